Source: an optimization exercise on an open RTL-to-GDS flow (aim: small area). Production flows keep margins and buffers that such runs may drop. Only simulation tests tie the RTL to the original design; equivalence was not proved. Runs are listed by start time; runs that overlapped did not see each other's results, and the first one shown may already differ from the original design. Not every run is shown, and edits may drop behaviour that the tests do not exercise.

`config.mk`:
```
export PLATFORM = sky130hd
export DESIGN_NAME = snn_fpga_top
export DESIGN_NICKNAME = snn_fpga_top
export VERILOG_FILES = /design/flow/design.v
export SDC_FILE = /design/flow/constraint.sdc
export NUM_CORES = 4
export LEC_CHECK = 0
export CAP_MARGIN = 20
export CORE_MARGIN = 2
export CORE_UTILIZATION = 30
export SLEW_MARGIN = 20
```
`constraint.sdc`:
```
create_clock -name core_clock -period 15.0 [get_ports {clk}]
set_input_delay 3.0000 -clock core_clock [delete_from_list [all_inputs] [get_ports {clk}]]
set_output_delay 3.0000 -clock core_clock [all_outputs]
set_load 0.01 [all_outputs]
```
`design.v`:
```
module snn_fpga_top (
    input wire clk,
    input wire rst_n,
    input wire [31:0] host_addr,
    input wire [31:0] host_data_in,
    output reg [31:0] host_data_out,
    input wire host_write_en,
    input wire host_read_en,
    input wire start_compute,
    output wire compute_done,
    input wire [63:0] pixel_buffer,     
    output reg [79:0] result_buffer     
);
    reg [79:0] spike_counts;
    wire [9:0] output_spikes;
    wire w1_wr_en = host_write_en && (host_addr[13:12] == 2'b01);
    wire w2_wr_en = host_write_en && (host_addr[13:12] == 2'b10);
    snn_computation_core snn_core (
        .clk(clk),
        .rst_n(rst_n),
        .start_compute(start_compute),
        .input_data(pixel_buffer),
        .w1_wr_en(w1_wr_en),
        .w2_wr_en(w2_wr_en),
        .wr_post(host_addr[9:6]),
        .wr_pre(host_addr[5:2]),
        .wr_data(host_data_in[7:0]),
        .output_spikes(output_spikes),
        .compute_done(compute_done)
    );
    integer i;
    always @(posedge clk or negedge rst_n) begin
        if (!rst_n) begin
            spike_counts <= 80'h0;
            result_buffer <= 80'h0;
        end else if (compute_done) begin
            result_buffer <= spike_counts;
            spike_counts <= 80'h0;
        end else if (start_compute) begin
            for (i = 0; i < 10; i = i + 1)
                spike_counts[8*i +: 8] <= spike_counts[8*i +: 8] + {7'd0, output_spikes[i]};
        end
    end
    reg [7:0] rd_byte;
    always @(*) begin
        case (host_addr[7:0])
            8'h04: rd_byte = result_buffer[7:0];
            8'h08: rd_byte = result_buffer[15:8];
            8'h0C: rd_byte = result_buffer[23:16];
            8'h10: rd_byte = result_buffer[31:24];
            8'h14: rd_byte = result_buffer[39:32];
            8'h18: rd_byte = result_buffer[47:40];
            8'h1C: rd_byte = result_buffer[55:48];
            8'h20: rd_byte = result_buffer[63:56];
            8'h24: rd_byte = result_buffer[71:64];
            8'h28: rd_byte = result_buffer[79:72];
            default: rd_byte = 8'h0;
        endcase
    end
    reg [8:0] rd_q;
    always @(posedge clk or negedge rst_n) begin
        if (!rst_n) begin
            rd_q <= 9'h0;
        end else if (host_read_en) begin
            rd_q <= {(host_addr[7:0] == 8'h00) & compute_done, rd_byte};
        end
    end
    always @(*) host_data_out = {22'h0, rd_q[8], 1'b0, rd_q[7:0]};
endmodule
module snn_computation_core (
    input wire clk,
    input wire rst_n,
    input wire start_compute,
    input wire [63:0] input_data,
    input wire w1_wr_en,
    input wire w2_wr_en,
    input wire [3:0] wr_post,
    input wire [3:0] wr_pre,
    input wire [7:0] wr_data,
    output wire [9:0] output_spikes,
    output reg compute_done
);
    reg [6:0] time_step;
    wire step_lt = (time_step < 7'd100);
    always @(posedge clk or negedge rst_n) begin
        if (!rst_n) begin
            time_step <= 7'd0;
            compute_done <= 1'b0;
        end else if (start_compute) begin
            if (step_lt) begin
                time_step <= time_step + 7'd1;
                compute_done <= 1'b0;
            end else begin
                time_step <= 7'd0;
                compute_done <= 1'b1;
            end
        end
    end
    wire step = start_compute & step_lt;
    wire [7:0] input_spikes;
    wire [7:0] hidden_spikes;
    wire [63:0] hidden_currents;    
    wire [109:0] output_currents;   
    spike_encoder #(.INPUT_SIZE(8)) encoder (
        .clk(clk),
        .rst_n(rst_n),
        .pixel_data(input_data),
        .pixel_valid(start_compute && time_step == 7'd0),
        .spike_out(input_spikes)
    );
    synapse_matrix #(
        .POST_NEURONS(8),
        .OUT_LAYER(0),
        .CW(8)
    ) input_hidden_synapses (
        .clk(clk),
        .rst_n(rst_n),
        .weight_update_enable(step),
        .pre_spikes(input_spikes),
        .post_spikes(hidden_spikes),
        .wr_en(w1_wr_en),
        .wr_post(wr_post),
        .wr_pre(wr_pre),
        .wr_data(wr_data),
        .post_currents(hidden_currents)
    );
    genvar h;
    generate
        for (h = 0; h < 8; h = h + 1) begin : hidden_neurons
            neuron_lif_improved #(.W(11), .IW(8), .LW(5)) hidden_neuron (
                .clk(clk),
                .rst_n(rst_n),
                .enable(step),
                .input_current(hidden_currents[8*h +: 8]),
                .spike(hidden_spikes[h])
            );
        end
    endgenerate
    synapse_matrix #(
        .POST_NEURONS(10),
        .OUT_LAYER(1),
        .CW(11)
    ) hidden_output_synapses (
        .clk(clk),
        .rst_n(rst_n),
        .weight_update_enable(step),
        .pre_spikes(hidden_spikes),
        .post_spikes(output_spikes),
        .wr_en(w2_wr_en),
        .wr_post(wr_post),
        .wr_pre(wr_pre),
        .wr_data(wr_data),
        .post_currents(output_currents)
    );
    genvar o;
    generate
        for (o = 0; o < 10; o = o + 1) begin : output_neurons
            neuron_lif_improved #(.W(13), .IW(11), .LW(8)) output_neuron (
                .clk(clk),
                .rst_n(rst_n),
                .enable(step),
                .input_current(output_currents[11*o +: 11]),
                .spike(output_spikes[o])
            );
        end
    endgenerate
endmodule
module spike_encoder #(
    parameter INPUT_SIZE = 8
)(
    input wire clk,
    input wire rst_n,
    input wire [8*INPUT_SIZE-1:0] pixel_data,       
    input wire pixel_valid,                         
    output reg [INPUT_SIZE-1:0] spike_out           
);
    reg [8*INPUT_SIZE-1:0] firing_thresholds;
    reg [15:0] lfsr;
    always @(posedge clk or negedge rst_n) begin
        if (!rst_n)
            lfsr <= 16'hACE1;
        else
            lfsr <= {lfsr[14:0], lfsr[15] ^ lfsr[13] ^ lfsr[12] ^ lfsr[10]};
    end
    wire [7:0] nr = ~lfsr[7:0];
    always @(posedge clk or negedge rst_n) begin
        if (!rst_n)
            firing_thresholds <= 0;
        else if (pixel_valid)
            firing_thresholds <= ~pixel_data;
    end
    genvar i, j;
    generate
        for (i = 0; i < INPUT_SIZE; i = i + 1) begin : cmp
            wire [7:0] t = firing_thresholds[8*i +: 8];
            wire [8:0] c;
            assign c[0] = 1'b0;
            for (j = 0; j < 8; j = j + 1) begin : ch
                assign c[j+1] = (t[j] & nr[j]) | (c[j] & (t[j] | nr[j]));
            end
            always @(posedge clk or negedge rst_n) begin
                if (!rst_n)
                    spike_out[i] <= 1'b0;
                else
                    spike_out[i] <= c[8];
            end
        end
    endgenerate
endmodule
module synapse_matrix #(
    parameter POST_NEURONS = 8,
    parameter OUT_LAYER = 0,          
    parameter CW = 8                  
)(
    input wire clk,
    input wire rst_n,
    input wire weight_update_enable,
    input wire [7:0] pre_spikes,
    input wire [POST_NEURONS-1:0] post_spikes,
    input wire wr_en,
    input wire [3:0] wr_post,
    input wire [3:0] wr_pre,
    input wire [7:0] wr_data,
    output wire [CW*POST_NEURONS-1:0] post_currents
);
    wire col_ok = wr_en & ~wr_pre[3];
    genvar i, k, b;
    generate
        for (i = 0; i < POST_NEURONS; i = i + 1) begin : post_neurons
            reg [63:0] weights;      
            reg [CW-1:0] current_sum;
            wire [63:0] terms;
            wire row_wr = col_ok & (wr_post == i);
            wire rq  = weight_update_enable & post_spikes[i];
            wire rnq = weight_update_enable & ~post_spikes[i];
            for (k = 0; k < 8; k = k + 1) begin : syn
                wire [7:0] w = weights[8*k +: 8];
                wire p = pre_spikes[k];
                assign terms[8*k +: 8] = w & {8{p}};
                wire ws = row_wr & (wr_pre[2:0] == k);
                wire hi_ones = &w[7:3];
                wire hi_zero = ~|w[7:3];
                wire inc_ok = ~(hi_ones & (w[2] | w[1]));   
                wire dec_ok = ~hi_zero | (w[2] & w[1]);     
                wire act = (rq & inc_ok) | (p & rnq & dec_ok);
                wire c5 = w[2] | (w[1] & w[0]);
                wire c2 = w[2] & w[1];
                wire [2:0] lo5 = {~(w[2] ^ (w[1] & w[0])), w[1] ^ w[0], ~w[0]};
                wire [2:0] lo2 = {w[2] ^ w[1], ~w[1], w[0]};
                wire inc = act & (p ? (rq & c5) : c2);
                wire dec = act & p & rnq & ~c5;
                wire [4:0] u = w[7:3];
                wire [4:0] all1, all0;
                assign all1[0] = 1'b1;
                assign all0[0] = 1'b1;
                for (b = 1; b < 5; b = b + 1) begin : pc
                    assign all1[b] = all1[b-1] & u[b-1];
                    assign all0[b] = all0[b-1] & ~u[b-1];
                end
                wire [4:0] tog = ({5{inc}} & all1) | ({5{dec}} & all0);
                wire [7:0] upd = {u ^ tog, act ? (p ? lo5 : lo2) : w[2:0]};
                always @(posedge clk or negedge rst_n) begin
                    if (!rst_n)
                        weights[8*k +: 8] <= 8'd128;
                    else if (ws)
                        weights[8*k +: 8] <= wr_data;
                    else
                        weights[8*k +: 8] <= upd;
                end
            end
            wire [CW-1:0] sum;
            if (OUT_LAYER) begin : so
                csa_sum_out add (.x(terms), .s(sum));
            end else begin : sh
                csa_sum_hid add (.x(terms), .s(sum));
            end
            always @(posedge clk or negedge rst_n) begin
                if (!rst_n)
                    current_sum <= {CW{1'b0}};
                else
                    current_sum <= sum;
            end
            assign post_currents[CW*i +: CW] = current_sum;
        end
    endgenerate
endmodule
module csa_sum_hid (
    input wire [63:0] x,
    output wire [7:0] s
);
    wire s0 = x[0] ^ x[8] ^ x[16];
    wire c0 = (x[0] & x[8]) | (x[0] & x[16]) | (x[8] & x[16]);
    wire s1 = x[24] ^ x[32] ^ x[40];
    wire c1 = (x[24] & x[32]) | (x[24] & x[40]) | (x[32] & x[40]);
    wire s2 = x[48] ^ x[56] ^ s0;
    wire c2 = (x[48] & x[56]) | (x[48] & s0) | (x[56] & s0);
    wire s3 = s1 ^ s2;
    wire c3 = s1 & s2;
    wire s4 = x[1] ^ x[9] ^ x[17];
    wire c4 = (x[1] & x[9]) | (x[1] & x[17]) | (x[9] & x[17]);
    wire s5 = x[25] ^ x[33] ^ x[41];
    wire c5 = (x[25] & x[33]) | (x[25] & x[41]) | (x[33] & x[41]);
    wire s6 = x[49] ^ x[57] ^ c0;
    wire c6 = (x[49] & x[57]) | (x[49] & c0) | (x[57] & c0);
    wire s7 = c1 ^ s4 ^ s5;
    wire c7 = (c1 & s4) | (c1 & s5) | (s4 & s5);
    wire s8 = c2 ^ s6 ^ s7;
    wire c8 = (c2 & s6) | (c2 & s7) | (s6 & s7);
    wire s9 = c3 ^ s8;
    wire c9 = c3 & s8;
    wire s10 = x[2] ^ x[10] ^ x[18];
    wire c10 = (x[2] & x[10]) | (x[2] & x[18]) | (x[10] & x[18]);
    wire s11 = x[26] ^ x[34] ^ x[42];
    wire c11 = (x[26] & x[34]) | (x[26] & x[42]) | (x[34] & x[42]);
    wire s12 = x[50] ^ x[58] ^ c4;
    wire c12 = (x[50] & x[58]) | (x[50] & c4) | (x[58] & c4);
    wire s13 = c5 ^ s10 ^ s11;
    wire c13 = (c5 & s10) | (c5 & s11) | (s10 & s11);
    wire s14 = c6 ^ c7 ^ s12;
    wire c14 = (c6 & c7) | (c6 & s12) | (c7 & s12);
    wire s15 = s13 ^ c8 ^ s14;
    wire c15 = (s13 & c8) | (s13 & s14) | (c8 & s14);
    wire s16 = c9 ^ s15;
    wire c16 = c9 & s15;
    wire s17 = x[3] ^ x[11] ^ x[19];
    wire c17 = (x[3] & x[11]) | (x[3] & x[19]) | (x[11] & x[19]);
    wire s18 = x[27] ^ x[35] ^ x[43];
    wire c18 = (x[27] & x[35]) | (x[27] & x[43]) | (x[35] & x[43]);
    wire s19 = x[51] ^ x[59] ^ c10;
    wire c19 = (x[51] & x[59]) | (x[51] & c10) | (x[59] & c10);
    wire s20 = c11 ^ s17 ^ s18;
    wire c20 = (c11 & s17) | (c11 & s18) | (s17 & s18);
    wire s21 = c12 ^ c13 ^ s19;
    wire c21 = (c12 & c13) | (c12 & s19) | (c13 & s19);
    wire s22 = s20 ^ c14 ^ s21;
    wire c22 = (s20 & c14) | (s20 & s21) | (c14 & s21);
    wire s23 = c15 ^ s22 ^ c16;
    wire c23 = (c15 & s22) | (c15 & c16) | (s22 & c16);
    wire s24 = x[4] ^ x[12] ^ x[20];
    wire c24 = (x[4] & x[12]) | (x[4] & x[20]) | (x[12] & x[20]);
    wire s25 = x[28] ^ x[36] ^ x[44];
    wire c25 = (x[28] & x[36]) | (x[28] & x[44]) | (x[36] & x[44]);
    wire s26 = x[52] ^ x[60] ^ c17;
    wire c26 = (x[52] & x[60]) | (x[52] & c17) | (x[60] & c17);
    wire s27 = c18 ^ s24 ^ s25;
    wire c27 = (c18 & s24) | (c18 & s25) | (s24 & s25);
    wire s28 = c19 ^ c20 ^ s26;
    wire c28 = (c19 & c20) | (c19 & s26) | (c20 & s26);
    wire s29 = s27 ^ c21 ^ s28;
    wire c29 = (s27 & c21) | (s27 & s28) | (c21 & s28);
    wire s30 = c22 ^ s29 ^ c23;
    wire c30 = (c22 & s29) | (c22 & c23) | (s29 & c23);
    wire s31 = x[5] ^ x[13] ^ x[21];
    wire c31 = (x[5] & x[13]) | (x[5] & x[21]) | (x[13] & x[21]);
    wire s32 = x[29] ^ x[37] ^ x[45];
    wire c32 = (x[29] & x[37]) | (x[29] & x[45]) | (x[37] & x[45]);
    wire s33 = x[53] ^ x[61] ^ c24;
    wire c33 = (x[53] & x[61]) | (x[53] & c24) | (x[61] & c24);
    wire s34 = c25 ^ s31 ^ s32;
    wire c34 = (c25 & s31) | (c25 & s32) | (s31 & s32);
    wire s35 = c26 ^ c27 ^ s33;
    wire c35 = (c26 & c27) | (c26 & s33) | (c27 & s33);
    wire s36 = s34 ^ c28 ^ s35;
    wire c36 = (s34 & c28) | (s34 & s35) | (c28 & s35);
    wire s37 = c29 ^ s36 ^ c30;
    wire c37 = (c29 & s36) | (c29 & c30) | (s36 & c30);
    wire s38 = x[6] ^ x[14] ^ x[22];
    wire c38 = (x[6] & x[14]) | (x[6] & x[22]) | (x[14] & x[22]);
    wire s39 = x[30] ^ x[38] ^ x[46];
    wire c39 = (x[30] & x[38]) | (x[30] & x[46]) | (x[38] & x[46]);
    wire s40 = x[54] ^ x[62] ^ c31;
    wire c40 = (x[54] & x[62]) | (x[54] & c31) | (x[62] & c31);
    wire s41 = c32 ^ s38 ^ s39;
    wire c41 = (c32 & s38) | (c32 & s39) | (s38 & s39);
    wire s42 = c33 ^ c34 ^ s40;
    wire c42 = (c33 & c34) | (c33 & s40) | (c34 & s40);
    wire s43 = s41 ^ c35 ^ s42;
    wire c43 = (s41 & c35) | (s41 & s42) | (c35 & s42);
    wire s44 = c36 ^ s43 ^ c37;
    wire c44 = (c36 & s43) | (c36 & c37) | (s43 & c37);
    wire s45 = x[7] ^ x[15] ^ x[23];
    wire c45 = (x[7] & x[15]) | (x[7] & x[23]) | (x[15] & x[23]);
    wire s46 = x[31] ^ x[39] ^ x[47];
    wire c46 = (x[31] & x[39]) | (x[31] & x[47]) | (x[39] & x[47]);
    wire s47 = x[55] ^ x[63] ^ c38;
    wire c47 = (x[55] & x[63]) | (x[55] & c38) | (x[63] & c38);
    wire s48 = c39 ^ s45 ^ s46;
    wire c48 = (c39 & s45) | (c39 & s46) | (s45 & s46);
    wire s49 = c40 ^ c41 ^ s47;
    wire c49 = (c40 & c41) | (c40 & s47) | (c41 & s47);
    wire s50 = s48 ^ c42 ^ s49;
    wire c50 = (s48 & c42) | (s48 & s49) | (c42 & s49);
    wire s51 = c43 ^ s50 ^ c44;
    wire c51 = (c43 & s50) | (c43 & c44) | (s50 & c44);
    wire s52 = c45 ^ c46 ^ c47;
    wire c52 = (c45 & c46) | (c45 & c47) | (c46 & c47);
    wire s53 = c48 ^ c49 ^ s52;
    wire c53 = (c48 & c49) | (c48 & s52) | (c49 & s52);
    wire s54 = c50 ^ s53 ^ c51;
    wire c54 = (c50 & s53) | (c50 & c51) | (s53 & c51);
    wire s55 = c52 ^ c53 ^ c54;
    wire c55 = (c52 & c53) | (c52 & c54) | (c53 & c54);
    assign s = {c55, s55, s54, s51, s44, s37, s30, s23};
endmodule
module csa_sum_out (
    input wire [63:0] x,
    output wire [10:0] s
);
    wire s0 = x[0] ^ x[8] ^ x[16];
    wire c0 = (x[0] & x[8]) | (x[0] & x[16]) | (x[8] & x[16]);
    wire s1 = x[24] ^ x[32] ^ x[40];
    wire c1 = (x[24] & x[32]) | (x[24] & x[40]) | (x[32] & x[40]);
    wire s2 = x[48] ^ x[56] ^ s0;
    wire c2 = (x[48] & x[56]) | (x[48] & s0) | (x[56] & s0);
    wire s3 = s1 ^ s2;
    wire c3 = s1 & s2;
    wire s4 = x[1] ^ x[9] ^ x[17];
    wire c4 = (x[1] & x[9]) | (x[1] & x[17]) | (x[9] & x[17]);
    wire s5 = x[25] ^ x[33] ^ x[41];
    wire c5 = (x[25] & x[33]) | (x[25] & x[41]) | (x[33] & x[41]);
    wire s6 = x[49] ^ x[57] ^ c0;
    wire c6 = (x[49] & x[57]) | (x[49] & c0) | (x[57] & c0);
    wire s7 = c1 ^ s4 ^ s5;
    wire c7 = (c1 & s4) | (c1 & s5) | (s4 & s5);
    wire s8 = c2 ^ s6 ^ s7;
    wire c8 = (c2 & s6) | (c2 & s7) | (s6 & s7);
    wire s9 = c3 ^ s8;
    wire c9 = c3 & s8;
    wire s10 = x[2] ^ x[10] ^ x[18];
    wire c10 = (x[2] & x[10]) | (x[2] & x[18]) | (x[10] & x[18]);
    wire s11 = x[26] ^ x[34] ^ x[42];
    wire c11 = (x[26] & x[34]) | (x[26] & x[42]) | (x[34] & x[42]);
    wire s12 = x[50] ^ x[58] ^ c4;
    wire c12 = (x[50] & x[58]) | (x[50] & c4) | (x[58] & c4);
    wire s13 = c5 ^ s10 ^ s11;
    wire c13 = (c5 & s10) | (c5 & s11) | (s10 & s11);
    wire s14 = c6 ^ c7 ^ s12;
    wire c14 = (c6 & c7) | (c6 & s12) | (c7 & s12);
    wire s15 = s13 ^ c8 ^ s14;
    wire c15 = (s13 & c8) | (s13 & s14) | (c8 & s14);
    wire s16 = c9 ^ s15;
    wire c16 = c9 & s15;
    wire s17 = x[3] ^ x[11] ^ x[19];
    wire c17 = (x[3] & x[11]) | (x[3] & x[19]) | (x[11] & x[19]);
    wire s18 = x[27] ^ x[35] ^ x[43];
    wire c18 = (x[27] & x[35]) | (x[27] & x[43]) | (x[35] & x[43]);
    wire s19 = x[51] ^ x[59] ^ c10;
    wire c19 = (x[51] & x[59]) | (x[51] & c10) | (x[59] & c10);
    wire s20 = c11 ^ s17 ^ s18;
    wire c20 = (c11 & s17) | (c11 & s18) | (s17 & s18);
    wire s21 = c12 ^ c13 ^ s19;
    wire c21 = (c12 & c13) | (c12 & s19) | (c13 & s19);
    wire s22 = s20 ^ c14 ^ s21;
    wire c22 = (s20 & c14) | (s20 & s21) | (c14 & s21);
    wire s23 = c15 ^ s22 ^ c16;
    wire c23 = (c15 & s22) | (c15 & c16) | (s22 & c16);
    wire s24 = x[4] ^ x[12] ^ x[20];
    wire c24 = (x[4] & x[12]) | (x[4] & x[20]) | (x[12] & x[20]);
    wire s25 = x[28] ^ x[36] ^ x[44];
    wire c25 = (x[28] & x[36]) | (x[28] & x[44]) | (x[36] & x[44]);
    wire s26 = x[52] ^ x[60] ^ c17;
    wire c26 = (x[52] & x[60]) | (x[52] & c17) | (x[60] & c17);
    wire s27 = c18 ^ s24 ^ s25;
    wire c27 = (c18 & s24) | (c18 & s25) | (s24 & s25);
    wire s28 = c19 ^ c20 ^ s26;
    wire c28 = (c19 & c20) | (c19 & s26) | (c20 & s26);
    wire s29 = s27 ^ c21 ^ s28;
    wire c29 = (s27 & c21) | (s27 & s28) | (c21 & s28);
    wire s30 = c22 ^ s29 ^ c23;
    wire c30 = (c22 & s29) | (c22 & c23) | (s29 & c23);
    wire s31 = x[5] ^ x[13] ^ x[21];
    wire c31 = (x[5] & x[13]) | (x[5] & x[21]) | (x[13] & x[21]);
    wire s32 = x[29] ^ x[37] ^ x[45];
    wire c32 = (x[29] & x[37]) | (x[29] & x[45]) | (x[37] & x[45]);
    wire s33 = x[53] ^ x[61] ^ c24;
    wire c33 = (x[53] & x[61]) | (x[53] & c24) | (x[61] & c24);
    wire s34 = c25 ^ s31 ^ s32;
    wire c34 = (c25 & s31) | (c25 & s32) | (s31 & s32);
    wire s35 = c26 ^ c27 ^ s33;
    wire c35 = (c26 & c27) | (c26 & s33) | (c27 & s33);
    wire s36 = s34 ^ c28 ^ s35;
    wire c36 = (s34 & c28) | (s34 & s35) | (c28 & s35);
    wire s37 = c29 ^ s36 ^ c30;
    wire c37 = (c29 & s36) | (c29 & c30) | (s36 & c30);
    wire s38 = x[6] ^ x[14] ^ x[22];
    wire c38 = (x[6] & x[14]) | (x[6] & x[22]) | (x[14] & x[22]);
    wire s39 = x[30] ^ x[38] ^ x[46];
    wire c39 = (x[30] & x[38]) | (x[30] & x[46]) | (x[38] & x[46]);
    wire s40 = x[54] ^ x[62] ^ c31;
    wire c40 = (x[54] & x[62]) | (x[54] & c31) | (x[62] & c31);
    wire s41 = c32 ^ s38 ^ s39;
    wire c41 = (c32 & s38) | (c32 & s39) | (s38 & s39);
    wire s42 = c33 ^ c34 ^ s40;
    wire c42 = (c33 & c34) | (c33 & s40) | (c34 & s40);
    wire s43 = s41 ^ c35 ^ s42;
    wire c43 = (s41 & c35) | (s41 & s42) | (c35 & s42);
    wire s44 = c36 ^ s43 ^ c37;
    wire c44 = (c36 & s43) | (c36 & c37) | (s43 & c37);
    wire s45 = x[7] ^ x[15] ^ x[23];
    wire c45 = (x[7] & x[15]) | (x[7] & x[23]) | (x[15] & x[23]);
    wire s46 = x[31] ^ x[39] ^ x[47];
    wire c46 = (x[31] & x[39]) | (x[31] & x[47]) | (x[39] & x[47]);
    wire s47 = x[55] ^ x[63] ^ c38;
    wire c47 = (x[55] & x[63]) | (x[55] & c38) | (x[63] & c38);
    wire s48 = c39 ^ s45 ^ s46;
    wire c48 = (c39 & s45) | (c39 & s46) | (s45 & s46);
    wire s49 = c40 ^ c41 ^ s47;
    wire c49 = (c40 & c41) | (c40 & s47) | (c41 & s47);
    wire s50 = s48 ^ c42 ^ s49;
    wire c50 = (s48 & c42) | (s48 & s49) | (c42 & s49);
    wire s51 = c43 ^ s50 ^ c44;
    wire c51 = (c43 & s50) | (c43 & c44) | (s50 & c44);
    wire s52 = c45 ^ c46 ^ c47;
    wire c52 = (c45 & c46) | (c45 & c47) | (c46 & c47);
    wire s53 = c48 ^ c49 ^ s52;
    wire c53 = (c48 & c49) | (c48 & s52) | (c49 & s52);
    wire s54 = c50 ^ s53 ^ c51;
    wire c54 = (c50 & s53) | (c50 & c51) | (s53 & c51);
    wire s55 = c52 ^ c53 ^ c54;
    wire c55 = (c52 & c53) | (c52 & c54) | (c53 & c54);
    assign s = {c55, s55, s54, s51, s44, s37, s30, s23, s16, s9, s3};
endmodule
module neuron_lif_improved #(
    parameter W = 13,        
    parameter IW = 11,       
    parameter LW = 8         
)(
    input wire clk,
    input wire rst_n,
    input wire enable,
    input wire [IW-1:0] input_current,
    output reg spike
);
    reg [W-1:0] d;
    reg [1:0] refractory_counter;
    wire neg = d[W-1];
    wire [W-2:0] m = d[W-2:0];
    wire [W:0] t;
    rca #(.N(W)) add_t (.a({1'b0, m}), .b({m, 1'b0}), .ci(1'b0), .s(t[W-1:0]), .co(t[W]));
    wire [W:0] u;
    rca #(.N(W+1)) add_u (.a(t), .b({4'b0, t[W:4]}), .ci(1'b0), .s(u), .co());
    wire [LW-1:0] leak_p = u[LW+5:6];
    wire [5:0] dl = d[5:0];                  
    wire [1:0] leak_n = (dl <= 6'd23) ? 2'd2 : (dl <= 6'd43) ? 2'd1 : 2'd0;
    wire [W-1:0] mterm = neg ? {{(W-2){1'b0}}, leak_n} : {{(W-LW){1'b1}}, ~leak_p};
    wire [W-1:0] e1;
    rca #(.N(W)) add_e1 (.a(d), .b(mterm), .ci(~neg), .s(e1), .co());
    wire [W-1:0] e2;
    rca #(.N(W)) add_e2 (.a(e1), .b({{(W-IW){1'b0}}, input_current}), .ci(1'b0), .s(e2), .co());
    wire fire = ~neg & (m >= 100);
    always @(posedge clk or negedge rst_n) begin
        if (!rst_n) begin
            d <= {W{1'b0}};
            spike <= 1'b0;
            refractory_counter <= 2'd0;
        end else if (enable) begin
            if (refractory_counter != 2'd0) begin
                refractory_counter <= refractory_counter - 2'd1;
                d <= -50;
                spike <= 1'b0;
            end else begin
                d <= e2;
                spike <= fire;
                if (fire)
                    refractory_counter <= 2'd2;
            end
        end
    end
endmodule
module rca #(
    parameter N = 8
)(
    input wire [N-1:0] a,
    input wire [N-1:0] b,
    input wire ci,
    output wire [N-1:0] s,
    output wire co
);
    wire [N:0] c;
    assign c[0] = ci;
    genvar j;
    generate
        for (j = 0; j < N; j = j + 1) begin : bit_
            assign s[j] = a[j] ^ b[j] ^ c[j];
            assign c[j+1] = (a[j] & b[j]) | (c[j] & (a[j] ^ b[j]));
        end
    endgenerate
    assign co = c[N];
endmodule
```
`run.sh`:
```
#!/bin/bash
# synth_recipe.tcl (not shown) runs the flow's synth.tcl, then flattens the netlist and writes it again
# the make line also repeats each setting of config.mk as NAME=value (left out here)
make -C /OpenROAD-flow-scripts/flow DESIGN_CONFIG=/design/flow/config.mk WORK_HOME=/design/flow/orfs CLKGATE_MAP_FILE= SYNTH_SCRIPT=/design/flow/synth_recipe.tcl finish
```
==> flow_summary_export.csv, run 1 <==
group,metric,value,unit
outcome,status,"complete, no violations",
synthesis,syn_inst,17600,
clock_tree,worstSkewPairLatency,0.95,ns
timing,fin_crit_sh,71.1,%
timing,period_minus_slack,10.66,ns
timing,final_hold_viol_count,0,
floorplan,io_pins,246,
clock_tree,ctsResizeCount,0,
grt,grt_max_degree,178,
synthesis,synth-async-reset-ratio,100,%
clock_tree,clockBufferDepth,4,
timing,setup_violations,0,
routing,drt.antenna.violating_nets,0,
worst_setup_path,cp_data_arrival_time,11.38,ns
worst_setup_path,r2r_cells,35,
worst_setup_path,r2r-end,"snn_core.output_neurons[9].output_neuron.d[11]",
routing,wl,466000,um
routing,dr.pass1.iters,6,
clock_tree,cts_buffers,220,
place,dp_hpwl,318000,um
grt,grt_first_pass_wirelength,730000,um
clock_tree,cts_hold_buf,0,
routing,detail_route.wl_per_cell,18.9,um
final_layout,ff_latch_area,0.0469,mm^2
grt,grt_pass1_vias,122000,
worst_setup_path,r2r_slack,4.34,ns
routing,vias,123000,
final_layout,fillCellCount,54900,
final_layout,multiInputGateArea,0.104,mm^2
min_path,whs_path_depth,0,
timing,finalMaxSlewViolations,0,
timing,worst_pin_slew,1.19,ns
timing,relSlewSlack,20.5,%
floorplan,dieArea,0.545,mm^2
synthesis,syn_avg_cell_area,9.17,um^2
synthesis,synth.distinct_cells,96,
timing,fin_worst_skew,0.0988,ns
flow_run,maxCapViolations,0,
worst_setup_path,slowest_delay,0.62,ns
min_path,hp-class,"flip-flop to flip-flop",
grt,grt_overflow,0,
timing,max_freq,93.8,MHz
worst_setup_path,start_kind,"flip-flop",
worst_setup_path,reg2reg_from,"snn_core.output_neurons[9].output_neuron.d[0]",
clock_tree,path_clk_slew,0.06,ns
worst_setup_path,setup.worst_path.end_class,"flip-flop",
worst_setup_path,worstSetupPathType,"flip-flop to flip-flop",
synthesis,synth_edf_count,0,
floorplan,core-area,0.537,mm^2
routing,drtIter0Drc,10500,
floorplan,die_y,738,um
worst_setup_path,required,15.73,ns
routing,viasPerCell,4.99,
grt,grt_usage,17.0,%
place,post-place-ws,4.33,ns
timing,tns,0,ns
timing,grt_setup_unrepaired,"false",
grt,antenna_found_initial,24,
final_layout,drive_gt1_share,6.24,%
floorplan,start_util,30.1,%
synthesis,ys.flop_type,"dfrtp_1",
clock_tree,cts_tree,"built",
synthesis,ys_seq_area_share,28.9,%
worst_setup_path,path_common_cell,"fa_1",
clock_tree,cts-root-buf,"clkbuf_16",
clock_tree,clock_sinks,1863,
worst_setup_path,cp_slowest_cell,"fa_1",
clock_tree,htreeDepth,4,
place,io_buffers,178,
clock_tree,postCtsSetupBuffers,0,
routing,drcViolationCount,0,
floorplan,rows,269,
min_path,holdCritStartpoint,"snn_core.encoder.lfsr[13]",
synthesis,ys_ff_latch,1863,
min_path,holdPathEnd,"snn_core.encoder.lfsr[14]",
place,place_congestion,0.862,
synthesis,yosysWarnings,7,
final_layout,area_growth,10.1,%
final_layout,nNetsFinal,19900,
worst_setup_path,cp_max_fo,4,
floorplan,die_x,738,um
synthesis,synth_area,0.162,mm^2
timing,final.setup.worst_slack,4.34,ns
-- worst max-delay path by stage --
stage	slack, ns	depth (start not counted)	startpoint	to
after floorplan	4.85	35	snn_core.output_neurons[2].output_neuron.d[0]	snn_core.output_neurons[2].output_neuron.d[11]
after global placement	4.36	35	snn_core.output_neurons[8].output_neuron.d[0]	snn_core.output_neurons[8].output_neuron.d[11]
after detailed placement	4.33	35	snn_core.output_neurons[2].output_neuron.d[0]	snn_core.output_neurons[2].output_neuron.d[11]
after CTS	4.23	35	snn_core.output_neurons[9].output_neuron.d[0]	snn_core.output_neurons[9].output_neuron.d[11]
after global routing	3.75	35	snn_core.output_neurons[7].output_neuron.d[0]	snn_core.output_neurons[7].output_neuron.d[11]
final	4.34	35	snn_core.output_neurons[9].output_neuron.d[0]	snn_core.output_neurons[9].output_neuron.d[11]
-- worst max-delay path: cells and delay by family, from the launching register on --
family,cells,cell delay (ns)
adders and majority gates,24,8.88
and+or+nand+nor,2,0.53
buffers and inverters,7,0.47
DFF,1,0.43
AOI/OAI and AO/OA,2,0.15
-- cells in the final DEF (no fill, tap or decap), types with 52 or more instances in the layout --
master and instances:
a211oi_1 72, a21boi_0 76, a21oi_1 542, a221oi_1 62, a311o_1 71, a31oi_1 336
and2_1 547, and3_1 93, buf_4 135, clkbuf_16 222, clkdlybuf4s50_1 167, clkinv_2 57
dfrtp_1 1693, dfstp_2 152, fa_1 1520, ha_1 1080, inv_1 1827, mux2_2 160
mux2i_1 294, nand2_1 2407, nand2b_1 152, nand3_1 196, nand3b_1 52, nand4_1 196
nand4b_1 70, nor2_1 1061, nor2b_1 241, nor3_1 188, nor3b_1 60, nor4_1 107
o211ai_1 98, o21ai_0 1428, o31ai_1 65, or2_2 71, or3_1 82, xnor2_1 292
xor2_1 672
-- flip-flops by register name, summed over array words and instances, names as in the netlist, 10 cells and up --
name / flops
snn_core.hidden_output_synapses.post_neurons.weights: 640
snn_core.input_hidden_synapses.post_neurons.weights: 512
snn_core.output_neurons.output_neuron.d: 130
snn_core.hidden_output_synapses.post_neurons.current_sum: 110
snn_core.hidden_neurons.hidden_neuron.d: 88
result_buffer: 80
spike_counts: 80
snn_core.encoder.firing_thresholds: 64
snn_core.input_hidden_synapses.post_neurons.current_sum: 64
snn_core.output_neurons.output_neuron.refractory_counter: 20
snn_core.encoder.lfsr: 16
snn_core.hidden_neurons.hidden_neuron.refractory_counter: 16
snn_core.output_neurons.output_neuron.spike: 10
-- metrics by stage --
stage,cell area (um^2),utilization [%],hold WS [ns],std cells
2_1_floorplan,162000,-,0.331,17700
6_report,178000,33.2,0.337,24600
3_3_place_gp,170000,31.7,0.337,24200
3_5_place_dp,170000,31.7,0.341,24200
5_1_grt,178000,33.2,0.331,24600
4_1_cts,178000,33.1,0.327,24600
-- final cells by class --
type	count	area share (%)
flip-flops and latches	1863	26.3
diodes	8	0.0112
inverters	1859	3.93
clock inverters	114	0.844
multi-input cells	12900	58.5
repair buffers	330	1.78
well taps	7181	5.05
clock buffers	299	3.53
-- cell families after synthesis --
family | share of synthesized area [%]
mux | 3.05
fa+ha+maj | 27.5
compound gates | 12.1
buf+inv | 6.76
xor+xnor | 5.22
simple gates | 16.5
other cells | 0.00232
flops | 28.9
-- layer usage --
| metal | wire length, um | vias up | global-route usage, % |
|---|---|---|---|
| met3 | 31400 | 675 | 2.33 |
| met2 | 207000 | 3530 | 26.6 |
| met5 | 57 | - | 0 |
| met1 | 212000 | 61100 | 24.3 |
| li1 | - | 57200 | - |
| met4 | 14900 | 8 | 4.99 |
-- synth_stat cells (65+ instances only) --
master | count | share of area [%]
inv_1 | 1836 | 4.3
or3_1 | 83 | 0.32
dfrtp_1 | 1711 | 26
or2_2 | 71 | 0.27
a21oi_1 | 542 | 1.7
buf_2 | 68 | 0.21
xor2_1 | 672 | 3.6
nand3_1 | 197 | 0.61
dfstp_2 | 152 | 2.5
ha_1 | 1080 | 8.4
a21boi_0 | 76 | 0.35
nor4_1 | 107 | 0.41
o211ai_1 | 98 | 0.45
nand4b_1 | 70 | 0.38
nand4_1 | 196 | 0.76
and3_1 | 93 | 0.36
o21ai_0 | 1428 | 4.4
and2_1 | 547 | 2.1
mux2_2 | 160 | 1.1
nand2_1 | 2411 | 5.6
nand2b_1 | 154 | 0.60
a31oi_1 | 336 | 1.3
nor2b_1 | 241 | 0.93
a311o_1 | 71 | 0.44
nor2_1 | 1072 | 2.5
o31ai_1 | 65 | 0.30
fa_1 | 1520 | 19
nor3_1 | 189 | 0.58
a211oi_1 | 72 | 0.33
xnor2_1 | 292 | 1.6
clkbuf_1 | 835 | 1.9
mux2i_1 | 294 | 1.8
Power of run 1 is not shown: the default activity estimate is doubtful for this run.
==> inputs of run 2 (changes only) <==
--- a/design.v
+++ b/design.v
@@ -97,6 +97,14 @@
         end
     end
     wire step = start_compute & step_lt;
+    reg primed;
+    always @(posedge clk or negedge rst_n) begin
+        if (!rst_n)
+            primed <= 1'b0;
+        else
+            primed <= 1'b1;
+    end
+    wire neuron_step = step & primed;
     wire [7:0] input_spikes;
     wire [7:0] hidden_spikes;
     wire [63:0] hidden_currents;    
@@ -130,7 +138,7 @@
             neuron_lif_improved #(.W(11), .IW(8), .LW(5)) hidden_neuron (
                 .clk(clk),
                 .rst_n(rst_n),
-                .enable(step),
+                .enable(neuron_step),
                 .input_current(hidden_currents[8*h +: 8]),
                 .spike(hidden_spikes[h])
             );
@@ -158,7 +166,7 @@
             neuron_lif_improved #(.W(13), .IW(11), .LW(8)) output_neuron (
                 .clk(clk),
                 .rst_n(rst_n),
-                .enable(step),
+                .enable(neuron_step),
                 .input_current(output_currents[11*o +: 11]),
                 .spike(output_spikes[o])
             );
@@ -227,14 +235,14 @@
     genvar i, k, b;
     generate
         for (i = 0; i < POST_NEURONS; i = i + 1) begin : post_neurons
-            reg [63:0] weights;      
+            reg [63:0] wreg;         
             reg [CW-1:0] current_sum;
             wire [63:0] terms;
             wire row_wr = col_ok & (wr_post == i);
             wire rq  = weight_update_enable & post_spikes[i];
             wire rnq = weight_update_enable & ~post_spikes[i];
             for (k = 0; k < 8; k = k + 1) begin : syn
-                wire [7:0] w = weights[8*k +: 8];
+                wire [7:0] w = wreg[8*k +: 8] ^ 8'h80;
                 wire p = pre_spikes[k];
                 assign terms[8*k +: 8] = w & {8{p}};
                 wire ws = row_wr & (wr_pre[2:0] == k);
@@ -242,30 +250,24 @@
                 wire hi_zero = ~|w[7:3];
                 wire inc_ok = ~(hi_ones & (w[2] | w[1]));   
                 wire dec_ok = ~hi_zero | (w[2] & w[1]);     
-                wire act = (rq & inc_ok) | (p & rnq & dec_ok);
-                wire c5 = w[2] | (w[1] & w[0]);
-                wire c2 = w[2] & w[1];
-                wire [2:0] lo5 = {~(w[2] ^ (w[1] & w[0])), w[1] ^ w[0], ~w[0]};
-                wire [2:0] lo2 = {w[2] ^ w[1], ~w[1], w[0]};
-                wire inc = act & (p ? (rq & c5) : c2);
-                wire dec = act & p & rnq & ~c5;
-                wire [4:0] u = w[7:3];
-                wire [4:0] all1, all0;
-                assign all1[0] = 1'b1;
-                assign all0[0] = 1'b1;
-                for (b = 1; b < 5; b = b + 1) begin : pc
-                    assign all1[b] = all1[b-1] & u[b-1];
-                    assign all0[b] = all0[b-1] & ~u[b-1];
+                wire a5 = p & ((rq & inc_ok) | (rnq & dec_ok));
+                wire a2 = ~p & rq & inc_ok;
+                wire m  = p & rnq & dec_ok;
+                wire [7:0] d = {m, m, m, m, m, a5, a2, a5};
+                wire [8:0] c;
+                wire [7:0] upd;
+                assign c[0] = 1'b0;
+                for (b = 0; b < 8; b = b + 1) begin : fa
+                    assign upd[b] = w[b] ^ d[b] ^ c[b];
+                    assign c[b+1] = (w[b] & d[b]) | (w[b] & c[b]) | (d[b] & c[b]);
                 end
-                wire [4:0] tog = ({5{inc}} & all1) | ({5{dec}} & all0);
-                wire [7:0] upd = {u ^ tog, act ? (p ? lo5 : lo2) : w[2:0]};
                 always @(posedge clk or negedge rst_n) begin
                     if (!rst_n)
-                        weights[8*k +: 8] <= 8'd128;
+                        wreg[8*k +: 8] <= 8'd0;                  
                     else if (ws)
-                        weights[8*k +: 8] <= wr_data;
+                        wreg[8*k +: 8] <= wr_data ^ 8'h80;
                     else
-                        weights[8*k +: 8] <= upd;
+                        wreg[8*k +: 8] <= upd ^ 8'h80;
                 end
             end
             wire [CW-1:0] sum;
@@ -274,12 +276,8 @@
             end else begin : sh
                 csa_sum_hid add (.x(terms), .s(sum));
             end
-            always @(posedge clk or negedge rst_n) begin
-                if (!rst_n)
-                    current_sum <= {CW{1'b0}};
-                else
-                    current_sum <= sum;
-            end
+            always @(posedge clk)
+                current_sum <= sum;
             assign post_currents[CW*i +: CW] = current_sum;
         end
     endgenerate
@@ -582,7 +580,7 @@
     generate
         for (j = 0; j < N; j = j + 1) begin : bit_
             assign s[j] = a[j] ^ b[j] ^ c[j];
-            assign c[j+1] = (a[j] & b[j]) | (c[j] & (a[j] ^ b[j]));
+            assign c[j+1] = (a[j] & b[j]) | (a[j] & c[j]) | (b[j] & c[j]);
         end
     endgenerate
     assign co = c[N];
==> flow/run.sh (new file) <==
#!/bin/bash
# Own layout flow: the standard synthesis, then the combinational logic between the
# registers and full adders is re-mapped with an area-oriented ABC script, then the standard flow's
# standard layout (floorplan .. finish) runs on that netlist. fapol.py first picks the
# polarity of each full adder cell so that fewer inverters are needed around them. Registers are untouched.
set -euo pipefail
WORK=$(pwd)
R=$WORK/orfs/results/${FLOW_PLATFORM}/snn_fpga_top/base
LIB=$FLOW_HOME/platforms/${FLOW_PLATFORM}/lib/sky130_fd_sc_hd__tt_025C_1v80.lib
YOSYS=$(command -v yosys || echo "$FLOW_HOME/../tools/install/yosys/bin/yosys")

bash standard.sh synth > "$WORK/flow_synth.log" 2>&1

cp "$R/1_2_yosys.v" "$WORK/std_synth.v"
python3 "$WORK/flow/fapol.py" "$WORK/std_synth.v" "$WORK/fapol.v" > "$WORK/flow_fapol.log" 2>&1
sed -e "s#@LIB@#$LIB#g" -e "s#@IN@#$WORK/fapol.v#g" -e "s#@OUT@#$WORK/resyn.v#g" \
    -e "s#@TOP@#${FLOW_TOP}#g" -e "s#@SCRIPT@#$WORK/flow/resyn.abc#g" "$WORK/flow/resyn.ys" > "$WORK/resyn_run.ys"
"$YOSYS" -s "$WORK/resyn_run.ys" > "$WORK/flow_resyn.log" 2>&1

# hand the re-mapped netlist to the standard flow
cp "$WORK/resyn.v" "$R/1_2_yosys.v"
rm -f "$R/1_synth.odb"
touch "$R/1_2_yosys.v"
bash standard.sh finish > "$WORK/flow_layout.log" 2>&1
==> flow/fapol.py (new file) <==
#!/usr/bin/env python3
"""Choose the polarity of each full-adder cell in a flat netlist so that fewer inverters sit
between full adders and registers. A full adder is self-dual: FA(~a,~b,~c) = (~s, ~co), so a
cell may be replaced by the same cell on inverted inputs with its outputs inverted. This script
only rewires: a flipped cell gets '~' on its inputs and its outputs drive new nets that are
inverted back onto the old ones; the re-mapping that follows removes double inversions.
usage: fapol.py in.v out.v"""
import re, sys

src = open(sys.argv[1]).read()
cell_re = re.compile(r'^(\s*)(sky130_fd_sc_hd__\w+)\s+(\S+)\s*\((.*?)\);', re.S | re.M)
cells = []
for m in cell_re.finditer(src):
    pins = dict((p, n.strip()) for p, n in re.findall(r'\.(\w+)\(([^()]*)\)', m.group(4)))
    cells.append((m.start(), m.end(), m.group(2), m.group(3), pins))

OUTP = {'X', 'Y', 'Q', 'Q_N', 'SUM', 'COUT', 'HI', 'LO'}
drv, loads = {}, {}
for idx, (_, _, typ, name, pins) in enumerate(cells):
    for p, n in pins.items():
        if p in OUTP:
            drv[n] = (idx, p)
        else:
            loads.setdefault(n, []).append((idx, p))

def kind(idx):
    t = cells[idx][2]
    if '__fa_' in t: return 'fa'
    if '__inv_' in t or '__clkinv_' in t: return 'inv'
    if '__buf_' in t or '__clkbuf_' in t: return 'buf'
    if '__df' in t: return 'ff'
    return 'logic'

W_FIXED, W_LOGIC = 1.0, 0.35

def resolve_back(net):
    """follow inverters/buffers backwards: (base net, parity)"""
    par = 0
    seen = 0
    while net in drv and seen < 20:
        i, p = drv[net]
        k = kind(i)
        if k == 'inv':
            par ^= 1; net = cells[i][4]['A']
        elif k == 'buf':
            net = cells[i][4]['A']
        else:
            break
        seen += 1
    return net, par

fa = [i for i in range(len(cells)) if kind(i) == 'fa']
faset = set(fa)
# edges: (fa_in_idx or None, fa_out_idx or None, parity, weight)
edges = []
for i in fa:
    for p in ('A', 'B', 'CIN'):
        base, par = resolve_back(cells[i][4][p])
        if base in drv:
            j, _ = drv[base]
            if j in faset:
                edges.append((j, i, par, 1.0)); continue
            w = W_FIXED if kind(j) == 'ff' else W_LOGIC
        else:
            w = W_FIXED  # port or constant
        edges.append((None, i, par, w))
# fa outputs to non-fa consumers (through inverter/buffer chains)
def consumers(net, par, depth=0):
    out = []
    for (j, p) in loads.get(net, []):
        k = kind(j)
        if k == 'inv' and depth < 20:
            out += consumers(cells[j][4]['Y'], par ^ 1, depth + 1)
        elif k == 'buf' and depth < 20:
            out += consumers(cells[j][4]['X'], par, depth + 1)
        else:
            out.append((j, par))
    return out
for i in fa:
    for p in ('SUM', 'COUT'):
        n = cells[i][4].get(p)
        if n is None: continue
        for j, par in consumers(n, 0):
            if j in faset: continue   # counted from the input side
            w = W_FIXED if kind(j) == 'ff' else W_LOGIC
            edges.append((i, None, par, w))

flip = {i: 0 for i in fa}
adj = {i: [] for i in fa}
for e in edges:
    a, b, _, _ = e
    if a is not None: adj[a].append(e)
    if b is not None and b != a: adj[b].append(e)

def ecost(e):
    a, b, par, w = e
    x = par ^ (flip[a] if a is not None else 0) ^ (flip[b] if b is not None else 0)
    return w * x

def gain(i):
    before = sum(ecost(e) for e in adj[i])
    flip[i] ^= 1
    after = sum(ecost(e) for e in adj[i])
    flip[i] ^= 1
    return before - after

total0 = sum(ecost(e) for e in edges)
for it in range(50):
    changed = 0
    for i in fa:
        if gain(i) > 1e-9:
            flip[i] ^= 1; changed += 1
    if not changed: break
total1 = sum(ecost(e) for e in edges)
sys.stderr.write(f"fapol: {len(fa)} full adders, {sum(flip.values())} flipped, cost {total0:.1f} -> {total1:.1f}\n")

# rewrite
out = []
extra = []
pos = 0
k = 0
for idx, (s, e, typ, name, pins) in enumerate(cells):
    out.append(src[pos:s]); pos = e
    if idx in faset and flip[idx]:
        newpins = {}
        for p, n in pins.items():
            if p in ('A', 'B', 'CIN'):
                w = f"_fapol_{k}_"; k += 1
                extra.append(f"  wire {w};\n  assign {w} = ~{n} ;\n")
                newpins[p] = w
            else:
                w = f"_fapol_{k}_"; k += 1
                extra.append(f"  wire {w};\n  assign {n} = ~{w} ;\n")
                newpins[p] = w
        body = ",\n".join(f"    .{p}({n} )" for p, n in newpins.items())
        out.append(f"  {typ} {name} (\n{body}\n  );")
    else:
        out.append(src[s:e])
out.append(src[pos:])
res = "".join(out)
i = res.rfind("endmodule")
res = res[:i] + "".join(extra) + res[i:]
open(sys.argv[2], "w").write(res)
==> flow/resyn.abc (new file) <==
strash
dch -f
amap
topo
==> flow/resyn.ys (new file) <==
read_liberty -ignore_miss_func -ignore_miss_dir @LIB@
read_verilog @IN@
hierarchy -top @TOP@
# registers, full adders and tie cells stay as they are; everything else is re-mapped
setattr -mod -set keep_hierarchy 1 sky130_fd_sc_hd__df* sky130_fd_sc_hd__fa_* sky130_fd_sc_hd__conb_1
flatten
opt -purge
abc -liberty @LIB@ -script @SCRIPT@ -dont_use sky130_fd_sc_hd__probe_p_8 -dont_use sky130_fd_sc_hd__probec_p_8 -dont_use sky130_fd_sc_hd__lpflow_*
setundef -zero
hilomap -singleton -hicell sky130_fd_sc_hd__conb_1 HI -locell sky130_fd_sc_hd__conb_1 LO
splitnets
opt_clean -purge
insbuf -buf sky130_fd_sc_hd__buf_4 A X
stat -liberty @LIB@
blackbox sky130_fd_sc_hd__*
write_verilog -noattr -nohex -nodec @OUT@
==> standard.sh (new file) <==
#!/bin/bash
# synth_recipe.tcl (not shown) runs the flow's synth.tcl, then flattens the netlist and writes it again
# the make line also repeats each setting of config.mk as NAME=value (left out here)
make -C /OpenROAD-flow-scripts/flow DESIGN_CONFIG=/design/flow/config.mk WORK_HOME=/design/flow/orfs CLKGATE_MAP_FILE= SYNTH_SCRIPT=/design/flow/synth_recipe.tcl "${@:-finish}"
removed: run.sh
==> run 2 against run 1 <==
Compared with the run above:
- the run now fails in netlist read-in after synthesis
==> flow_summary_export.csv, run 2 <==
group,metric,value,unit
outcome,status,"stopped before the end",
synthesis,yosysWarnings,7,
outcome,firstError,"[ERROR STA-0171] /design/flow/orfs/results/sky130hd/snn_fpga_top/base/1_2_yosys.v line 60068, syntax error",
outcome,stop_stage,"netlist read-in after synthesis",
==> inputs of run 3 (changes only) <==
--- a/flow/run.sh
+++ b/flow/run.sh
@@ -21,4 +21,7 @@
 cp "$WORK/resyn.v" "$R/1_2_yosys.v"
 rm -f "$R/1_synth.odb"
 touch "$R/1_2_yosys.v"
-bash standard.sh finish > "$WORK/flow_layout.log" 2>&1
+# clock tree: larger sink clusters and no dummy loads (fewer, still balanced, clock buffers)
+bash standard.sh finish \
+    "CTS_ARGS=-sink_clustering_enable -repair_clock_nets -dont_use_dummy_load -sink_clustering_size 30 -sink_clustering_max_diameter 80" \
+    > "$WORK/flow_layout.log" 2>&1
--- a/flow/resyn.ys
+++ b/flow/resyn.ys
@@ -4,6 +4,7 @@
 # registers, full adders and tie cells stay as they are; everything else is re-mapped
 setattr -mod -set keep_hierarchy 1 sky130_fd_sc_hd__df* sky130_fd_sc_hd__fa_* sky130_fd_sc_hd__conb_1
 flatten
+simplemap
 opt -purge
 abc -liberty @LIB@ -script @SCRIPT@ -dont_use sky130_fd_sc_hd__probe_p_8 -dont_use sky130_fd_sc_hd__probec_p_8 -dont_use sky130_fd_sc_hd__lpflow_*
 setundef -zero
--- a/config.mk
+++ b/config.mk
@@ -7,5 +7,5 @@
 export LEC_CHECK = 0
 export CAP_MARGIN = 20
 export CORE_MARGIN = 2
-export CORE_UTILIZATION = 30
+export CORE_UTILIZATION = 50
 export SLEW_MARGIN = 20
==> run 3 against run 2 <==
Compared with the run above:
- now clean on timing, DRC and antenna
==> flow_summary_export.csv, run 3 <==
group,metric,value,unit
routing,drcViolationCount,0,
flow_run,maxCapViolations,0,
final_layout,mostFrequentLayoutCells,"fa_1, nor2_1, dfrtp_1, clkinv_1, o22a_1",
floorplan,io_pins,246,
timing,worst_pin_slew,1.23,ns
routing,route.met3.wl,33800,um
worst_setup_path,r2r-end,"snn_core.output_neurons[9].output_neuron.d[12]",
synthesis,synth_area,0.137,mm^2
synthesis,yosysWarnings,7,
routing,met2_length,190000,um
floorplan,die_x,528,um
clock_tree,cts_buffers,144,
worst_setup_path,cp_top_family,"adder cells",
worst_setup_path,path_common_cell,"fa_1",
final_layout,largest_reg_flops,640,
routing,vias,99800,
clock_tree,path_clk_slew,0.08,ns
worst_setup_path,r2r_cells,34,
worst_setup_path,required,15.79,ns
floorplan,core-area,0.273,mm^2
grt,grt_pass1_vias,107000,
final_layout,reg_top3,"snn_core.hidden_output_synapses.post_neurons.wreg (640), snn_core.input_hidden_synapses.post_neurons.wreg (512), snn_core.output_neurons.output_neuron.d (130)",
worst_setup_path,r2r_slack,3.94,ns
routing,viasPerCell,6.05,
clock_tree,ctsResizeCount,0,
clock_tree,cts-root-buf,"clkbuf_16",
routing,drtIter0Drc,8630,
synthesis,syn_avg_cell_area,11.0,um^2
place,dp_hpwl,292000,um
min_path,holdCritStartpoint,"snn_core.encoder.lfsr[9]",
clock_tree,htreeDepth,4,
place,place_congestion,0.902,
clock_tree,worstSkewPairLatency,0.88,ns
worst_setup_path,reg2reg_from,"snn_core.output_neurons[9].output_neuron.d[0]",
clock_tree,cts_hold_buf,0,
grt,grt_usage,30.4,%
timing,grt_setup_unrepaired,"false",
timing,tns,0,ns
floorplan,start_util,50.2,%
worst_setup_path,slowest_delay,0.56,ns
timing,setup_violations,0,
floorplan,die_y,528,um
routing,wl,415000,um
grt,grt_overflow,0,
clock_tree,clock_sinks,1864,
timing,final_hold_viol_count,0,
worst_setup_path,cp_data_arrival_time,11.85,ns
floorplan,rows,192,
place,io_buffers,178,
routing,drt-met1-wl,173000,um
floorplan,dieArea,0.279,mm^2
worst_setup_path,worstSetupPathType,"flip-flop to flip-flop",
clock_tree,postCtsSetupBuffers,0,
min_path,whs_path_depth,0,
routing,detail_route.wl_per_cell,25.1,um
clock_tree,clockBufferDepth,4,
routing,dr.pass1.iters,7,
final_layout,fillCellCount,23700,
final_layout,drive_gt1_share,3.65,%
routing,dr.max_layer_used,"met5",
worst_setup_path,setup.worst_path.end_class,"flip-flop",
worst_setup_path,cp_slowest_cell,"fa_1",
grt,grt_max_degree,180,
timing,max_freq,90.4,MHz
timing,fin_crit_sh,73.7,%
grt,antenna_found_initial,43,
worst_setup_path,cp_max_fo,6,
timing,finalMaxSlewViolations,0,
synthesis,syn_inst,12500,
final_layout,regMostFlops,"snn_core.hidden_output_synapses.post_neurons.wreg",
worst_setup_path,start_kind,"flip-flop",
routing,drt.antenna.violating_nets,0,
timing,fin_worst_skew,0.0703,ns
final_layout,area_growth,8.17,%
timing,relSlewSlack,17.9,%
outcome,status,"complete, no violations",
clock_tree,cts_tree,"built",
final_layout,nNetsFinal,15400,
timing,period_minus_slack,11.06,ns
min_path,holdPathEnd,"snn_core.encoder.lfsr[10]",
worst_setup_path,critical_path_buf_inv_count,2,
grt,grt_first_pass_wirelength,646000,um
min_path,hp-class,"flip-flop to flip-flop",
final_layout,mostFrequentLayoutCell,"fa_1",
-- run 3: layout make-up --
class,count,area (um^2),area share [%]
well taps,3589,4490,3.02
flip-flops and latches,1864,45800,30.8
clock buffers,144,3600,2.43
multi-input cells,8971,85400,57.5
inverters,1537,5800,3.91
diodes,23,57.6,0.0387
repair buffers,375,3390,2.28
-- run 3: per-stage QoR --
step	cells	instance area, um^2	worst slack, ns	util, %	hold WS, ns
floorplan	12500	137000	4.48	-	0.331
global placement	16300	144000	4.04	52.8	0.332
detailed placement	16300	145000	3.95	52.9	0.340
CTS	16500	148000	3.93	54.2	0.356
global route	16500	149000	3.29	54.3	0.359
finish	16500	149000	3.94	54.4	0.355
-- run 3: worst max-delay path by stage --
| stage | startpoint | cells past startpoint | endpoint | slack (ns) |
|---|---|---|---|---|
| after floorplan | snn_core.output_neurons[9].output_neuron.d[0] | 32 | snn_core.output_neurons[9].output_neuron.d[11] | 4.48 |
| after global placement | snn_core.output_neurons[9].output_neuron.d[0] | 34 | snn_core.output_neurons[9].output_neuron.d[12] | 4.04 |
| after detailed placement | snn_core.output_neurons[9].output_neuron.d[0] | 34 | snn_core.output_neurons[9].output_neuron.d[12] | 3.95 |
| after CTS | snn_core.output_neurons[9].output_neuron.d[0] | 34 | snn_core.output_neurons[9].output_neuron.d[12] | 3.93 |
| after global routing | snn_core.output_neurons[9].output_neuron.d[0] | 34 | snn_core.output_neurons[9].output_neuron.d[12] | 3.29 |
| final | snn_core.output_neurons[9].output_neuron.d[0] | 34 | snn_core.output_neurons[9].output_neuron.d[12] | 3.94 |
-- run 3: layer usage --
layer | GRT usage [%] | vias to the layer above
met3 | 5.90 | 730
li1 | - | 43300
met4 | 11.5 | 38
met1 | 42.7 | 52300
met2 | 47.1 | 3387
met5 | 0 | -
Power of run 3 is left out: the tool's default activity adds up to more than one toggle a clock period on the data nets, which glitch-free logic cannot reach.
==> inputs of run 4 (changes only) <==
--- a/flow/run.sh
+++ b/flow/run.sh
@@ -21,7 +21,7 @@
 cp "$WORK/resyn.v" "$R/1_2_yosys.v"
 rm -f "$R/1_synth.odb"
 touch "$R/1_2_yosys.v"
-# clock tree: larger sink clusters and no dummy loads (fewer, still balanced, clock buffers)
+# clock tree: no dummy loads
 bash standard.sh finish \
-    "CTS_ARGS=-sink_clustering_enable -repair_clock_nets -dont_use_dummy_load -sink_clustering_size 30 -sink_clustering_max_diameter 80" \
+    "CTS_ARGS=-sink_clustering_enable -repair_clock_nets -dont_use_dummy_load" \
     > "$WORK/flow_layout.log" 2>&1
==> run 4 against run 3 <==
Compared with the run above:
- cell count rose by 0.44%
- count of clock-buffer cells in the layout rose by 74
- maximum frequency barely moved
- worst setup slack barely moved
- core utilization rose by 0.68 points
- critical endpoint unchanged
==> flow_summary_export.csv, run 4 <==
group,metric,value,unit
outcome,status,"complete, no violations",
floorplan,core-area,0.273,mm^2
routing,detail_route.wl_per_cell,25.2,um
final_layout,largest_reg_flops,640,
clock_tree,cts_buffers,218,
final_layout,fillCellCount,23500,
clock_tree,clockBufferDepth,4,
final_layout,area_growth,9.52,%
final_layout,regMostFlops,"snn_core.hidden_output_synapses.post_neurons.wreg",
routing,drcViolationCount,0,
timing,tns,0,ns
timing,fin_worst_skew,0.0728,ns
worst_setup_path,r2r_cells,34,
grt,grt_usage,30.6,%
worst_setup_path,cp_max_fo,6,
worst_setup_path,path_common_cell,"fa_1",
worst_setup_path,r2r-end,"snn_core.output_neurons[9].output_neuron.d[12]",
grt,grt_first_pass_wirelength,650000,um
floorplan,io_pins,246,
timing,fin_crit_sh,73.7,%
floorplan,dieArea,0.279,mm^2
floorplan,start_util,50.2,%
timing,max_freq,90.4,MHz
synthesis,syn_avg_cell_area,11.0,um^2
clock_tree,worstSkewPairLatency,0.91,ns
synthesis,yosysWarnings,7,
clock_tree,cts_hold_buf,0,
worst_setup_path,r2r_slack,3.94,ns
floorplan,rows,192,
min_path,holdCritStartpoint,"snn_core.encoder.lfsr[8]",
worst_setup_path,slowest_delay,0.56,ns
clock_tree,postCtsSetupBuffers,0,
grt,grt_pass1_vias,108000,
final_layout,reg_top3,"snn_core.hidden_output_synapses.post_neurons.wreg (640), snn_core.input_hidden_synapses.post_neurons.wreg (512), snn_core.output_neurons.output_neuron.d (130)",
min_path,hp-class,"flip-flop to flip-flop",
place,io_buffers,178,
clock_tree,ctsResizeCount,0,
routing,wl,417000,um
flow_run,maxCapViolations,0,
floorplan,die_x,528,um
place,dp_hpwl,292000,um
clock_tree,clock_sinks,1864,
synthesis,syn_inst,12500,
synthesis,synth_area,0.137,mm^2
routing,drtIter0Drc,8671,
timing,finalMaxSlewViolations,0,
grt,grt_overflow,0,
timing,final_hold_viol_count,0,
worst_setup_path,reg2reg_from,"snn_core.output_neurons[9].output_neuron.d[0]",
worst_setup_path,required,15.79,ns
floorplan,die_y,528,um
routing,dr.pass1.iters,6,
timing,period_minus_slack,11.06,ns
final_layout,drive_gt1_share,4.21,%
timing,setup_violations,0,
timing,relSlewSlack,18.6,%
timing,grt_setup_unrepaired,"false",
worst_setup_path,cp_data_arrival_time,11.85,ns
routing,vias,100000,
routing,drt.antenna.violating_nets,0,
clock_tree,path_clk_slew,0.06,ns
timing,worst_pin_slew,1.22,ns
final_layout,nNetsFinal,15500,
clock_tree,htreeDepth,4,
worst_setup_path,start_kind,"flip-flop",
clock_tree,cts_tree,"built",
routing,viasPerCell,6.04,
final_layout,mostFrequentLayoutCell,"fa_1",
min_path,holdPathEnd,"snn_core.encoder.lfsr[9]",
worst_setup_path,cp_slowest_cell,"fa_1",
min_path,whs_path_depth,0,
final_layout,mostFrequentLayoutCells,"fa_1, nor2_1, dfrtp_1, clkinv_1, o22a_1",
grt,grt_max_degree,180,
place,place_congestion,0.902,
worst_setup_path,cp_top_family,"adder cells",
grt,antenna_found_initial,38,
worst_setup_path,critical_path_buf_inv_count,2,
clock_tree,cts-root-buf,"clkbuf_16",
worst_setup_path,worstSetupPathType,"flip-flop to flip-flop",
worst_setup_path,setup.worst_path.end_class,"flip-flop",
-- run 4: per-stage QoR --
stage | worst slack (ns) | utilization [%] | std cells | area, um^2 | hold slack, ns
finish | 3.94 | 55.0 | 16600 | 150000 | 0.347
global route | 3.29 | 55.0 | 16600 | 150000 | 0.368
floorplan | 4.48 | - | 12500 | 137000 | 0.331
global placement | 4.04 | 52.8 | 16300 | 144000 | 0.332
CTS | 3.93 | 54.9 | 16600 | 150000 | 0.353
detailed placement | 3.95 | 52.9 | 16300 | 145000 | 0.340
-- run 4: worst reg2reg max path: cells and delay by family, from the launching register on --
| family | cells | cell delay (ns) |
|---|---|---|
| AO/OA/AOI/OAI | 9 | 1.93 |
| AND/OR/NAND/NOR | 4 | 0.37 |
| adder cells (fa/ha/maj) | 19 | 8.06 |
| flip-flops | 1 | 0.45 |
| buffers and inverters | 2 | 0.17 |
-- run 4: worst max-delay path by stage --
stage                                                       start  slack [ns]  cells after the start                                        endpoint
floorplan           snn_core.output_neurons[9].output_neuron.d[0]        4.48                     32  snn_core.output_neurons[9].output_neuron.d[11]
global placement    snn_core.output_neurons[9].output_neuron.d[0]        4.04                     34  snn_core.output_neurons[9].output_neuron.d[12]
detailed placement  snn_core.output_neurons[9].output_neuron.d[0]        3.95                     34  snn_core.output_neurons[9].output_neuron.d[12]
CTS                 snn_core.output_neurons[9].output_neuron.d[0]        3.93                     34  snn_core.output_neurons[9].output_neuron.d[12]
global route        snn_core.output_neurons[9].output_neuron.d[0]        3.29                     34  snn_core.output_neurons[9].output_neuron.d[12]
finish              snn_core.output_neurons[9].output_neuron.d[0]        3.94                     34  snn_core.output_neurons[9].output_neuron.d[12]
-- run 4: cell type report --
cell class | count | area [um^2] | share of cell area, %
Clock buffer | 218 | 5460 | 3.63
Antenna cell | 21 | 52.6 | 0.0349
Inverter | 1537 | 5800 | 3.86
Tap cell | 3589 | 4490 | 2.98
Multi-Input combinational cell | 8971 | 85400 | 56.8
Timing Repair Buffer | 376 | 3390 | 2.26
Sequential cell | 1864 | 45800 | 30.4
-- run 4: routing by layer --
metal,wire [um],global-route usage [%],up-vias
met1,175000,42.9,52400
met3,32900,5.94,769
met4,18400,11.8,34
li1,-,-,43500
met2,191000,47.4,3314
met5,229,0,-
Power of run 4 is left out for the same reason.
==> inputs of run 5 (changes only) <==
--- a/design.v
+++ b/design.v
@@ -242,7 +242,7 @@
             wire rq  = weight_update_enable & post_spikes[i];
             wire rnq = weight_update_enable & ~post_spikes[i];
             for (k = 0; k < 8; k = k + 1) begin : syn
-                wire [7:0] w = wreg[8*k +: 8] ^ 8'h80;
+                wire [7:0] w = ~wreg[8*k +: 8];
                 wire p = pre_spikes[k];
                 assign terms[8*k +: 8] = w & {8{p}};
                 wire ws = row_wr & (wr_pre[2:0] == k);
@@ -263,11 +263,11 @@
                 end
                 always @(posedge clk or negedge rst_n) begin
                     if (!rst_n)
-                        wreg[8*k +: 8] <= 8'd0;                  
+                        wreg[8*k +: 8] <= 8'h7f;                 
                     else if (ws)
-                        wreg[8*k +: 8] <= wr_data ^ 8'h80;
+                        wreg[8*k +: 8] <= ~wr_data;
                     else
-                        wreg[8*k +: 8] <= upd ^ 8'h80;
+                        wreg[8*k +: 8] <= ~upd;
                 end
             end
             wire [CW-1:0] sum;
--- a/flow/run.sh
+++ b/flow/run.sh
@@ -17,11 +17,19 @@
     -e "s#@TOP@#${FLOW_TOP}#g" -e "s#@SCRIPT@#$WORK/flow/resyn.abc#g" "$WORK/flow/resyn.ys" > "$WORK/resyn_run.ys"
 "$YOSYS" -s "$WORK/resyn_run.ys" > "$WORK/flow_resyn.log" 2>&1
 
+# the re-mapped netlist must hold only library cells
+if grep -q '^ *\\\$\|^ *\$\|assign .*[~&|^]' "$WORK/resyn.v"; then
+    echo "re-mapped netlist has unmapped logic" >&2
+    exit 1
+fi
+
 # hand the re-mapped netlist to the standard flow
 cp "$WORK/resyn.v" "$R/1_2_yosys.v"
 rm -f "$R/1_synth.odb"
 touch "$R/1_2_yosys.v"
-# clock tree: no dummy loads
+# clock tree: larger sink clusters and no dummy loads (fewer, still balanced, clock buffers);
+# ports are buffered as in the standard flow, with the smallest buffer
 bash standard.sh finish \
-    "CTS_ARGS=-sink_clustering_enable -repair_clock_nets -dont_use_dummy_load" \
+    "CTS_ARGS=-sink_clustering_enable -repair_clock_nets -dont_use_dummy_load -sink_clustering_size 27 -sink_clustering_max_diameter 70" \
+    "BUFFER_PORTS_ARGS=-buffer_cell sky130_fd_sc_hd__buf_1" \
     > "$WORK/flow_layout.log" 2>&1
--- a/flow/fapol.py
+++ b/flow/fapol.py
@@ -28,7 +28,7 @@
     if '__fa_' in t: return 'fa'
     if '__inv_' in t or '__clkinv_' in t: return 'inv'
     if '__buf_' in t or '__clkbuf_' in t: return 'buf'
-    if '__df' in t: return 'ff'
+    if '__df' in t or '__edf' in t or '__sdf' in t or '__sedf' in t or '__dl' in t: return 'ff'
     return 'logic'
 
 W_FIXED, W_LOGIC = 1.0, 0.35
--- a/flow/resyn.ys
+++ b/flow/resyn.ys
@@ -2,7 +2,7 @@
 read_verilog @IN@
 hierarchy -top @TOP@
 # registers, full adders and tie cells stay as they are; everything else is re-mapped
-setattr -mod -set keep_hierarchy 1 sky130_fd_sc_hd__df* sky130_fd_sc_hd__fa_* sky130_fd_sc_hd__conb_1
+setattr -mod -set keep_hierarchy 1 sky130_fd_sc_hd__df* sky130_fd_sc_hd__edf* sky130_fd_sc_hd__sdf* sky130_fd_sc_hd__sedf* sky130_fd_sc_hd__dl* sky130_fd_sc_hd__fa_* sky130_fd_sc_hd__conb_1
 flatten
 simplemap
 opt -purge
--- a/config.mk
+++ b/config.mk
@@ -7,5 +7,5 @@
 export LEC_CHECK = 0
 export CAP_MARGIN = 20
 export CORE_MARGIN = 2
-export CORE_UTILIZATION = 50
+export CORE_UTILIZATION = 60
 export SLEW_MARGIN = 20
==> run 5 against run 4 <==
Compared with the run above:
- still clean
- clock skew fell by 0.0056 ns
- count of clock-buffer cells in the layout decreased by 72
- non-clock buffer count decreased by 45
- worst hold slack better by 0.017 ns
- sequential share of layout area up 1.9 points
- synthesized cell count grew 4.7%
- via count up 0.37%
- critical path type unchanged
- highest routed layer unchanged
==> flow_summary_export.csv, run 5 <==
group,metric,value,unit
timing,fin_worst_skew,0.0672,ns
final_layout,area_growth,6.53,%
final_layout,mostFrequentLayoutCell,"nor2_1",
routing,dr.pass1.iters,7,
worst_setup_path,slowest_delay,0.58,ns
clock_tree,path_clk_slew,0.09,ns
place,io_buffers,178,
floorplan,core-area,0.227,mm^2
floorplan,dieArea,0.231,mm^2
worst_setup_path,start_kind,"flip-flop",
timing,relSlewSlack,18.9,%
timing,fin_crit_sh,73.4,%
final_layout,fillCellCount,18600,
routing,drt.antenna.violating_nets,0,
final_layout,nNetsFinal,15900,
worst_setup_path,setup.worst_path.end_class,"flip-flop",
grt,grt_first_pass_wirelength,615000,um
clock_tree,ctsResizeCount,0,
worst_setup_path,cp_slowest_cell,"fa_1",
clock_tree,clockBufferDepth,3,
worst_setup_path,cp_data_arrival_time,11.78,ns
timing,grt_setup_unrepaired,"false",
min_path,whs_path_depth,0,
timing,worst_pin_slew,1.22,ns
floorplan,die_x,481,um
synthesis,syn_avg_cell_area,10.5,um^2
timing,period_minus_slack,11.01,ns
timing,max_freq,90.8,MHz
worst_setup_path,r2r_cells,34,
worst_setup_path,r2r_slack,3.99,ns
routing,vias,100000,
final_layout,reg_top3,"snn_core.hidden_output_synapses.post_neurons.wreg (640), snn_core.input_hidden_synapses.post_neurons.wreg (512), snn_core.output_neurons.output_neuron.d (130)",
clock_tree,cts_hold_buf,0,
worst_setup_path,required,15.77,ns
final_layout,regMostFlops,"snn_core.hidden_output_synapses.post_neurons.wreg",
worst_setup_path,reg2reg_from,"snn_core.output_neurons[5].output_neuron.d[1]",
min_path,hp-class,"flip-flop to flip-flop",
routing,wl,391000,um
timing,setup_violations,0,
grt,grt_max_degree,159,
clock_tree,htreeDepth,4,
worst_setup_path,path_common_cell,"fa_1",
floorplan,start_util,60.2,%
flow_run,maxCapViolations,0,
routing,viasPerCell,6.09,
clock_tree,clock_sinks,1864,
grt,grt_pass1_vias,104000,
grt,antenna_found_initial,33,
floorplan,die_y,481,um
clock_tree,cts_buffers,146,
place,place_congestion,0.924,
clock_tree,postCtsSetupBuffers,0,
floorplan,rows,175,
synthesis,synth_area,0.136,mm^2
routing,detail_route.wl_per_cell,23.7,um
timing,final_hold_viol_count,0,
routing,drtIter0Drc,8614,
worst_setup_path,worstSetupPathType,"flip-flop to flip-flop",
final_layout,largest_reg_flops,640,
clock_tree,worstSkewPairLatency,0.85,ns
outcome,status,"complete, no violations",
grt,grt_usage,35.0,%
grt,grt_overflow,0,
clock_tree,cts-root-buf,"clkbuf_16",
worst_setup_path,r2r-end,"snn_core.output_neurons[5].output_neuron.d[12]",
final_layout,mostFrequentLayoutCells,"nor2_1, fa_1, a21oi_1, clkinv_1, dfstp_2",
worst_setup_path,cp_max_fo,6,
timing,finalMaxSlewViolations,0,
synthesis,yosysWarnings,7,
final_layout,drive_gt1_share,10.2,%
routing,drcViolationCount,0,
clock_tree,cts_tree,"built",
synthesis,syn_inst,13100,
floorplan,io_pins,246,
place,dp_hpwl,277000,um
min_path,holdPathEnd,"snn_core.encoder.lfsr[11]",
min_path,holdCritStartpoint,"snn_core.encoder.lfsr[10]",
timing,tns,0,ns
-- run 5: cell types whose count changed in the layout (fill, tap and decap cells not counted), moves of 145 or more --
cell,delta
a21oi_1,+1062
buf_1,+169
clkdlybuf4s50_1,-170
clkinv_1,-495
dfrtp_1,-1004
dfstp_2,+1008
nand2_1,+228
nor2_1,+1011
nor2b_1,-415
o21ai_0,+365
o22a_1,-906
o32ai_1,-151
or2_0,+145
-- run 5: worst max path at each step --
stage                                                   from                                        endpoint  slack (ns)  depth (start not counted)
2_1_floorplan                                  start_compute          snn_core.encoder.firing_thresholds[15]        3.27                          4
3_3_place_gp   snn_core.output_neurons[5].output_neuron.d[2]  snn_core.output_neurons[5].output_neuron.d[12]        4.11                         34
3_5_place_dp   snn_core.output_neurons[5].output_neuron.d[2]  snn_core.output_neurons[5].output_neuron.d[12]        3.97                         34
4_1_cts        snn_core.output_neurons[5].output_neuron.d[1]  snn_core.output_neurons[5].output_neuron.d[12]        3.96                         34
5_1_grt        snn_core.output_neurons[5].output_neuron.d[1]  snn_core.output_neurons[5].output_neuron.d[12]        3.40                         34
6_report       snn_core.output_neurons[5].output_neuron.d[1]  snn_core.output_neurons[5].output_neuron.d[12]        3.99                         34
-- run 5: final cells by class --
cell class | instances | area (um^2) | share of cell area, %
antenna | 40 | 100 | 0.0689
timing repair buffer | 331 | 1980 | 1.36
tap | 3009 | 3760 | 2.59
multi-input combinational | 10100 | 84900 | 58.4
clock buffer | 146 | 3650 | 2.51
sequential | 1864 | 47100 | 32.4
inverter | 1038 | 3930 | 2.70
-- run 5: worst max-delay path, delay by kind of cell, from the launching register on --
kind / cells / cell delay, ns
buffers and inverters: 2 / 0.16
AND/OR/NAND/NOR: 5 / 0.45
adder cells (fa/ha/maj): 19 / 8.10
flip-flops: 1 / 0.46
AO/OA/AOI/OAI: 8 / 1.79
-- run 5: metrics by stage --
stage | std cells | area, um^2 | hold WS (ns) | util (%) | setup slack, ns
2_1_floorplan | 13100 | 137000 | 0.331 | - | 3.27
3_3_place_gp | 16300 | 142000 | 0.340 | 62.4 | 4.11
3_5_place_dp | 16300 | 142000 | 0.337 | 62.4 | 3.97
4_1_cts | 16400 | 145000 | 0.362 | 64.1 | 3.96
5_1_grt | 16500 | 145000 | 0.366 | 64.1 | 3.40
6_report | 16500 | 145000 | 0.364 | 64.1 | 3.99
-- run 5: per-layer routing --
metal | global-route usage [%] | vias to the layer above | part of all wire (%)
li1 | - | 44200 | -
met3 | 6.29 | 741 | 8.4
met2 | 53.8 | 3831 | 47
met4 | 13.4 | 14 | 4.2
met5 | 0 | - | 0.024
met1 | 50.3 | 51600 | 41
Power of run 5 is left out for the same reason.
==> inputs of run 6 (changes only) <==
--- a/design.v
+++ b/design.v
@@ -135,7 +135,7 @@
     genvar h;
     generate
         for (h = 0; h < 8; h = h + 1) begin : hidden_neurons
-            neuron_lif_improved #(.W(11), .IW(8), .LW(5)) hidden_neuron (
+            neuron_lif_improved #(.W(10), .IW(8), .LW(5)) hidden_neuron (
                 .clk(clk),
                 .rst_n(rst_n),
                 .enable(neuron_step),
@@ -527,10 +527,13 @@
     input wire rst_n,
     input wire enable,
     input wire [IW-1:0] input_current,
-    output reg spike
+    output wire spike
 );
     reg [W-1:0] d;
-    reg [1:0] refractory_counter;
+    localparam [W-1:0] R1 = {1'b1, {(W-1){1'b0}}};           
+    localparam [W-1:0] R2 = {1'b1, {(W-2){1'b0}}, 1'b1};     
+    wire refractory = d[W-1] & ~d[W-2];
+    assign spike = refractory & d[0];
     wire neg = d[W-1];
     wire [W-2:0] m = d[W-2:0];
     wire [W:0] t;
@@ -547,21 +550,15 @@
     rca #(.N(W)) add_e2 (.a(e1), .b({{(W-IW){1'b0}}, input_current}), .ci(1'b0), .s(e2), .co());
     wire fire = ~neg & (m >= 100);
     always @(posedge clk or negedge rst_n) begin
-        if (!rst_n) begin
+        if (!rst_n)
             d <= {W{1'b0}};
-            spike <= 1'b0;
-            refractory_counter <= 2'd0;
-        end else if (enable) begin
-            if (refractory_counter != 2'd0) begin
-                refractory_counter <= refractory_counter - 2'd1;
-                d <= -50;
-                spike <= 1'b0;
-            end else begin
+        else if (enable) begin
+            if (refractory)
+                d <= d[0] ? R1 : -50;
+            else if (fire)
+                d <= R2;
+            else
                 d <= e2;
-                spike <= fire;
-                if (fire)
-                    refractory_counter <= 2'd2;
-            end
         end
     end
 endmodule
--- a/flow/run.sh
+++ b/flow/run.sh
@@ -13,9 +13,24 @@
 
 cp "$R/1_2_yosys.v" "$WORK/std_synth.v"
 python3 "$WORK/flow/fapol.py" "$WORK/std_synth.v" "$WORK/fapol.v" > "$WORK/flow_fapol.log" 2>&1
-sed -e "s#@LIB@#$LIB#g" -e "s#@IN@#$WORK/fapol.v#g" -e "s#@OUT@#$WORK/resyn.v#g" \
-    -e "s#@TOP@#${FLOW_TOP}#g" -e "s#@SCRIPT@#$WORK/flow/resyn.abc#g" "$WORK/flow/resyn.ys" > "$WORK/resyn_run.ys"
-"$YOSYS" -s "$WORK/resyn_run.ys" > "$WORK/flow_resyn.log" 2>&1
+# re-map with a few ABC scripts and keep the smallest result
+best=""
+bestarea=""
+for abc in resyn_a.abc resyn_b.abc resyn_c.abc; do
+    tag=${abc%.abc}
+    sed -e "s#@LIB@#$LIB#g" -e "s#@IN@#$WORK/fapol.v#g" -e "s#@OUT@#$WORK/$tag.v#g" \
+        -e "s#@TOP@#${FLOW_TOP}#g" -e "s#@SCRIPT@#$WORK/flow/$abc#g" "$WORK/flow/resyn.ys" > "$WORK/${tag}_run.ys"
+    if "$YOSYS" -s "$WORK/${tag}_run.ys" > "$WORK/flow_${tag}.log" 2>&1; then
+        area=$(grep "Chip area for top module" "$WORK/flow_${tag}.log" | tail -1 | awk '{print $NF}')
+        echo "$tag $area" >> "$WORK/flow_resyn_areas.log"
+        if [[ -n "$area" ]] && { [[ -z "$bestarea" ]] || python3 -c "import sys; sys.exit(0 if $area < $bestarea else 1)"; }; then
+            best="$WORK/$tag.v"; bestarea=$area
+        fi
+    fi
+done
+[[ -n "$best" ]] || { echo "no re-mapped netlist" >&2; exit 1; }
+cp "$best" "$WORK/resyn.v"
+echo "kept $best $bestarea" >> "$WORK/flow_resyn_areas.log"
 
 # the re-mapped netlist must hold only library cells
 if grep -q '^ *\\\$\|^ *\$\|assign .*[~&|^]' "$WORK/resyn.v"; then
==> flow/resyn_a.abc (new file) <==
strash
dch -f
amap
topo
==> flow/resyn_b.abc (new file) <==
strash
dch -f
map -a
topo
==> flow/resyn_c.abc (new file) <==
&get -n
&st
&dch
&nf
&put
topo
--- a/config.mk
+++ b/config.mk
@@ -5,7 +5,7 @@
 export SDC_FILE = /design/flow/constraint.sdc
 export NUM_CORES = 4
 export LEC_CHECK = 0
-export CAP_MARGIN = 20
+export CAP_MARGIN = 10
 export CORE_MARGIN = 2
 export CORE_UTILIZATION = 60
-export SLEW_MARGIN = 20
+export SLEW_MARGIN = 10
removed: flow/resyn.abc
==> run 6 against run 5 <==
Compared with the run above:
- worst setup slack lost 0.47 ns
- highest routed layer unchanged
- clock skew grew 0.0090 ns
- via count shrank 0.73%
- worst hold slack lost 0.0061 ns
- sequential cell count shrank 62
- die area shrank 2.2%
- cell count shrank 2.3%
- non-clock buffer count shrank 14
==> flow_summary_export.csv, run 6 <==
group,metric,value,unit
floorplan,core-area,0.222,mm^2
worst_setup_path,cp.depth,35,
synthesis,yosysWarnings,7,
worst_setup_path,cp_slowest_cell,"fa_1",
worst_setup_path,critical_path_buf_inv_count,0,
routing,drtIter0Drc,9247,
timing,fin_worst_skew,0.0762,ns
worst_setup_path,cp_data_arrival_time,12.12,ns
flow_run,maxCapViolations,0,
place,io_buffers,178,
routing,detail_route.wl_per_cell,24.4,um
timing,worst_pin_slew,1.23,ns
final_layout,mostFrequentLayoutCells,"nor2_1, fa_1, a21oi_1, dfstp_2, clkinv_1",
place,dp_hpwl,280000,um
worst_setup_path,path_common_cell,"fa_1",
grt,antenna_found_initial,42,
min_path,hp-class,"flip-flop to flip-flop",
final_layout,drive_gt1_share,10.3,%
place,post-place-ws,3.48,ns
clock_tree,cts_tree,"built",
final_layout,regMostFlops,"snn_core.hidden_output_synapses.post_neurons.wreg",
synthesis,synth_area,0.133,mm^2
worst_setup_path,r2r_cells,35,
clock_tree,cts_buffers,147,
grt,grt_max_degree,149,
timing,final.setup.worst_slack,3.52,ns
floorplan,dieArea,0.226,mm^2
routing,drcViolationCount,0,
min_path,whs_path_depth,0,
grt,grt_pass1_vias,102000,
timing,setup_violations,0,
timing,fin_crit_sh,76.5,%
timing,period_minus_slack,11.48,ns
clock_tree,postCtsSetupBuffers,0,
final_layout,mostFrequentLayoutCell,"nor2_1",
clock_tree,clock_sinks,1802,
timing,tns,0,ns
timing,grt_setup_unrepaired,"false",
grt,grt_overflow,0,
clock_tree,path_clk_slew,0.09,ns
final_layout,area_growth,6.56,%
worst_setup_path,setup.worst_path.end_class,"flip-flop",
clock_tree,clockBufferDepth,3,
final_layout,largest_reg_flops,640,
timing,finalMaxSlewViolations,0,
routing,drt-met1-wl,161000,um
timing,relSlewSlack,17.5,%
routing,wl,393000,um
worst_setup_path,start_kind,"flip-flop",
routing,route.met3.wl,32200,um
worst_setup_path,cp_max_fo,7,
routing,met2_length,181000,um
worst_setup_path,cp_top_family,"adder cells",
routing,dr.max_layer_used,"met5",
worst_setup_path,required,15.65,ns
clock_tree,cts-root-buf,"clkbuf_16",
synthesis,syn_inst,12700,
floorplan,rows,173,
routing,dr.pass1.iters,6,
grt,grt_usage,35.8,%
floorplan,start_util,60.2,%
place,place_congestion,0.944,
timing,max_freq,87.1,MHz
worst_setup_path,slowest_delay,0.62,ns
outcome,status,"complete, no violations",
final_layout,reg_top3,"snn_core.hidden_output_synapses.post_neurons.wreg (640), snn_core.input_hidden_synapses.post_neurons.wreg (512), snn_core.output_neurons.output_neuron.d (130)",
clock_tree,ctsResizeCount,0,
routing,drt.antenna.violating_nets,0,
floorplan,die_y,476,um
synthesis,syn_avg_cell_area,10.5,um^2
timing,final_hold_viol_count,0,
floorplan,io_pins,246,
floorplan,die_x,476,um
worst_setup_path,worstSetupPathType,"flip-flop to flip-flop",
clock_tree,htreeDepth,4,
final_layout,nNetsFinal,15600,
clock_tree,cts_hold_buf,0,
grt,grt_first_pass_wirelength,610000,um
clock_tree,worstSkewPairLatency,0.85,ns
routing,viasPerCell,6.19,
routing,vias,99700,
## run 6: final timing paths
| check | startpoint | end | slack (ns) |
|---|---|---|---|
| max | snn_core.output_neurons[8].output_neuron.d[0] | snn_core.output_neurons[8].output_neuron.d[12] | 3.52 |
| min | snn_core.encoder.lfsr[9] | snn_core.encoder.lfsr[10] | 0.36 |
| max reg2reg | snn_core.output_neurons[8].output_neuron.d[0] | snn_core.output_neurons[8].output_neuron.d[12] | 3.52 |
| min reg2reg | snn_core.encoder.lfsr[9] | snn_core.encoder.lfsr[10] | 0.36 |
| max in group asynchronous | rst_n | snn_core.output_neurons[5].output_neuron.d[1] | 9.75 |
| min in group asynchronous | rst_n | snn_core.output_neurons[6].output_neuron.d[5] | 2.24 |
## run 6: final cells by class
class	count	area (um^2)
Sequential cell	1802	45500
Timing Repair Buffer	317	1840
Multi-Input combinational cell	10000	84300
Antenna cell	37	92.6
Inverter	803	3030
Clock buffer	147	3680
Tap cell	2975	3720
Fill cell	18200	79500
## run 6: metrics by stage
stage,hold slack (ns),instance area (um^2),instances,util (%)
final,0.358,142000,16100,64.1
after global routing,0.368,142000,16100,64.1
after CTS,0.358,142000,16100,64.1
after detailed placement,0.337,138000,15900,62.4
after global placement,0.339,138000,15900,62.4
after floorplan,0.331,134000,12800,-
## run 6: worst reg2reg max path, delay by kind of cell, from the launching register on
kind / cells / cell delay [ns]
fa+ha+maj: 19 / 8.86
compound gates: 10 / 1.29
simple gates: 6 / 0.71
flops: 1 / 0.50
## run 6: routing by layer
metal  vias to the layer above  global-route usage (%)
li1                      43400                       -
met5                         -                       0
met4                        14                    14.9
met3                       772                    5.92
met1                     51400                    51.5
met2                      4098                    54.6
Power of run 6 is not shown: the default activity estimate is doubtful for this run.
==> inputs of run 7 (changes only) <==
--- a/design.v
+++ b/design.v
@@ -135,7 +135,7 @@
     genvar h;
     generate
         for (h = 0; h < 8; h = h + 1) begin : hidden_neurons
-            neuron_lif_improved #(.W(10), .IW(8), .LW(5)) hidden_neuron (
+            neuron_lif_improved #(.W(9), .IW(8), .LW(5)) hidden_neuron (
                 .clk(clk),
                 .rst_n(rst_n),
                 .enable(neuron_step),
@@ -163,7 +163,7 @@
     genvar o;
     generate
         for (o = 0; o < 10; o = o + 1) begin : output_neurons
-            neuron_lif_improved #(.W(13), .IW(11), .LW(8)) output_neuron (
+            neuron_lif_improved #(.W(12), .IW(11), .LW(7)) output_neuron (
                 .clk(clk),
                 .rst_n(rst_n),
                 .enable(neuron_step),
@@ -519,9 +519,9 @@
     assign s = {c55, s55, s54, s51, s44, s37, s30, s23, s16, s9, s3};
 endmodule
 module neuron_lif_improved #(
-    parameter W = 13,        
+    parameter W = 12,        
     parameter IW = 11,       
-    parameter LW = 8         
+    parameter LW = 7         
 )(
     input wire clk,
     input wire rst_n,
@@ -530,16 +530,16 @@
     output wire spike
 );
     reg [W-1:0] d;
-    localparam [W-1:0] R1 = {1'b1, {(W-1){1'b0}}};           
-    localparam [W-1:0] R2 = {1'b1, {(W-2){1'b0}}, 1'b1};     
-    wire refractory = d[W-1] & ~d[W-2];
+    localparam [W-1:0] R1 = {2'b11, {(W-2){1'b0}}};
+    localparam [W-1:0] R2 = {2'b11, {(W-3){1'b0}}, 1'b1};
+    wire refractory = d[W-1] & d[W-2] & ~d[W-3];
     assign spike = refractory & d[0];
-    wire neg = d[W-1];
-    wire [W-2:0] m = d[W-2:0];
-    wire [W:0] t;
-    rca #(.N(W)) add_t (.a({1'b0, m}), .b({m, 1'b0}), .ci(1'b0), .s(t[W-1:0]), .co(t[W]));
-    wire [W:0] u;
-    rca #(.N(W+1)) add_u (.a(t), .b({4'b0, t[W:4]}), .ci(1'b0), .s(u), .co());
+    wire neg = &d[W-1:6];
+    wire [W-1:0] m = d;
+    wire [W+1:0] t;
+    rca #(.N(W+1)) add_t (.a({1'b0, m}), .b({m, 1'b0}), .ci(1'b0), .s(t[W:0]), .co(t[W+1]));
+    wire [W+1:0] u;
+    rca #(.N(W+2)) add_u (.a(t), .b({4'b0, t[W+1:4]}), .ci(1'b0), .s(u), .co());
     wire [LW-1:0] leak_p = u[LW+5:6];
     wire [5:0] dl = d[5:0];                  
     wire [1:0] leak_n = (dl <= 6'd23) ? 2'd2 : (dl <= 6'd43) ? 2'd1 : 2'd0;
==> run 7 against run 6 <==
Compared with the run above:
- still clean on timing, DRC and antenna
- first-iteration DRC count decreased by 4.7%
- worst hold slack improved by 0.012 ns
- critical path depth is 2 lower
- routed wire length shrank 3.4%
- sequential cell count is 18 lower
- non-clock buffer count decreased by 8
- count of clock-buffer cells in the layout decreased by 2
- synthesized cell count rose by 1.4%
- clock skew down 0.0015 ns
- sequential share of layout area down 0.11 points
- core utilization is 0.15 points higher
==> flow_summary_export.csv, run 7 <==
group,metric,value,unit
outcome,status,"complete, no violations",
worst_setup_path,required,15.68,ns
routing,route.met3.wl,32200,um
worst_setup_path,worstSetupPathType,"flip-flop to flip-flop",
timing,whs,0.371,ns
min_path,hp-class,"flip-flop to flip-flop",
final_layout,drive_gt1_share,11.5,%
final_layout,layoutNonFillerInstCount,16300,
place,dp.cells,16100,
clock_tree,ctsResizeCount,0,
routing,drt.antenna.violating_nets,0,
clock_tree,htreeDepth,4,
timing,period_minus_slack,11.42,ns
final_layout,final_core_util,64.3,%
final_layout,nNetsFinal,15700,
flow_run,maxCapViolations,0,
timing,fin_worst_skew,0.0747,ns
grt,grt_pass1_vias,101000,
worst_setup_path,setup.worst_path.end_class,"flip-flop",
floorplan,die_x,474,um
final_layout,fillCellCount,17900,
worst_setup_path,reg2reg_from,"snn_core.output_neurons[3].output_neuron.d[1]",
routing,vias,98200,
worst_setup_path,start_kind,"flip-flop",
clock_tree,cts_tree,"built",
worst_setup_path,r2r-end,"snn_core.output_neurons[3].output_neuron.d[11]",
final_layout,mostFrequentLayoutCell,"nor2_1",
clock_tree,clock_sinks,1784,
final_layout,ff_latch_area,0.0450,mm^2
final_layout,multiInputGateArea,0.0840,mm^2
routing,wl,380000,um
min_path,holdCritStartpoint,"snn_core.encoder.lfsr[5]",
floorplan,start_util,60.4,%
routing,detail_route.wl_per_cell,23.4,um
worst_setup_path,slowest_delay,0.64,ns
clock_tree,cts_hold_buf,0,
min_path,holdPathEnd,"snn_core.encoder.lfsr[6]",
clock_tree,path_clk_slew,0.08,ns
worst_setup_path,cp_slowest_cell,"fa_1",
worst_setup_path,cp_data_arrival_time,12.09,ns
place,io_buffers,178,
grt,grt_first_pass_wirelength,596000,um
clock_tree,postCtsSetupBuffers,0,
worst_setup_path,r2r_cells,33,
clock_tree,worstSkewPairLatency,0.84,ns
timing,finalMaxSlewViolations,0,
timing,worst_pin_slew,1.38,ns
timing,final_hold_viol_count,0,
routing,dr.max_layer_used,"met5",
routing,drcViolationCount,0,
synthesis,synth_area,0.133,mm^2
synthesis,syn_inst,12900,
grt,grt_overflow,0,
worst_setup_path,cp_max_fo,7,
worst_setup_path,crit_start,"snn_core.output_neurons[3].output_neuron.d[1]",
grt,antenna_found_initial,22,
timing,max_freq,87.6,MHz
routing,viasPerCell,6.04,
floorplan,die_y,474,um
routing,drtIter0Drc,8817,
timing,fin_crit_sh,76.1,%
clock_tree,clockBufferDepth,3,
place,dp_hpwl,267000,um
floorplan,io_pins,246,
synthesis,syn_avg_cell_area,10.3,um^2
min_path,whs_path_depth,0,
grt,grt_max_degree,163,
floorplan,dieArea,0.225,mm^2
final_layout,largest_reg_flops,640,
clock_tree,cts_buffers,145,
timing,setup_violations,0,
final_layout,mostFrequentLayoutCells,"nor2_1, fa_1, nand2_1, o21ai_0, a21oi_1",
final_layout,reg_top3,"snn_core.hidden_output_synapses.post_neurons.wreg (640), snn_core.input_hidden_synapses.post_neurons.wreg (512), snn_core.output_neurons.output_neuron.d (120)",
final_layout,area_growth,6.47,%
timing,grt_setup_unrepaired,"false",
routing,met2_length,176000,um
routing,drt-met1-wl,157000,um
floorplan,core-area,0.220,mm^2
place,place_congestion,0.943,
timing,relSlewSlack,7.42,%
final_layout,regMostFlops,"snn_core.hidden_output_synapses.post_neurons.wreg",
synthesis,yosysWarnings,7,
grt,grt_usage,34.9,%
clock_tree,cts-root-buf,"clkbuf_16",
worst_setup_path,path_common_cell,"fa_1",
floorplan,rows,172,
routing,dr.pass1.iters,6,
worst_setup_path,r2r_slack,3.58,ns
timing,tns,0,ns
## run 7: metal layers
| metal | track usage, % | vias up |
|---|---|---|
| met2 | 53.6 | 3884 |
| met4 | 13.0 | 14 |
| met1 | 49.9 | 50500 |
| met3 | 6.74 | 679 |
| li1 | - | 43100 |
| met5 | 0 | - |
## run 7: area by class of cell
class                      instances  area share (%)
multi-input combinational      10200            59.5
sequential                      1784            31.9
tap                             2958            2.62
clock buffer                     145            2.57
inverter                         800            2.15
timing repair buffer             309            1.27
antenna                           21          0.0372
## run 7: worst max path at each step
| stage | cells after the start | slack (ns) | endpoint |
|---|---|---|---|
| floorplan | 33 | 4.04 | snn_core.output_neurons[3].output_neuron.d[11] |
| global placement | 33 | 3.61 | snn_core.output_neurons[3].output_neuron.d[11] |
| detailed placement | 33 | 3.51 | snn_core.output_neurons[3].output_neuron.d[11] |
| CTS | 33 | 3.50 | snn_core.output_neurons[3].output_neuron.d[11] |
| global route | 33 | 2.93 | snn_core.output_neurons[3].output_neuron.d[11] |
| finish | 33 | 3.58 | snn_core.output_neurons[3].output_neuron.d[11] |
## run 7: worst max-delay path, delay by kind of cell (launching register included)
| family | cells | cell delay (ns) |
|---|---|---|
| flip-flops | 1 | 0.46 |
| adder cells (fa/ha/maj) | 20 | 9.09 |
| AND/OR/NAND/NOR | 4 | 0.44 |
| buffers and inverters | 1 | 0.11 |
| XOR/XNOR | 2 | 0.40 |
| AO/OA/AOI/OAI | 6 | 0.79 |
## run 7: per-stage QoR
| stage | area (um^2) | setup slack, ns |
|---|---|---|
| final | 141000 | 3.58 |
| after global routing | 141000 | 2.93 |
| after CTS | 141000 | 3.50 |
| after detailed placement | 138000 | 3.51 |
| after global placement | 138000 | 3.61 |
| after floorplan | 133000 | 4.04 |
Power of run 7 is not shown: default switching activity piles up to over one toggle a cycle in this logic, so the estimate is an artifact.
==> inputs of run 8 (changes only) <==
--- a/config.mk
+++ b/config.mk
@@ -7,5 +7,5 @@
 export LEC_CHECK = 0
 export CAP_MARGIN = 10
 export CORE_MARGIN = 2
-export CORE_UTILIZATION = 60
+export CORE_UTILIZATION = 70
 export SLEW_MARGIN = 10
==> run 8 against run 7 <==
Compared with the run above:
- still clean
- count of clock-buffer cells in the layout decreased by 9
- sequential share of layout area increased by 0.20 points
- die area fell by 14%
- global-route usage grew 5.3 points
- register-to-register slack barely moved
- routed wire length down 1.7%
- clock skew shrank 0.0033 ns
- largest cell class unchanged
==> flow_summary_export.csv, run 8 <==
group,metric,value,unit
timing,final_hold_viol_count,0,
routing,viasPerCell,6.32,
grt,grt_max_degree,156,
worst_setup_path,cp_top_family,"adder cells",
outcome,status,"complete, no violations",
clock_tree,cts_buffers,136,
routing,detail_route.wl_per_cell,23.6,um
final_layout,regMostFlops,"snn_core.hidden_output_synapses.post_neurons.wreg",
final_layout,reg_top3,"snn_core.hidden_output_synapses.post_neurons.wreg (640), snn_core.input_hidden_synapses.post_neurons.wreg (512), snn_core.output_neurons.output_neuron.d (120)",
timing,fin_worst_skew,0.0714,ns
worst_setup_path,slowest_delay,0.62,ns
synthesis,syn_avg_cell_area,10.3,um^2
min_path,whs_path_depth,0,
clock_tree,ctsResizeCount,0,
floorplan,io_pins,246,
routing,vias,99600,
final_layout,mostFrequentLayoutCell,"nor2_1",
grt,grt_first_pass_wirelength,589000,um
routing,drtIter0Drc,9837,
place,io_buffers,178,
clock_tree,cts-root-buf,"clkbuf_16",
clock_tree,clockBufferDepth,3,
floorplan,dieArea,0.193,mm^2
timing,tns,0,ns
final_layout,fillCellCount,13200,
timing,setup_violations,0,
clock_tree,worstSkewPairLatency,0.85,ns
worst_setup_path,start_kind,"flip-flop",
worst_setup_path,r2r_cells,33,
clock_tree,htreeDepth,4,
routing,drcViolationCount,0,
place,placed_area,0.137,mm^2
worst_setup_path,cp_max_fo,7,
final_layout,multiInputGateArea,0.0840,mm^2
final_layout,ff_latch_area,0.0450,mm^2
worst_setup_path,path_common_cell,"fa_1",
final_layout,drive_gt1_share,11.3,%
worst_setup_path,r2r_slack,3.60,ns
routing,drt.antenna.violating_nets,0,
final_layout,final_core_util,74.7,%
clock_tree,cts_hold_buf,0,
worst_setup_path,setup.worst_path.end_class,"flip-flop",
final_layout,mostFrequentLayoutCells,"nor2_1, fa_1, nand2_1, o21ai_0, a21oi_1",
place,dp_hpwl,261000,um
place,place_congestion,0.953,
timing,max_freq,87.7,MHz
flow_run,maxCapViolations,0,
routing,wl,373000,um
timing,period_minus_slack,11.40,ns
floorplan,start_util,70.6,%
grt,antenna_found_initial,21,
clock_tree,path_clk_slew,0.10,ns
floorplan,die_y,439,um
final_layout,nNetsFinal,15700,
clock_tree,postCtsSetupBuffers,0,
worst_setup_path,worstSetupPathType,"flip-flop to flip-flop",
worst_setup_path,cp_data_arrival_time,12.11,ns
grt,grt_pass1_vias,104000,
timing,finalMaxSlewViolations,0,
timing,grt_setup_unrepaired,"false",
final_layout,area_growth,5.80,%
clock_tree,clock_sinks,1784,
final_layout,largest_reg_flops,640,
floorplan,rows,159,
clock_tree,cts_tree,"built",
final_layout,final_area,0.140,mm^2
timing,relSlewSlack,15.6,%
grt,grt_usage,40.2,%
routing,dr.pass1.iters,9,
worst_setup_path,required,15.71,ns
grt,grt_overflow,0,
worst_setup_path,cp.depth,33,
synthesis,yosysWarnings,7,
min_path,hp-class,"flip-flop to flip-flop",
synthesis,syn_inst,12900,
timing,worst_pin_slew,1.27,ns
floorplan,core-area,0.188,mm^2
worst_setup_path,critical_path_buf_inv_count,1,
floorplan,die_x,439,um
worst_setup_path,cp_slowest_cell,"fa_1",
timing,fin_crit_sh,76.0,%
synthesis,synth_area,0.133,mm^2
## run 8: worst register-to-register path, delay by kind of cell (launching register included)
| kind | cells | cell delay, ns |
|---|---|---|
| AOI/OAI and AO/OA | 6 | 0.76 |
| xor gates and xnor gates | 2 | 0.39 |
| DFF | 1 | 0.47 |
| buffers and inverters | 1 | 0.12 |
| adders and majority gates | 20 | 9.10 |
| and+or+nand+nor | 4 | 0.44 |
## run 8: final cells by class
cell class	instances	area share (%)
Antenna cell	24	0.0428
Clock buffer	136	2.42
Inverter	800	2.16
Multi-Input combinational cell	10200	59.8
Sequential cell	1784	32.1
Tap cell	2495	2.22
Timing Repair Buffer	296	1.21
## run 8: per-stage QoR
stage | cells | hold slack, ns | worst slack, ns
after global placement | 15600 | 0.340 | 3.67
after global routing | 15800 | 0.368 | 2.95
final | 15800 | 0.363 | 3.60
after detailed placement | 15600 | 0.342 | 3.57
after floorplan | 12900 | 0.331 | 4.04
after CTS | 15700 | 0.359 | 3.50
## run 8: per-layer routing
metal | track usage (%) | share of wire, % | vias up | routed length, um
met5 | 0 | 0.034 | - | 125
met4 | 20.2 | 5.9 | 14 | 21900
met3 | 8.96 | 9.8 | 1111 | 36700
met2 | 62.1 | 47 | 5018 | 175000
met1 | 54.5 | 37 | 50500 | 140000
li1 | - | - | 43000 | -
## run 8: worst paths after layout
path / startpoint / end
worst max-delay path: snn_core.output_neurons[3].output_neuron.d[1] / snn_core.output_neurons[3].output_neuron.d[11]
worst min-delay path: snn_core.encoder.lfsr[14] / snn_core.encoder.lfsr[15]
worst max register to register: snn_core.output_neurons[3].output_neuron.d[1] / snn_core.output_neurons[3].output_neuron.d[11]
worst min register to register: snn_core.encoder.lfsr[14] / snn_core.encoder.lfsr[15]
max in group asynchronous: rst_n / snn_core.hidden_neurons[7].hidden_neuron.d[5]
min in group asynchronous: rst_n / async pin
Power of run 8 is left out for the same reason.

==> separate check: timing with driven ports <==
The flow's constraints put no driver on any port. The routed layouts listed below were extracted and timed again, unchanged, in two steps.
Step 1: set_driving_cell puts a clkbuf_16 on clk and a buf_2 on each other input, an assumption about the parent block.
Step 2, shift: input delay + t, output delay - t, t = (earliest + latest rising clock arrival at the registers) / 2. This alone moves slack from input paths to output paths.
Slacks: no drivers / after step 1 / after step 2; pairs: no drivers / after step 1.
| run | shift t [ns] | slack for setup (ns) | worst setup path at the end | latest minus earliest clock arrival (ns) | worst data-port slew with drivers (ns) |
|---|---|---|---|---|---|
| run 1 | 1.028 | 4.340 / 4.340 / 4.340 | register to register | 0.099 / 0.099 | 0.25 |
| run 3 | 0.933 | 3.943 / 3.943 / 3.943 | register to register | 0.094 / 0.094 | 0.15 |
| run 4 | 0.983 | 3.943 / 3.943 / 3.943 | register to register | 0.075 / 0.074 | 0.14 |
| run 5 | 0.917 | 3.987 / 3.987 / 3.987 | register to register | 0.077 / 0.077 | 0.11 |
| run 6 | 0.904 | 3.521 / 3.521 / 3.521 | register to register | 0.088 / 0.088 | 0.16 |
| run 7 | 0.909 | 3.584 / 3.584 / 3.584 | register to register | 0.075 / 0.075 | 0.22 |
| run 8 | 0.908 | 3.597 / 3.597 / 3.597 | register to register | 0.080 / 0.080 | 0.21 |
After both steps every run listed still meets setup and hold.
